This is an optimization exercise on Yosys and OpenROAD, whose aim is small area, not a production implementation.
In this exercise RTL edits were held to simulation tests only and were not proved equivalent to the original.
Order is by start time. A run may have started before the one above it ended, and the first run may already hold edits.
Some runs may be left out. An edit can pass the tests and still lose a function that they never use.

==> flow/run.sh <==
#!/bin/bash
# synth_recipe.tcl (not shown) runs the flow's synth.tcl, then flattens the netlist and writes it again
# the make line also repeats each setting of config.mk as NAME=value (left out here)
make -C /OpenROAD-flow-scripts/flow DESIGN_CONFIG=/design/flow/config.mk WORK_HOME=/design/flow/orfs CLKGATE_MAP_FILE= SYNTH_SCRIPT=/design/flow/synth_recipe.tcl finish
==> flow/config.mk <==
export PLATFORM = sky130hd
export DESIGN_NAME = MasterShell
export DESIGN_NICKNAME = MasterShell
export VERILOG_FILES = /design/flow/design.v
export SDC_FILE = /design/flow/constraint.sdc
export NUM_CORES = 4
export LEC_CHECK = 0
export CAP_MARGIN = 20
export CORE_MARGIN = 2
export CORE_UTILIZATION = 40
export SLEW_MARGIN = 20
==> flow/constraint.sdc <==
create_clock -name core_clock -period 10.0 [get_ports {i_clk}]
set_input_delay 2.0000 -clock core_clock [delete_from_list [all_inputs] [get_ports {i_clk}]]
set_output_delay 2.0000 -clock core_clock [all_outputs]
set_load 0.01 [all_outputs]
==> flow/design.v <==
module MasterShell(
    input             i_clk,
    input             i_reset,
    input      [7:0]  i_dat,
    output     [7:0]  o_dat,
    output    [15:0]  o_addr,
    output            o_cs,
    output            o_we,
    input             i_ack,
    output            o_hsync,
    output            o_vsync,
    output            o_pixel,
    input             i_uart_rx,
    output            o_uart_tx
);
wire [15:0] vgamaster_addr;
wire vgamaster_cs;
wire vgamaster_access;
wire vgaslave_cs;
wire [7:0] o_vgaslave_dat;
wire [7:0] uartmaster_dat;
wire [15:0] uartmaster_addr;
wire uartmaster_ack;
wire uartmaster_we;
wire uartmaster_cs;
reg r_vga_active;
always @(posedge i_clk)
    if (vgamaster_access)
        r_vga_active <= 1;
    else
        r_vga_active <= 0;
MonoVgaText vga0(
    .i_clk(i_clk),
    .i_reset(i_reset),
    .o_vgamaster_addr(vgamaster_addr),
    .i_vgamaster_dat(i_dat),
    .o_vgamaster_cs(vgamaster_cs),
    .o_vgamaster_access(vgamaster_access),
    .i_vgaslave_dat(i_dat),
    .o_vgaslave_dat(o_vgaslave_dat),
    .i_vgaslave_addr(o_addr[1:0]),
    .i_vgaslave_cs(vgaslave_cs),
    .i_vgaslave_we(o_we),
    .o_vgaslave_ack(),
    .o_hsync(o_hsync),
    .o_vsync(o_vsync),
    .o_pixel(o_pixel)
);
UartMaster #(.BAUDRATE(115200),.SYS_FREQ(25000000)) uartmaster0(
    .i_clk(i_clk),
    .i_reset(i_reset),
    .i_data(i_dat),
    .o_data(uartmaster_dat),
    .o_addr(uartmaster_addr),
    .i_ack(uartmaster_ack),
    .o_we(uartmaster_we),
    .o_cs(uartmaster_cs),
    .i_uart_rx(i_uart_rx),
    .o_uart_tx(o_uart_tx)
);
assign          o_dat =  vgaslave_cs ? o_vgaslave_dat : uartmaster_dat;
assign         o_addr = r_vga_active ? vgamaster_addr : uartmaster_addr;
assign           o_we = r_vga_active ? 1'b0 : uartmaster_we;
assign           o_cs = r_vga_active ? vgamaster_cs : 
                         vgaslave_cs ? 1'b0 : uartmaster_cs;
assign    vgaslave_cs = (o_addr[15:1] == 15'h7ff8);  
assign uartmaster_ack = ~r_vga_active && i_ack;
endmodule
module MonoVgaText(
    input             i_clk,
    input             i_reset,
    output     [15:0] o_vgamaster_addr,
    input      [7:0]  i_vgamaster_dat,
    output            o_vgamaster_cs,
    output            o_vgamaster_access,
    input      [7:0]  i_vgaslave_dat,
    output reg [7:0]  o_vgaslave_dat,
    input      [1:0]  i_vgaslave_addr,
    input             i_vgaslave_cs,
    input             i_vgaslave_we,
    output reg        o_vgaslave_ack,
    output reg        o_hsync,
    output reg        o_vsync,
    output            o_pixel
);
parameter
    HSIZE = 640,
    HFP   = 16,
    HSYNC = 96,
    HBP   = 48,
    HPOL  = 0,
    VSIZE = 480,
    VFP   = 10,
    VSYNC = 2,
    VBP   = 33,
    VPOL  = 0;
parameter
    FONT_WIDTH = 8,
    FONT_HEIGHT = 16;
parameter
    FONT_BASE_INITIAL   = 4'h0,  
    SCREEN_BASE_INITIAL = 4'h1;  
reg [9:0] x;
reg [9:0] y;
wire h_start   = (x == 8 - 1);
wire h_fp      = (x == 8 + HSIZE - 1);  
wire h_sp      = (x == 8 + HSIZE + HFP - 1);  
wire h_bp      = (x == 8 + HSIZE + HFP + HSYNC - 1);  
wire h_last    = (x ==     HSIZE + HFP + HSYNC + HBP - 1);  
always @(posedge i_clk)
begin
    x <= h_last ? 'h0 : x + 'd1;
    if (i_reset)
        x <= 0;
end
reg isVisible_x;
always @(posedge i_clk)
begin
    if (h_start)
        isVisible_x <= 1'b1;
    if (h_fp || i_reset)
        isVisible_x <= 1'b0;
end
wire v_fp   = (y == VSIZE - 1);  
wire v_sp   = (y == VSIZE + VFP - 1);  
wire v_bp   = (y == VSIZE + VFP + VSYNC - 1);  
wire v_last = (y == VSIZE + VFP + VSYNC + VBP - 1);  
always @(posedge i_clk)
begin
    if (h_last)
        y <= v_last ? 'h0 : y + 'd1;
    if (i_reset)
        y <= VSIZE + VFP - 1;  
end
reg isVisible_y;
always @(posedge i_clk)
begin
    if (v_last && h_last)
        isVisible_y <= 1'b1;
    if (v_fp || i_reset)
        isVisible_y <= 1'b0;
end
wire isVisible = isVisible_x && isVisible_y;
always @(posedge i_clk)
begin
    if (h_sp) o_hsync <= HPOL;
    if (h_bp) o_hsync <= ~HPOL;
    if (v_sp) o_vsync <= VPOL;
    if (v_bp) o_vsync <= ~VPOL;
    if (i_reset) begin
        o_hsync <= ~HPOL;
        o_vsync <= ~VPOL;
    end
end
reg [15:12] r_font_base;  
reg [15:12] r_screen_base;  
reg [ 7: 0] r_cursor;
reg [11: 0] r_cursor_addr;
always @(posedge i_clk)
    case (i_vgaslave_addr)
        2'h0: o_vgaslave_dat <= {r_font_base[15:12], r_screen_base [15:12]};
        2'h1: o_vgaslave_dat <= r_cursor;
        2'h2: o_vgaslave_dat <= r_cursor_addr[ 7:0];
        2'h3: o_vgaslave_dat <= { 4'h0, r_cursor_addr[11:8]};
    endcase
always @(posedge i_clk)
begin
    if (i_vgaslave_cs)
    begin
        if (i_vgaslave_we) begin
            case (i_vgaslave_addr)
                2'h0: {r_font_base[15:12], r_screen_base [15:12]} <= i_vgaslave_dat[7:0];
                2'h1: r_cursor <= i_vgaslave_dat;
                2'h2: r_cursor_addr[ 7:0] <= i_vgaslave_dat;
                2'h3: r_cursor_addr[11:8] <= i_vgaslave_dat[3:0];
            endcase
        end
    end
    if (i_reset) begin
        r_font_base   <= FONT_BASE_INITIAL;
        r_screen_base <= SCREEN_BASE_INITIAL;
        r_cursor      <= 8'd219;
        r_cursor_addr <= 12'd0;
    end
end
always @(posedge i_clk)
    o_vgaslave_ack <= i_vgaslave_cs;
wire start_fetch = (isVisible && (x[2:0] == 3'h3)) || (isVisible_y && (x==3));
reg [3:0] r_phases;
always @(posedge i_clk)
begin
    if (start_fetch)
        r_phases <= 4'b0001;
    else
        r_phases <= { r_phases[2:0], 1'b0 };
end
wire output_addr_char_from_screen = r_phases[0];
wire       fetch_char_from_screen = r_phases[1];
wire      output_address_fontline = r_phases[2];
wire               fetch_fontline = r_phases[3];
reg [11:0] r_screen_addr_nextline;
always @(posedge i_clk)
begin
    if (h_last && (y[3:0] == 4'b1111))
        r_screen_addr_nextline <= r_screen_addr_nextline + HSIZE / FONT_WIDTH;
    if (~isVisible_y)
        r_screen_addr_nextline <= 0;
end
reg  [11:0] r_screen_addr_rel;  
always @(posedge i_clk)
begin
    if (x[2:0] == 3'b111) begin
        r_screen_addr_rel <= r_screen_addr_rel + 'h1;  
    end
    if (x==0)
        r_screen_addr_rel <= r_screen_addr_nextline;
end
wire [15:0] screen_addr = { r_screen_base[15:12], r_screen_addr_rel[11:0] };
reg [23:0] blink;
always @(posedge i_clk)
    if (i_reset)
        blink <= 24'd0;
    else
        blink <= blink + 1'b1;
wire on_cursor_position = (r_screen_addr_rel == r_cursor_addr) && blink[23];
wire [11:0] font_addr_rel;
wire [15:0] font_addr = { r_font_base[15:12], r_font_addr_rel[11:0] };
wire [7:0] character = on_cursor_position ? r_cursor : i_vgamaster_dat;
reg [11:0] r_font_addr_rel;
always @(posedge i_clk)
begin
    if (fetch_char_from_screen) begin
        r_font_addr_rel <= { character, y[3:0] };
    end
end
reg [7:0] r_fontline;
always @(posedge i_clk)
begin
    if (fetch_fontline)
    begin
        r_fontline <= i_vgamaster_dat;
    end
end
assign o_vgamaster_cs   = output_address_fontline || output_addr_char_from_screen;
assign o_vgamaster_addr = output_address_fontline      ? font_addr :
                          output_addr_char_from_screen ? screen_addr : 16'h00;
assign o_vgamaster_access = start_fetch || fetch_char_from_screen;
assign o_pixel = isVisible && r_fontline[~x[2:0]];
endmodule
module UartMaster(
    input  i_clk,
    input  i_reset,
    input  [7:0]  i_data,
    output [7:0]  o_data,
    output [15:0] o_addr,
    input  i_ack,
    output o_we,
    output o_cs,
    input  i_uart_rx,
    output o_uart_tx
);
parameter
    BAUDRATE = 115200,
    SYS_FREQ = 2500000;
wire uart_tx_ready;
wire uart_tx_pulse;
wire uart_rx_received;
wire [7:0] uart_rx_dat;
wire [7:0] uart_tx_dat;
UartProtocol uartprotocol0 (
    .i_clk(i_clk),
    .i_reset(i_reset),
    .i_ack(i_ack),
    .i_dat(i_data),
    .o_dat(o_data),
    .o_addr(o_addr),
    .o_we(o_we),
    .o_cs(o_cs),
    .i_uart_received_pulse(uart_rx_received),
    .i_uart_dat(uart_rx_dat),
    .i_uart_send_ready(uart_tx_ready),
    .o_uart_send_pulse(uart_tx_pulse),
    .o_uart_dat(uart_tx_dat)
);
uart_rx #(.TICK(SYS_FREQ/BAUDRATE)) uart_rx0(
    .i_clk(i_clk),
    .i_reset(i_reset),
    .o_dat(uart_rx_dat),
    .o_received(uart_rx_received),
    .rx(i_uart_rx)
);
uart_tx #(.TICK(SYS_FREQ/BAUDRATE)) uart_tx0(
    .i_clk(i_clk),
    .i_reset(i_reset),
    .i_dat(uart_tx_dat),
    .i_start(uart_tx_pulse),
    .o_ready(uart_tx_ready),
    .tx(o_uart_tx)
);
endmodule
module UartProtocol (
    input i_clk,
    input i_reset,
    input i_ack,
    input [7:0] i_dat,
    output [7:0] o_dat,
    output [15:0] o_addr,
    output o_we,
    output o_cs,
    input i_uart_received_pulse,
    input [7:0] i_uart_dat,
    input i_uart_send_ready,
    output o_uart_send_pulse,
    output [7:0] o_uart_dat
);
localparam
    MODE_ADDRESS = 0,
    MODE_WRITE   = 1;
reg r_mode;
wire address_pulse = i_uart_received_pulse && (i_uart_dat == "L");
wire write_pulse = i_uart_received_pulse && (i_uart_dat == "W");
wire perform_read_pulse = i_uart_received_pulse && (i_uart_dat == "R");
always @(posedge i_clk)
begin
    if (address_pulse || i_reset)
        r_mode <= MODE_ADDRESS;
    if (write_pulse)
        r_mode <= MODE_WRITE;
end
reg [1:0] r_nibble_idx;
always @(posedge i_clk)
begin
    if (address_pulse || write_pulse || perform_read_pulse || i_reset)
        r_nibble_idx <= 0;
    else if (i_uart_received_pulse)
        r_nibble_idx <= r_nibble_idx + 1'b1;
end
wire [7:0] nibble_09 = i_uart_dat - 8'd48;  
wire [7:0] nibble_af = i_uart_dat - 8'd97 + 8'd10;  
wire [7:0] nibble    = i_uart_dat[6] ? nibble_af : nibble_09; 
wire nibble_valid = ~|nibble[7:4] && i_uart_received_pulse;
wire perform_write_pulse = (r_mode == MODE_WRITE) && nibble_valid && r_nibble_idx[0];
reg [7:0] r_data;
always @(posedge i_clk)
begin
    if (r_mode == MODE_WRITE) begin
        if (nibble_valid) begin
            case (r_nibble_idx[0])
                0: r_data[3:0] <= nibble[3:0];
                1: r_data[7:4] <= nibble[3:0];
            endcase
        end
    end
    if (read_done_pulse) begin
        r_data <= i_dat;
    end
end
reg r_wstate;
always @(posedge i_clk)
begin
    case (r_wstate)
        0: if (perform_write_pulse) r_wstate <= 1;
        1: if (i_ack) r_wstate <= 0;
    endcase
    if (i_reset) begin
        r_wstate <= 0;
    end
end
wire write_done_pulse = r_wstate && i_ack;
reg [1:0] r_rstate;
always @(posedge i_clk)
begin
    case (r_rstate)
        0: if (perform_read_pulse) r_rstate <= 1;
        1: if (i_ack)              r_rstate <= 2;
        2: if (i_uart_send_ready)  r_rstate <= 3;
        3: if (i_uart_send_ready)  r_rstate <= 0;
    endcase
    if(i_reset) begin
        r_rstate <= 0;
    end
end
wire [3:0] nibble_read  = (r_rstate == 2) ? r_data[7:4] : r_data[3:0];
wire [7:0] ascii_nibble = { 4'd0, nibble_read } + ((nibble_read > 9) ? 8'd87 : 8'd48);
assign o_uart_dat = ascii_nibble;
assign o_uart_send_pulse = r_rstate[1] && i_uart_send_ready;
wire read_done_pulse = (r_rstate==1) && i_ack;
reg [15:0] r_address;
always @(posedge i_clk)
begin
    if (r_mode == MODE_ADDRESS) begin
        if (nibble_valid) begin
            case (r_nibble_idx)
                0: r_address[3:0] <= nibble[3:0];
                1: r_address[7:4] <= nibble[3:0];
                2: r_address[11:8] <= nibble[3:0];
                3: r_address[15:12] <= nibble[3:0];
            endcase
        end
    end
    if (read_done_pulse || write_done_pulse) begin
        r_address <= r_address + 1'b1;
    end
    if (i_reset) begin
        r_address <= 16'h0000;
    end
end
assign o_cs = r_wstate || (r_rstate == 1);
assign o_we = r_wstate;
assign o_addr = r_address;
assign o_dat = r_data;
endmodule
module uart_rx(
    input i_clk,
    input i_reset,
    output [7:0] o_dat,
    output o_received,
    input rx
);
parameter TICK = 21;  
reg [8:0] baud_rx;
wire baud_start;
wire baud_reset = (baud_rx[8:0] == TICK[8:0]);
wire tick_rx = (baud_rx[8:0] == TICK[8:0]/2);
always @(posedge i_clk) begin
    if( baud_start || baud_reset ) begin
        baud_rx <= 0;
    end else begin
        baud_rx <= baud_rx + 1;
    end
end
localparam
    IDLE = 10,
    STARTBIT = 11,
    STOPBIT = 8,
    INTERRUPT = 9,
    RECEIVE = 0;
reg [3:0] state_rx;
wire [2:0] bit_idx = state_rx[2:0];
assign baud_start = (state_rx == IDLE) && (rx == 1'b0);
assign o_received = (state_rx == INTERRUPT);
reg [7:0] rx_buf;  
always @(posedge i_clk) begin
    case( state_rx )
        IDLE:  
            if( rx == 1'b0 ) begin
                state_rx <= STARTBIT;
            end
        STARTBIT:
            if( tick_rx ) begin
                state_rx <= rx ? IDLE : RECEIVE;
            end
        STOPBIT:
            if( tick_rx ) begin
                state_rx <= rx ? INTERRUPT : IDLE;
            end
        INTERRUPT:
            begin
                state_rx <= IDLE;
            end
        default:
            if( tick_rx ) begin
                rx_buf[ bit_idx ] <= rx;
                state_rx <= state_rx + 1;
            end
    endcase
    if( i_reset ) begin
        state_rx <= IDLE;
    end
end
assign o_dat = rx_buf;
endmodule
/*verilator lint_off UNUSED*/
module uart_tx(
    i_clk,
    i_reset,
    i_dat,
    i_start,
    o_ready,
    tx
);
input i_clk;
input i_reset;
input [7:0] i_dat;
input i_start;
output o_ready;
output tx;
parameter TICK = 21;  
reg [7:0] r_data;
always @(posedge i_clk)
    if (i_start)
        r_data <= i_dat;
reg [8:0] baud_tx;
wire tick_tx = (baud_tx[8:0] == TICK[8:0]);
wire idle;
always @(posedge i_clk) begin
	if(idle || tick_tx) begin
		baud_tx <= 0;
	end else begin
		baud_tx <= baud_tx + 1;
	end
end
localparam
    SEND      = 4'd0,
    STOPBIT1  = 4'd8,
    STOPBIT2  = 4'd9,
    INTERRUPT = 4'd10,
    IDLE      = 4'd11,
    STARTBIT  = 4'd12;
reg [3:0] state_tx;
wire [2:0] bit_idx = state_tx[2:0];
assign tx = (state_tx  < STOPBIT1) ? r_data[ bit_idx ] :
            (state_tx == STARTBIT) ? 1'b0 :  
                                     1'b1;   
assign idle = (state_tx == IDLE);
always @(posedge i_clk)
begin
    case( state_tx )
        INTERRUPT:  
            begin
                state_tx <= IDLE;
            end
        IDLE:  
            if( i_start ) begin
                state_tx <= STARTBIT;
            end
        STARTBIT:  
            if( tick_tx ) begin
                state_tx <= SEND;
            end
        default:
            if( tick_tx ) begin
                state_tx <= state_tx + 1;
            end
    endcase
    if( i_reset ) begin
        state_tx <= IDLE;
    end
end
assign o_ready = idle;
endmodule
==> results of run 1 <==
-- cell families (layout without fill, tap and decap cells) --
group | after synthesis | in the layout | share of synthesized area (%)
simple gates | 455 | 455 | 22.2
flops | 200 | 200 | 44.6
compound gates | 198 | 198 | 12.0
xor+xnor | 84 | 84 | 7.20
buf+inv | 80 | 113 | 3.39
mux | 45 | 45 | 5.48
fa+ha+maj | 42 | 42 | 5.14
other cells | 1 | 1 | 0.0367
-- tightest hold or removal path: stages (launching register included) --
cell,delay (ps)
dfxtp_1,320
nand2_1,50
nand2_1,50
-- routing by layer --
| layer | routed length (microns) | global-route usage, % | vias up |
|---|---|---|---|
| li1 | - | - | 3969 |
| met1 | 11600 | 26.1 | 3673 |
| met2 | 10900 | 29.2 | 178 |
| met3 | 1220 | 3.18 | 31 |
| met4 | 469 | 6.50 | 0 |
| met5 | 0 | 0 | - |
-- sequential cells by signal (all words and copies together), names as in the netlist, 9 cells and up --
name,count
uartmaster0.uartprotocol0.r_address,16
vga0.x,10
vga0.y,10
uartmaster0.uart_tx0.baud_tx,9
vga0.blink,24
vga0.r_font_addr_rel,12
vga0.r_cursor_addr,12
vga0.r_screen_addr_rel,12
uartmaster0.uart_rx0.baud_rx,9
-- cell usage after synthesis (3+ instances only) --
cell        n  area [sq um]
inv_1      33           124
a41oi_1     5          43.8
nor3_1     15          75.1
a21boi_0    4          30.0
o311ai_0    4          35.0
a31o_2      4          35.0
nand3_1    47           235
mux2_2     18           203
and3_1     13          81.3
mux2i_1    20           200
nand4_1    33           206
a21o_1      3          22.5
buf_4       3          22.5
or3_1       8          50.1
nor4b_1     3          26.3
xnor2_1    32           280
o211ai_1   14           105
nand3b_1   21           158
and2_1     17           106
and4_1      5          43.8
nand2_1   106           398
or2_2       3          18.8
mux4_2      7           158
clkbuf_1   29           109
ha_1       42           526
nor2b_1    21           131
o22ai_1     5          31.3
o21ai_0    45           225
edfxtp_1   55          1650
buf_2      10          50.1
xor2_1     52           455
o21a_1      8          60.1
a21oi_1    58           290
buf_6       3          33.8
dfxtp_1   145          2900
nand2b_1   14          87.6
a31oi_1    25           156
nor2_1    131           492
nor4_1      6          37.5
-- layout make-up --
cell class / instances / area share [%]
Multi-Input combinational cell: 825 / 46.4
Tap cell: 330 / 3.60
Inverter: 34 / 1.11
Clock buffer: 17 / 3.71
Sequential cell: 200 / 39.7
Clock inverter: 15 / 1.51
Timing Repair Buffer: 47 / 3.93
-- metrics by stage --
stage / cell area, sq um / setup WS [ps] / std cells
after global routing: 11500 / 3740 / 1468
after CTS: 11500 / 3960 / 1468
after detailed placement: 10900 / 4450 / 1436
after floorplan: 10200 / 5900 / 1105
final: 11500 / 4020 / 1468
after global placement: 10900 / 4450 / 1436
-- path summary, 6_finish.rpt --
check | endpoint | cells past startpoint
setup / recovery | o_dat[3] | 9
hold / removal | vga0.o_vsync$_SDFFE_PP1N_ | 2
setup reg to reg | uartmaster0.uartprotocol0.r_data[6]$_DFFE_PP_ | 7
hold reg to reg | vga0.o_vsync$_SDFFE_PP1N_ | 2
==> results.sh, run 1 <==
export IMPL_gp_congestion=0.850
export IMPL_utilization_pct=45.7
export IMPL_setup_viol=0
export IMPL_crit_family="simple AND/OR/NAND/NOR gates"
export IMPL_drtAntennaViolNets=0
export IMPL_layout_commonest_cell="dfxtp_1"
export IMPL_synth_yosys_seq_area_share_pct=44.6
export IMPL_wl_per_cell_microns=16.5
export IMPL_track_usage_pct=18.7
export IMPL_antenna_found_initial=0
export IMPL_synth_edf_count=55
export IMPL_drc=0
export IMPL_drt_iter0_drc=723
export IMPL_cp_common_cell="buf_4"
export IMPL_crit_slowest_cell="dfxtp_1"
export IMPL_whs_ps=470
export IMPL_cts_made_buffers=17
export IMPL_ys_ff_latch=200
export IMPL_tns_ps=0
export IMPL_dp_hpwl_microns=17200
export IMPL_critPathArrivalTime_ps=3980
export IMPL_core_sq_um=25100
export IMPL_yosysWarnings=5
export IMPL_rows=58
export IMPL_path_class="register to output pin"
export IMPL_grt_max_degree=57
export IMPL_clock_latency_ps=440
export IMPL_rsz0062_at_grt="false"
export IMPL_status="timing/DRC/antenna clean"
export IMPL_cts_setup_buffers=0
export IMPL_cts_hold_buf=0
export IMPL_htree_levels=4
export IMPL_final_period_utilization_pct=59.8
export IMPL_portBuffers=41
export IMPL_worstHoldStart="vga0.o_vsync$_SDFFE_PP1N_"
export IMPL_path_buf_inv=3
export IMPL_drv_cap=0
export IMPL_grt_pass1_vias=7440
export IMPL_cts_max_path_buffers=2
export IMPL_cts_root_buf="clkbuf_16"
export IMPL_r2r_start="uartmaster0.uart_rx0.state_rx[0]$_SDFFE_PP0P_"
export IMPL_vias=7851
export IMPL_syn_nets=1159
export IMPL_syn_to_final_growth_pct=12.2
export IMPL_start_kind="register"
export IMPL_synth_distinct_cells=70
export IMPL_grt_pass1_wl_microns=39600
export IMPL_clkTransAtPathRegs_ps=80
export IMPL_filler_cell_count=2486
export IMPL_ioPinCount=42
export IMPL_worst_ep_required_time_ps=8000
export IMPL_worstMarginPinSlew_ps=917
export IMPL_clock_skew_ps=10.2
export IMPL_finalHoldViolCount=0
export IMPL_start_util_pct=40.7
export IMPL_crit_path_start="vga0.r_phases[2]$_SDFF_PP0_"
export IMPL_relSlewSlack_pct=38.8
export IMPL_drive_above_1_share_pct=7.03
export IMPL_crit_chain="nand3b_1, a31oi_2, buf_4, or4b_4, nor4_2, buf_4, nand2_1, mux2_2, clkdlybuf4s50_1"
export IMPL_final_seq_area_sq_um=4560
export IMPL_cts_num_sinks=200
export IMPL_syn_area_sq_um=10200
export IMPL_ctsResizeCount=0
export IMPL_path_max_fanout=34
export IMPL_cpPeakStageDelay_ps=920
export IMPL_via_per_inst=5.35
export IMPL_fmax_mhz=167
export IMPL_hold_path_class="register to register"
export IMPL_reg2reg_slack_ps=6570
export IMPL_multi_input_area_sq_um=5320
export IMPL_fp_dieH_microns=164
export IMPL_wl_microns=24200
export IMPL_fin_crit_ps=5980
export IMPL_postSynthCellCount=1105
export IMPL_ys_flop_type="dfxtp_1"
export IMPL_finalNetCount=1179
export IMPL_synthArstFlopShare_pct=0
export IMPL_syn_area_per_cell_sq_um=9.25
export IMPL_grt_overflow_total=0
export IMPL_first_pass_iters=5
export IMPL_dieArea_sq_um=26800
export IMPL_die_width_microns=164
export IMPL_diodes=0
export IMPL_final_cell_mix="144 x dfxtp_1, 131 x nor2_1, 106 x nand2_1"
export IMPL_critPathCaptureType="output pin"
export IMPL_drv_slew=0
export IMPL_tritoncts="done"
Power of run 1 is not shown: the default activity estimate is doubtful for this run.
==> run 2, diff against run 1 <==
==> flow/design.v (replaced) <==
module MasterShell(
    input             i_clk,
    input             i_reset,
    input      [7:0]  i_dat,
    output     [7:0]  o_dat,
    output    [15:0]  o_addr,
    output            o_cs,
    output            o_we,
    input             i_ack,
    output            o_hsync,
    output            o_vsync,
    output            o_pixel,
    input             i_uart_rx,
    output            o_uart_tx
);
wire [15:0] vga_addr;
wire        vga_active;
wire [7:0]  uart_dat;
wire [15:0] uart_addr;
wire        uart_we;
wire        uart_cs;
wire slave_hit = (uart_addr[15:1] == 15'h7ff8);
wire reg_we    = ~vga_active & uart_we & slave_hit;
MonoVgaText vga0(
    .i_clk(i_clk),
    .i_reset(i_reset),
    .i_dat(i_dat),
    .i_reg_we(reg_we),
    .i_reg_sel(uart_addr[0]),
    .o_addr(vga_addr),
    .o_active(vga_active),
    .o_hsync(o_hsync),
    .o_vsync(o_vsync),
    .o_pixel(o_pixel)
);
UartMaster uartmaster0(
    .i_clk(i_clk),
    .i_reset(i_reset),
    .i_data(i_dat),
    .o_data(uart_dat),
    .o_addr(uart_addr),
    .i_ack(~vga_active & i_ack),
    .o_we(uart_we),
    .o_cs(uart_cs),
    .i_uart_rx(i_uart_rx),
    .o_uart_tx(o_uart_tx)
);
assign o_dat  = uart_dat;
assign o_addr = vga_active ? vga_addr : uart_addr;
assign o_we   = ~vga_active & uart_we;
assign o_cs   = vga_active | (uart_cs & ~slave_hit);
endmodule
module MonoVgaText(
    input             i_clk,
    input             i_reset,
    input      [7:0]  i_dat,
    input             i_reg_we,
    input             i_reg_sel,
    output     [15:0] o_addr,
    output            o_active,
    output            o_hsync,
    output            o_vsync,
    output            o_pixel
);
reg [9:0] x;
reg [9:0] y;
wire h_last = x[9] & x[8] & (&x[4:0]);    
wire v_last = y[9] & y[3] & y[2];         
always @(posedge i_clk)
begin
    x <= h_last ? 10'd0 : x + 10'd1;
    if (i_reset)
        x <= 10'd0;
end
always @(posedge i_clk)
begin
    if (h_last)
        y <= v_last ? 10'd0 : y + 10'd1;
    if (i_reset)
        y <= 10'd489;
end
wire vis_y = (y <= 10'd478);
wire vis_x = (x >= 10'd8) && (x <= 10'd647);
assign o_hsync = ~((x >= 10'd664) && (x <= 10'd759));
assign o_vsync = ~(((y == 10'd489) && (x != 10'd0)) || (y == 10'd490) ||
                   ((y == 10'd491) && (x == 10'd0)));
reg [3:0] r_font_base;
reg [3:0] r_screen_base;
reg [7:0] r_cursor;
always @(posedge i_clk)
begin
    if (i_reg_we) begin
        if (i_reg_sel)
            r_cursor <= i_dat;
        else
            {r_font_base, r_screen_base} <= i_dat;
    end
    if (i_reset) begin
        r_font_base   <= 4'h0;
        r_screen_base <= 4'h1;
        r_cursor      <= 8'd219;
    end
end
reg [18:0] blink;
always @(posedge i_clk)
    if (i_reset)
        blink <= 19'd0;
    else if (&x[4:0])
        blink <= blink + 19'd1;
wire start_fetch = vis_y && (x[2:0] == 3'd3) && (x[9:3] <= 7'd80);
reg [3:0] r_phases;
always @(posedge i_clk)
    r_phases <= {r_phases[2:0], start_fetch};
wire [11:0] rel_addr = {{3'd0, y[8:4]} + {1'b0, y[8:4], 2'b0} + {5'd0, x[9:7]}, x[6:3]};
wire on_cursor = blink[18] && (y[8:4] == 5'd0) && (x[9:3] == 7'd0);
wire [7:0] character = on_cursor ? r_cursor : i_dat;
reg [11:0] r_addr;
always @(posedge i_clk)
    r_addr <= r_phases[1] ? {character, y[3:0]} : rel_addr;
reg [7:0] r_fontline;
always @(posedge i_clk)
    r_fontline <= r_phases[3] ? i_dat : {r_fontline[6:0], 1'b0};
assign o_active = r_phases[0] | r_phases[2];
assign o_addr   = {r_phases[2] ? r_font_base : r_screen_base, r_addr};
assign o_pixel  = vis_x && vis_y && r_fontline[7];
endmodule
module UartMaster(
    input  i_clk,
    input  i_reset,
    input  [7:0]  i_data,
    output [7:0]  o_data,
    output [15:0] o_addr,
    input  i_ack,
    output o_we,
    output o_cs,
    input  i_uart_rx,
    output o_uart_tx
);
wire uart_tx_ready;
wire uart_tx_pulse;
wire uart_rx_received;
wire [7:0] uart_rx_dat;
wire [3:0] uart_tx_nibble;
UartProtocol uartprotocol0 (
    .i_clk(i_clk),
    .i_reset(i_reset),
    .i_ack(i_ack),
    .i_dat(i_data),
    .o_dat(o_data),
    .o_addr(o_addr),
    .o_we(o_we),
    .o_cs(o_cs),
    .i_uart_received_pulse(uart_rx_received),
    .i_uart_dat(uart_rx_dat),
    .i_uart_send_ready(uart_tx_ready),
    .o_uart_send_pulse(uart_tx_pulse),
    .o_uart_nibble(uart_tx_nibble)
);
uart_rx uart_rx0(
    .i_clk(i_clk),
    .i_reset(i_reset),
    .o_dat(uart_rx_dat),
    .o_received(uart_rx_received),
    .rx(i_uart_rx)
);
uart_tx uart_tx0(
    .i_clk(i_clk),
    .i_reset(i_reset),
    .i_nibble(uart_tx_nibble),
    .i_start(uart_tx_pulse),
    .o_ready(uart_tx_ready),
    .tx(o_uart_tx)
);
endmodule
module UartProtocol (
    input i_clk,
    input i_reset,
    input i_ack,
    input [7:0] i_dat,
    output [7:0] o_dat,
    output [15:0] o_addr,
    output o_we,
    output o_cs,
    input i_uart_received_pulse,
    input [7:0] i_uart_dat,
    input i_uart_send_ready,
    output o_uart_send_pulse,
    output [3:0] o_uart_nibble
);
localparam
    MODE_ADDRESS = 0,
    MODE_WRITE   = 1;
reg r_mode;
wire address_pulse      = i_uart_received_pulse && (i_uart_dat == "L");
wire write_pulse        = i_uart_received_pulse && (i_uart_dat == "W");
wire perform_read_pulse = i_uart_received_pulse && (i_uart_dat == "R");
always @(posedge i_clk)
begin
    if (address_pulse || i_reset)
        r_mode <= MODE_ADDRESS;
    if (write_pulse)
        r_mode <= MODE_WRITE;
end
reg [1:0] r_nibble_idx;
always @(posedge i_clk)
begin
    if (address_pulse || write_pulse || perform_read_pulse || i_reset)
        r_nibble_idx <= 0;
    else if (i_uart_received_pulse)
        r_nibble_idx <= r_nibble_idx + 1'b1;
end
wire [7:0] nibble_09 = i_uart_dat - 8'd48;
wire [7:0] nibble_af = i_uart_dat - 8'd87;
wire [7:0] nibble    = i_uart_dat[6] ? nibble_af : nibble_09;
wire nibble_valid = ~|nibble[7:4] && i_uart_received_pulse;
wire perform_write_pulse = (r_mode == MODE_WRITE) && nibble_valid && r_nibble_idx[0];
reg r_wstate;
reg [1:0] r_rstate;
wire write_done_pulse = r_wstate && i_ack;
wire read_done_pulse  = (r_rstate == 2'd1) && i_ack;
reg [7:0] r_data;
always @(posedge i_clk)
begin
    if (r_mode == MODE_WRITE && nibble_valid) begin
        if (r_nibble_idx[0])
            r_data[7:4] <= nibble[3:0];
        else
            r_data[3:0] <= nibble[3:0];
    end
    if (read_done_pulse)
        r_data <= i_dat;
end
always @(posedge i_clk)
begin
    case (r_wstate)
        1'b0: if (perform_write_pulse) r_wstate <= 1'b1;
        1'b1: if (i_ack) r_wstate <= 1'b0;
    endcase
    if (i_reset)
        r_wstate <= 1'b0;
end
always @(posedge i_clk)
begin
    case (r_rstate)
        2'd0: if (perform_read_pulse) r_rstate <= 2'd1;
        2'd1: if (i_ack)              r_rstate <= 2'd2;
        2'd2: if (i_uart_send_ready)  r_rstate <= 2'd3;
        2'd3: if (i_uart_send_ready)  r_rstate <= 2'd0;
    endcase
    if (i_reset)
        r_rstate <= 2'd0;
end
assign o_uart_nibble     = (r_rstate == 2'd2) ? r_data[7:4] : r_data[3:0];
assign o_uart_send_pulse = r_rstate[1] && i_uart_send_ready;
reg [15:0] r_address;
always @(posedge i_clk)
begin
    if (r_mode == MODE_ADDRESS && nibble_valid) begin
        case (r_nibble_idx)
            2'd0: r_address[3:0]   <= nibble[3:0];
            2'd1: r_address[7:4]   <= nibble[3:0];
            2'd2: r_address[11:8]  <= nibble[3:0];
            2'd3: r_address[15:12] <= nibble[3:0];
        endcase
    end
    if (read_done_pulse || write_done_pulse)
        r_address <= r_address + 1'b1;
    if (i_reset)
        r_address <= 16'h0000;
end
assign o_cs   = r_wstate || (r_rstate == 2'd1);
assign o_we   = r_wstate;
assign o_addr = r_address;
assign o_dat  = r_data;
endmodule
module uart_rx(
    input i_clk,
    input i_reset,
    output [7:0] o_dat,
    output o_received,
    input rx
);
reg [7:0] baud_rx;
localparam
    IDLE = 10,
    STARTBIT = 11,
    STOPBIT = 8,
    INTERRUPT = 9;
reg [3:0] state_rx;
wire baud_start = (state_rx == IDLE) && (rx == 1'b0);
wire baud_reset = (baud_rx == 8'd217);
wire tick_rx    = (baud_rx == 8'd108);
always @(posedge i_clk)
    if (baud_start || baud_reset)
        baud_rx <= 8'd0;
    else
        baud_rx <= baud_rx + 8'd1;
assign o_received = (state_rx == INTERRUPT);
reg [7:0] rx_buf;
always @(posedge i_clk) begin
    case (state_rx)
        IDLE:
            if (rx == 1'b0)
                state_rx <= STARTBIT;
        STARTBIT:
            if (tick_rx)
                state_rx <= rx ? IDLE : 4'd0;
        STOPBIT:
            if (tick_rx)
                state_rx <= rx ? INTERRUPT : IDLE;
        INTERRUPT:
            state_rx <= IDLE;
        default:
            if (tick_rx) begin
                rx_buf   <= {rx, rx_buf[7:1]};
                state_rx <= state_rx + 4'd1;
            end
    endcase
    if (i_reset)
        state_rx <= IDLE;
end
assign o_dat = rx_buf;
endmodule
module uart_tx(
    input i_clk,
    input i_reset,
    input [3:0] i_nibble,
    input i_start,
    output o_ready,
    output tx
);
reg [3:0] r_nibble;
always @(posedge i_clk)
    if (i_start)
        r_nibble <= i_nibble;
wire [7:0] ascii = {4'd0, r_nibble} + ((r_nibble > 4'd9) ? 8'd87 : 8'd48);
reg [7:0] baud_tx;
wire tick_tx = (baud_tx == 8'd217);
wire idle;
always @(posedge i_clk)
    if (idle || tick_tx)
        baud_tx <= 8'd0;
    else
        baud_tx <= baud_tx + 8'd1;
localparam
    STOPBIT1  = 4'd8,
    INTERRUPT = 4'd10,
    IDLE      = 4'd11,
    STARTBIT  = 4'd12;
reg [3:0] state_tx;
assign tx = (state_tx < STOPBIT1)  ? ascii[state_tx[2:0]] :
            (state_tx == STARTBIT) ? 1'b0 : 1'b1;
assign idle = (state_tx == IDLE);
always @(posedge i_clk)
begin
    case (state_tx)
        INTERRUPT:
            state_tx <= IDLE;
        IDLE:
            if (i_start)
                state_tx <= STARTBIT;
        STARTBIT:
            if (tick_tx)
                state_tx <= 4'd0;
        default:
            if (tick_tx)
                state_tx <= state_tx + 4'd1;
    endcase
    if (i_reset)
        state_tx <= IDLE;
end
assign o_ready = idle;
endmodule
==> results.sh, run 2 <==
export IMPL_r2r_start="uartmaster0.uart_rx0.rx_buf[4]$_DFFE_PP_"
export IMPL_ys_flop_type="dfxtp_1"
export IMPL_antenna_found_initial=0
export IMPL_worst_ep_required_time_ps=8000
export IMPL_first_pass_iters=5
export IMPL_critPathCaptureType="output pin"
export IMPL_syn_to_final_growth_pct=15.5
export IMPL_postSynthCellCount=850
export IMPL_hold_depth=1
export IMPL_start_kind="register"
export IMPL_synth_top_area_share_pct=32.1
export IMPL_grt_max_degree=57
export IMPL_gp_congestion=0.842
export IMPL_largest_reg_flops=19
export IMPL_reg2regPathDepth=7
export IMPL_die_width_microns=144
export IMPL_drv_slew=0
export IMPL_finalHoldViolCount=0
export IMPL_status="timing/DRC/antenna clean"
export IMPL_wl_per_cell_microns=15.6
export IMPL_worstMarginPinSlew_ps=904
export IMPL_core_sq_um=19300
export IMPL_start_util_pct=40.4
export IMPL_synth_most_common_cell="dfxtp_1"
export IMPL_path_class="register to output pin"
export IMPL_synth_fa_ha_area_share_pct=8.06
export IMPL_syn_nets=911
export IMPL_final_cell_mix="125 x dfxtp_1, 94 x nor2_1, 62 x nand2_1"
export IMPL_portBuffers=41
export IMPL_synthMuxAreaShare_pct=9.18
export IMPL_final_area_sq_um=9000
export IMPL_fmax_mhz=199
export IMPL_clock_skew_ps=5.04
export IMPL_synth_top_family_by_area="simple AND/OR/NAND/NOR gates"
export IMPL_hold_path_class="register to register"
export IMPL_yosys_top_cells_count="125 x dfxtp_1, 94 x nor2_1, 62 x nand2_1"
export IMPL_final_period_utilization_pct=50.1
export IMPL_place_area_sq_um=8420
export IMPL_cts_max_path_buffers=2
export IMPL_drc=0
export IMPL_synth_largest_area_cell="dfxtp_1"
export IMPL_synth_simple_gate_area_share_pct=21.0
export IMPL_synth_compound_area_share_pct=12.9
export IMPL_drtAntennaViolNets=0
export IMPL_rsz0062_at_grt="false"
export IMPL_synth_yosys_seq_area_share_pct=39.8
export IMPL_synth_edf_count=20
export IMPL_fin_crit_ps=5010
export IMPL_fp_dieH_microns=144
export IMPL_critPathArrivalTime_ps=3010
export IMPL_cts_root_buf="clkbuf_16"
export IMPL_drv_cap=0
export IMPL_clock_latency_ps=420
export IMPL_synth_xor_area_share_pct=5.39
export IMPL_diodes=0
export IMPL_drive_above_1_share_pct=9.38
export IMPL_tns_ps=0
export IMPL_rows=51
export IMPL_dieArea_sq_um=20600
export IMPL_whs_ps=451
export IMPL_dp_hpwl_microns=13000
export IMPL_drt_iter0_drc=484
export IMPL_layout_commonest_cell="dfxtp_1"
export IMPL_ioPinCount=42
export IMPL_cts_setup_buffers=0
export IMPL_regMostFlops="vga0.blink"
export IMPL_reg_largest_list="vga0.blink: 19 flops, uartmaster0.uartprotocol0.r_address: 16 flops, vga0.r_addr: 12 flops"
export IMPL_syn_area_per_cell_sq_um=9.17
export IMPL_ctsResizeCount=0
export IMPL_relSlewSlack_pct=39.7
export IMPL_clkTransAtPathRegs_ps=60
export IMPL_ys_ff_latch=145
export IMPL_whs_endpoint="vga0.r_fontline[3]$_DFF_P_"
export IMPL_grt_pass1_wl_microns=29900
export IMPL_tritoncts="done"
export IMPL_setup_viol=0
export IMPL_finalNetCount=944
export IMPL_cts_hold_buf=0
export IMPL_path_max_fanout=9
export IMPL_syn_area_sq_um=7790
export IMPL_track_usage_pct=18.5
export IMPL_yosysWarnings=4
export IMPL_synth_distinct_cells=75
export IMPL_worstHoldStart="vga0.r_fontline[2]$_DFF_P_"
export IMPL_synthArstFlopShare_pct=0
export IMPL_grt_overflow_total=0
export IMPL_filler_cell_count=1872
export IMPL_yosys_top_cells_area="dfxtp_1 32%, edfxtp_1 7.7%, ha_1 7.5%"
export IMPL_cts_num_sinks=145
export IMPL_reg2reg_slack_ps=7190
export IMPL_grt_pass1_vias=5756
export IMPL_reg2reg_to="uartmaster0.uartprotocol0.r_data[3]$_DFFE_PP_"
export IMPL_via_per_inst=5.33
export IMPL_wl_microns=18100
export IMPL_vias=6192
export IMPL_htree_levels=4
export IMPL_cts_made_buffers=17
## run 2: changes by cell type in the layout (fill, tap and decap cells not counted), sizes merged, moves of 12 or more
cell    previous run  this run
dfxtp            145       125
nand4             33        21
mux2              18        34
a31oi             26        12
xor2              52        22
nor2b             21         8
nand3b            21         6
nand3             47        33
nand2            106        62
a21oi             58        39
o211ai            14         2
edfxtp            55        20
nor2             133        94
## run 2: kinds of logic (layout without fill, tap and decap cells)
kind of cell / count (synthesis) / after routing
mux: 66 / 66
buf+inv: 72 / 118
fa+ha+maj: 49 / 49
compound gates: 152 / 152
xor+xnor: 48 / 48
flops: 145 / 145
simple gates: 318 / 318
## run 2: worst max-delay path by stage
stage | start | to | slack [ps] | depth (start not counted)
2_1_floorplan | uartmaster0.uart_tx0.r_nibble[1]$_DFFE_PP_ | o_uart_tx | 6000 | 8
3_3_place_gp | uartmaster0.uart_tx0.r_nibble[1]$_DFFE_PP_ | o_uart_tx | 5510 | 8
3_5_place_dp | uartmaster0.uart_tx0.r_nibble[1]$_DFFE_PP_ | o_uart_tx | 5430 | 8
4_1_cts | uartmaster0.uart_tx0.r_nibble[1]$_DFFE_PP_ | o_uart_tx | 4970 | 8
5_1_grt | uartmaster0.uart_tx0.r_nibble[1]$_DFFE_PP_ | o_uart_tx | 4800 | 10
6_report | uartmaster0.uart_tx0.r_nibble[1]$_DFFE_PP_ | o_uart_tx | 4990 | 8
## run 2: per-stage QoR
step,utilization [%],setup WS (ps),cells
after global routing,46.7,4800,1161
after floorplan,-,6000,850
final,46.7,4990,1161
after detailed placement,43.7,5430,1129
after global placement,43.7,5510,1129
after CTS,46.7,4970,1161
## run 2: routing by layer
metal / share of wire [%] / GRT usage [%] / vias to the layer above
met5: 0 / 0 / -
met4: 1.5 / 5.83 / 0
met3: 3.4 / 3.63 / 21
met2: 46 / 29.2 / 112
met1: 49 / 25.6 / 2913
li1: - / - / 3146
## run 2: area by class of cell
class / count / area [sq um] / share of cell area, %
Multi-Input combinational cell: 633 / 4400 / 48.9
Tap cell: 265 / 332 / 3.68
Clock buffer: 20 / 478 / 5.31
Sequential cell: 145 / 3100 / 34.5
Clock inverter: 12 / 105 / 1.17
Timing Repair Buffer: 44 / 428 / 4.75
Inverter: 42 / 158 / 1.75
## run 2: worst max-delay path: stages, from the launching register on
cell and delay (ps):
edfxtp_1 500, nor2_1 190, nor2b_1 90, ha_1 370
a311oi_1 250, a21oi_1 60, mux4_2 480, o22a_1 180
clkdlybuf4s50_1 470
Power of run 2 is not shown: the default activity estimate is doubtful for this run.
==> run 3, diff against run 2 <==
--- a/flow/design.v
+++ b/flow/design.v
@@ -211,6 +211,8 @@
 end
-wire [7:0] nibble_09 = i_uart_dat - 8'd48;
-wire [7:0] nibble_af = i_uart_dat - 8'd87;
-wire [7:0] nibble    = i_uart_dat[6] ? nibble_af : nibble_09;
-wire nibble_valid = ~|nibble[7:4] && i_uart_received_pulse;
+wire [3:0] d = i_uart_dat[3:0];
+wire [3:0] nibble = i_uart_dat[6] ? {~(d[3] ^ (d[2] & d[1] & d[0])), d[2] ^ (d[1] & d[0]), d[1] ^ d[0], ~d[0]} : d;
+wire is_09 = (i_uart_dat[7:4] == 4'h3);
+wire is_57 = (i_uart_dat[7:4] == 4'h5) && (d >= 4'd7);
+wire is_60 = (i_uart_dat[7:4] == 4'h6) && (d <= 4'd6);
+wire nibble_valid = (is_09 || is_57 || is_60) && i_uart_received_pulse;
 wire perform_write_pulse = (r_mode == MODE_WRITE) && nibble_valid && r_nibble_idx[0];
@@ -290,4 +292,4 @@
 wire baud_start = (state_rx == IDLE) && (rx == 1'b0);
-wire baud_reset = (baud_rx == 8'd217);
-wire tick_rx    = (baud_rx == 8'd108);
+wire baud_reset = (baud_rx == 8'd115);
+wire tick_rx    = (baud_rx == 8'd72);
 always @(posedge i_clk)
@@ -296,3 +298,3 @@
     else
-        baud_rx <= baud_rx + 8'd1;
+        baud_rx <= {baud_rx[6:0], ~(baud_rx[7] ^ baud_rx[5] ^ baud_rx[4] ^ baud_rx[3])};
 assign o_received = (state_rx == INTERRUPT);
@@ -335,5 +337,17 @@
         r_nibble <= i_nibble;
-wire [7:0] ascii = {4'd0, r_nibble} + ((r_nibble > 4'd9) ? 8'd87 : 8'd48);
+wire letter = r_nibble[3] & (r_nibble[2] | r_nibble[1]);
+reg [3:0] low;
+always @(*)
+    case (r_nibble)
+        4'ha: low = 4'h1;
+        4'hb: low = 4'h2;
+        4'hc: low = 4'h3;
+        4'hd: low = 4'h4;
+        4'he: low = 4'h5;
+        4'hf: low = 4'h6;
+        default: low = r_nibble;
+    endcase
+wire [7:0] ascii = {1'b0, letter, 1'b1, ~letter, low};
 reg [7:0] baud_tx;
-wire tick_tx = (baud_tx == 8'd217);
+wire tick_tx = (baud_tx == 8'd115);
 wire idle;
@@ -343,3 +357,3 @@
     else
-        baud_tx <= baud_tx + 8'd1;
+        baud_tx <= {baud_tx[6:0], ~(baud_tx[7] ^ baud_tx[5] ^ baud_tx[4] ^ baud_tx[3])};
 localparam
==> flow/flow/run.sh (new file) <==
#!/bin/bash
# Standard synthesis, then the combinational logic remapped for area with
# Yosys/ABC (flip-flops untouched), then the standard layout.
set -euo pipefail
W=$PWD
F=$W/flow
R=$W/orfs/results/$FLOW_PLATFORM/MasterShell/base
LIB=$FLOW_HOME/platforms/$FLOW_PLATFORM/lib/sky130_fd_sc_hd__tt_025C_1v80.lib

bash standard.sh synth > $W/std_synth.log 2>&1

mkdir -p $W/resyn
python3 $F/splitlib.py $LIB $F/dontuse.txt $W/resyn > $W/splitlib.log 2>&1
cp $R/1_2_yosys.v $W/resyn/in.v
cp $F/resyn.ys $F/abc.script $W/resyn/
(cd $W/resyn && yosys -l $W/resyn.log -q resyn.ys) > /dev/null 2>&1
cp $W/resyn/out.v $R/1_2_yosys.v
rm -f $R/1_synth.odb $W/resyn/*.lib

bash standard.sh finish > $W/std_layout.log 2>&1
==> flow/flow/abc.script (new file) <==
strash
ifraig
scorr
dc2
balance
rewrite
refactor
balance
rewrite
rewrite -z
balance
refactor -z
rewrite -z
balance
strash
dch -f
amap
==> flow/flow/dontuse.txt (new file) <==
sky130_fd_sc_hd__fill_1
sky130_fd_sc_hd__fill_2
sky130_fd_sc_hd__fill_4
sky130_fd_sc_hd__fill_8
sky130_fd_sc_hd__lpflow_bleeder_1
sky130_fd_sc_hd__lpflow_clkbufkapwr_1
sky130_fd_sc_hd__lpflow_clkbufkapwr_16
sky130_fd_sc_hd__lpflow_clkbufkapwr_2
sky130_fd_sc_hd__lpflow_clkbufkapwr_4
sky130_fd_sc_hd__lpflow_clkbufkapwr_8
sky130_fd_sc_hd__lpflow_clkinvkapwr_1
sky130_fd_sc_hd__lpflow_clkinvkapwr_16
sky130_fd_sc_hd__lpflow_clkinvkapwr_2
sky130_fd_sc_hd__lpflow_clkinvkapwr_4
sky130_fd_sc_hd__lpflow_clkinvkapwr_8
sky130_fd_sc_hd__lpflow_decapkapwr_12
sky130_fd_sc_hd__lpflow_decapkapwr_3
sky130_fd_sc_hd__lpflow_decapkapwr_4
sky130_fd_sc_hd__lpflow_decapkapwr_6
sky130_fd_sc_hd__lpflow_decapkapwr_8
sky130_fd_sc_hd__lpflow_inputiso0n_1
sky130_fd_sc_hd__lpflow_inputiso0p_1
sky130_fd_sc_hd__lpflow_inputiso1n_1
sky130_fd_sc_hd__lpflow_inputiso1p_1
sky130_fd_sc_hd__lpflow_inputisolatch_1
sky130_fd_sc_hd__lpflow_isobufsrc_1
sky130_fd_sc_hd__lpflow_isobufsrc_16
sky130_fd_sc_hd__lpflow_isobufsrc_2
sky130_fd_sc_hd__lpflow_isobufsrc_4
sky130_fd_sc_hd__lpflow_isobufsrc_8
sky130_fd_sc_hd__lpflow_isobufsrckapwr_16
sky130_fd_sc_hd__lpflow_lsbuf_lh_hl_isowell_tap_1
sky130_fd_sc_hd__lpflow_lsbuf_lh_hl_isowell_tap_2
sky130_fd_sc_hd__lpflow_lsbuf_lh_hl_isowell_tap_4
sky130_fd_sc_hd__lpflow_lsbuf_lh_isowell_4
sky130_fd_sc_hd__lpflow_lsbuf_lh_isowell_tap_1
sky130_fd_sc_hd__lpflow_lsbuf_lh_isowell_tap_2
sky130_fd_sc_hd__lpflow_lsbuf_lh_isowell_tap_4
sky130_fd_sc_hd__probe_p_8
sky130_fd_sc_hd__probec_p_8
==> flow/flow/resyn.ys (new file) <==
# Remap the combinational logic of the standard synthesis' netlist for area.
# The flip-flops stay as they are, with their names and cell types.
read_liberty -lib seq.lib
read_liberty -ignore_miss_func comb.lib
read_verilog in.v
hierarchy -top MasterShell
flatten
opt -purge
abc -liberty map.lib -D 10000 -script abc.script
opt_clean -purge
setundef -zero
hilomap -singleton -hicell sky130_fd_sc_hd__conb_1 HI -locell sky130_fd_sc_hd__conb_1 LO
splitnets
opt_clean -purge
stat -liberty map.lib -liberty seq.lib
write_verilog -noattr -nohex -nodec out.v
==> flow/flow/splitlib.py (new file) <==
# Split a liberty file into its combinational cells (comb.lib), its sequential
# cells (seq.lib) and the combinational cells that mapping may use (map.lib).
import re, sys

lib, dontuse_file, outdir = sys.argv[1:4]
src = open(lib).read()
dont = set(open(dontuse_file).read().split())
pat = re.compile(r'\bcell\s*\(\s*"?([\w]+)"?\s*\)\s*\{')
m = pat.search(src)
head = src[:m.start()]
pos = m.start()
cells = []
while True:
    m = pat.search(src, pos)
    if not m:
        break
    depth = 0
    j = m.end() - 1
    while True:
        c = src[j]
        if c == '{':
            depth += 1
        elif c == '}':
            depth -= 1
            if depth == 0:
                break
        j += 1
    cells.append((m.group(1), src[m.start():j + 1]))
    pos = j + 1
tail = src[pos:]
seq_re = re.compile(r'\b(ff|latch|ff_bank|latch_bank|statetable)\s*\(')
comb = [(n, t) for n, t in cells if not seq_re.search(t)]
seq = [(n, t) for n, t in cells if seq_re.search(t)]
usable = [t for n, t in comb if n not in dont and 'lpflow' not in n and 'probe' not in n]
open(outdir + '/comb.lib', 'w').write(head + "\n".join(t for n, t in comb) + tail)
open(outdir + '/seq.lib', 'w').write(head + "\n".join(t for n, t in seq) + tail)
open(outdir + '/map.lib', 'w').write(head + "\n".join(usable) + tail)
print(len(comb), len(seq), len(usable))
==> flow/standard.sh (new file) <==
#!/bin/bash
# synth_recipe.tcl (not shown) runs the flow's synth.tcl, then flattens the netlist and writes it again
# the make line also repeats each setting of config.mk as NAME=value (left out here)
make -C /OpenROAD-flow-scripts/flow DESIGN_CONFIG=/design/flow/config.mk WORK_HOME=/design/flow/orfs CLKGATE_MAP_FILE= SYNTH_SCRIPT=/design/flow/synth_recipe.tcl "${@:-finish}"
removed: flow/run.sh
==> results.sh, run 3 <==
export IMPL_status="timing/DRC/antenna clean"
export IMPL_drtAntennaViolNets=0
export IMPL_drt_iter0_drc=350
export IMPL_track_usage_pct=19.8
export IMPL_cts_root_buf="clkbuf_16"
export IMPL_crit_slowest_cell="nor3_1"
export IMPL_fin_crit_ps=5000
export IMPL_final_period_utilization_pct=50.0
export IMPL_drv_slew=0
export IMPL_reg2reg_slack_ps=6150
export IMPL_syn_nets=770
export IMPL_cts_made_buffers=17
export IMPL_final_cell_mix="167 x nor2_1, 125 x dfxtp_1, 96 x clkinv_1"
export IMPL_yosysWarnings=4
export IMPL_syn_area_sq_um=6180
export IMPL_wl_met2_microns=7340
export IMPL_clkTransAtPathRegs_ps=60
export IMPL_first_pass_iters=5
export IMPL_worst_ep_required_time_ps=10290
export IMPL_wl_microns=15600
export IMPL_wl_met1_microns=7170
export IMPL_syn_to_final_growth_pct=19.0
export IMPL_diodes=0
export IMPL_relSlewSlack_pct=30.6
export IMPL_hold_path_class="register to register"
export IMPL_dieArea_sq_um=16500
export IMPL_top_layer_used="met4"
export IMPL_ctsResizeCount=0
export IMPL_crit_chain="clkdlybuf4s50_1, nand2_1, nor3_1, nor2_1, nor3_1, nand2_1, nor2_1, nand2_1, nor2_1, nand2_1, nor3_1, nand2_1, a31oi_1, nor2_1"
export IMPL_wl_per_cell_microns=15.2
export IMPL_cts_num_sinks=145
export IMPL_die_width_microns=128
export IMPL_reg2regPathDepth=15
export IMPL_critPathCaptureType="register"
export IMPL_drc=0
export IMPL_fmax_mhz=200
export IMPL_ioPinCount=42
export IMPL_tritoncts="done"
export IMPL_rsz0062_at_grt="false"
export IMPL_gp_congestion=0.905
export IMPL_portBuffers=41
export IMPL_drv_cap=0
export IMPL_cp_depth=14
export IMPL_worstMarginPinSlew_ps=1030
export IMPL_grt_pass1_vias=5259
export IMPL_core_sq_um=15100
export IMPL_grt_pass1_wl_microns=25500
export IMPL_grt_max_degree=58
export IMPL_htree_levels=4
export IMPL_path_buf_inv=1
export IMPL_critPathArrivalTime_ps=5300
export IMPL_start_kind="input pin"
export IMPL_hold_depth=0
export IMPL_cts_setup_buffers=0
export IMPL_start_util_pct=40.8
export IMPL_crit_family="simple AND/OR/NAND/NOR gates"
export IMPL_wl_met3_microns=774
export IMPL_rows=45
export IMPL_cp_common_cell="nand2_1"
export IMPL_grt_overflow_total=0
export IMPL_largest_reg_flops=19
export IMPL_antenna_found_initial=0
export IMPL_drive_above_1_share_pct=3.84
export IMPL_finalNetCount=832
export IMPL_reg_largest_list="vga0.blink: 19 flops, uartmaster0.uartprotocol0.r_address: 16 flops, vga0.r_addr: 12 flops"
export IMPL_clock_latency_ps=420
export IMPL_clock_skew_ps=7.45
export IMPL_tns_ps=0
export IMPL_vias=5555
export IMPL_postSynthCellCount=758
export IMPL_via_per_inst=5.44
export IMPL_regMostFlops="vga0.blink"
export IMPL_fp_dieH_microns=128
export IMPL_setup_viol=0
export IMPL_cts_hold_buf=0
export IMPL_path_max_fanout=8
export IMPL_layout_commonest_cell="nor2_1"
export IMPL_dp_hpwl_microns=11300
export IMPL_syn_area_per_cell_sq_um=8.15
export IMPL_path_class="input pin to register"
export IMPL_cts_max_path_buffers=2
export IMPL_finalHoldViolCount=0
export IMPL_cpPeakStageDelay_ps=650
## run 3: layer usage
metal	track usage (%)	vias to the layer above
li1	-	2830
met1	25.0	2563
met5	0	-
met2	32.7	139
met4	7.37	0
met3	5.01	23
## run 3: per-stage QoR
step | instances | hold slack [ps] | cell area, sq um | setup slack (ps) | util (%)
2_1_floorplan | 758 | 355 | 6180 | 5620 | -
3_3_place_gp | 989 | 416 | 6830 | 4800 | 45.1
3_5_place_dp | 989 | 410 | 6830 | 4650 | 45.1
4_1_cts | 1021 | 418 | 7350 | 5080 | 48.6
5_1_grt | 1021 | 426 | 7350 | 4720 | 48.6
6_report | 1021 | 421 | 7350 | 5000 | 48.6
## run 3: worst paths after layout
kind                                 start                                                   end
setup / recovery                     i_ack  uartmaster0.uartprotocol0.r_address[12]$_SDFFE_PP0P_
hold / removal    vga0.r_phases[0]$_DFF_P_                              vga0.r_phases[1]$_DFF_P_
setup reg to reg  vga0.r_phases[2]$_DFF_P_  uartmaster0.uartprotocol0.r_address[12]$_SDFFE_PP0P_
hold reg to reg   vga0.r_phases[0]$_DFF_P_                              vga0.r_phases[1]$_DFF_P_
## run 3: cell type report
| cell class | count | area [sq um] |
|---|---|---|
| flip-flops and latches | 145 | 3100 |
| well taps | 188 | 235 |
| fillers | 1419 | 7790 |
| multi-input cells | 519 | 2720 |
| repair buffers | 43 | 420 |
| clock inverters | 14 | 91.3 |
| clock buffers | 18 | 429 |
| inverters | 94 | 353 |
Power of run 3 is not shown: the default activity estimate is doubtful for this run.
==> run 4, diff against run 3 <==
--- a/flow/flow/run.sh
+++ b/flow/flow/run.sh
@@ -2,3 +2,4 @@
 # Standard synthesis, then the combinational logic remapped for area with
-# Yosys/ABC (flip-flops untouched), then the standard layout.
+# Yosys/ABC (flip-flops untouched), then the standard layout with buf_1 port
+# buffers.
 set -euo pipefail
@@ -19,2 +20,6 @@
 
-bash standard.sh finish > $W/std_layout.log 2>&1
+EXTRA=("BUFFER_PORTS_ARGS=-buffer_cell sky130_fd_sc_hd__buf_1")
+if [[ -f $F/cts_args.txt ]]; then
+  EXTRA+=("CTS_ARGS=$(cat $F/cts_args.txt)")
+fi
+bash standard.sh "${EXTRA[@]}" finish > $W/std_layout.log 2>&1
==> flow/flow/abc.script (replaced) <==
strash
&get -n
&deepsyn -T 60
&put
dch -f
amap
--- a/flow/config.mk
+++ b/flow/config.mk
@@ -10,2 +10,3 @@
 export CORE_UTILIZATION = 40
+export CTS_BUF_LIST = sky130_fd_sc_hd__clkbuf_8
 export SLEW_MARGIN = 20
==> results.sh, run 4 <==
export IMPL_status="timing/DRC/antenna clean"
export IMPL_clock_latency_ps=450
export IMPL_finalNonFillerCells=986
export IMPL_reg2reg_slack_ps=6220
export IMPL_first_pass_iters=5
export IMPL_ioPinCount=42
export IMPL_relSlewSlack_pct=35.1
export IMPL_antenna_found_initial=0
export IMPL_yosysWarnings=4
export IMPL_vias=5276
export IMPL_fmax_mhz=214
export IMPL_place_ws_ps=4970
export IMPL_hold_path_class="register to register"
export IMPL_critPathCaptureType="register"
export IMPL_whs_endpoint="vga0.r_phases[1]$_DFF_P_"
export IMPL_core_sq_um=14600
export IMPL_diodes=0
export IMPL_clock_skew_ps=12.9
export IMPL_setup_viol=0
export IMPL_finalNetCount=802
export IMPL_gp_congestion=0.884
export IMPL_final_area_sq_um=6780
export IMPL_reg2reg_to="uartmaster0.uartprotocol0.r_address[10]$_SDFFE_PP0P_"
export IMPL_syn_area_per_cell_sq_um=8.22
export IMPL_syn_area_sq_um=5990
export IMPL_cts_max_path_buffers=2
export IMPL_wl_microns=14600
export IMPL_dp_hpwl_microns=10900
export IMPL_grt_overflow_total=0
export IMPL_reg_largest_list="vga0.blink: 19 flops, uartmaster0.uartprotocol0.r_address: 16 flops, vga0.r_addr: 12 flops"
export IMPL_finalHoldViolCount=0
export IMPL_fp_dieH_microns=126
export IMPL_place_area_sq_um=6390
export IMPL_dieArea_sq_um=16000
export IMPL_drv_slew=0
export IMPL_cts_hold_buf=0
export IMPL_die_width_microns=126
export IMPL_start_kind="input pin"
export IMPL_wl_per_cell_microns=14.8
export IMPL_cts_root_buf="clkbuf_8"
export IMPL_path_class="input pin to register"
export IMPL_drt_iter0_drc=408
export IMPL_dp_cells=955
export IMPL_drive_above_1_share_pct=3.62
export IMPL_cts_made_buffers=17
export IMPL_drc=0
export IMPL_hold_depth=0
export IMPL_start_util_pct=41.0
export IMPL_path_max_fanout=10
export IMPL_htree_levels=4
export IMPL_clkTransAtPathRegs_ps=70
export IMPL_cts_setup_buffers=0
export IMPL_cts_num_sinks=145
export IMPL_layout_commonest_cell="nor2_1"
export IMPL_worstMarginPinSlew_ps=966
export IMPL_critPathArrivalTime_ps=5060
export IMPL_track_usage_pct=19.0
export IMPL_rsz0062_at_grt="false"
export IMPL_fin_ws_ps=5330
export IMPL_tritoncts="done"
export IMPL_postSynthCellCount=728
export IMPL_grt_max_degree=40
export IMPL_r2r_start="vga0.r_phases[2]$_DFF_P_"
export IMPL_syn_nets=740
export IMPL_grt_pass1_vias=4998
export IMPL_grt_pass1_wl_microns=24000
export IMPL_ctsResizeCount=0
export IMPL_final_cell_mix="134 x nor2_1, 125 x dfxtp_1, 100 x clkinv_1"
export IMPL_fin_crit_ps=4670
export IMPL_syn_to_final_growth_pct=13.2
export IMPL_portBuffers=41
export IMPL_worst_ep_required_time_ps=10390
export IMPL_reg2regPathDepth=19
export IMPL_regMostFlops="vga0.blink"
export IMPL_drv_cap=0
export IMPL_via_per_inst=5.35
export IMPL_final_period_utilization_pct=46.7
export IMPL_rows=44
export IMPL_worstHoldStart="vga0.r_phases[0]$_DFF_P_"
export IMPL_tns_ps=0
export IMPL_drtAntennaViolNets=0
export IMPL_largest_reg_flops=19
[run 4: worst max-delay path by stage]
stage          start                                                   end  slack [ps]  cells after the start
3_5_place_dp   i_ack  uartmaster0.uartprotocol0.r_address[10]$_SDFFE_PP0P_        4970                     18
2_1_floorplan  i_ack  uartmaster0.uartprotocol0.r_address[10]$_SDFFE_PP0P_        5570                     17
6_report       i_ack  uartmaster0.uartprotocol0.r_address[10]$_SDFFE_PP0P_        5330                     18
4_1_cts        i_ack  uartmaster0.uartprotocol0.r_address[10]$_SDFFE_PP0P_        5450                     18
5_1_grt        i_ack  uartmaster0.uartprotocol0.r_address[10]$_SDFFE_PP0P_        5030                     18
3_3_place_gp   i_ack  uartmaster0.uartprotocol0.r_address[10]$_SDFFE_PP0P_        5170                     18
[run 4: routing by layer]
metal  wire (microns)  part of all wire (%)  GRT usage (%)
met5                0                     0              0
met4              249                   1.7           7.24
met3              636                   4.4           4.26
met2             6770                    46           31.3
met1             6920                    47           24.6
[run 4: final cells by class]
cell class	instances	area (sq um)
clock buffers	19	262
repair buffers	43	170
inverters	100	375
multi-input cells	483	2510
clock inverters	12	129
flip-flops and latches	145	3100
fillers	1430	7810
well taps	184	230
[run 4: through the flow]
| step | hold slack (ps) | util [%] |
|---|---|---|
| floorplan | 345 | - |
| global placement | 382 | 43.8 |
| detailed placement | 380 | 43.8 |
| global route | 402 | 46.4 |
| finish | 397 | 46.4 |
| CTS | 400 | 46.4 |
[run 4: critical path, cell delays in order]
cell      delay [ps]
buf_1            120
nand2_1           80
nor3_1           740
nor2_1           210
clkinv_1         110
nand2_1           70
nor2_1           200
nand2_1          120
nor2_1           170
nand2_1          130
nor2_1           170
nand2_1          110
nor2_1           150
clkinv_1         130
nor3_1           250
o21ai_0          110
o21a_1           110
nor2_1            70
Power of run 4 is not shown: the default activity estimate is doubtful for this run.
==> run 5, diff against run 4 <==
--- a/flow/flow/run.sh
+++ b/flow/flow/run.sh
@@ -3,3 +3,4 @@
 # Yosys/ABC (flip-flops untouched), then the standard layout with buf_1 port
-# buffers.
+# buffers and a clock tree of clkbuf_4 without dummy loads (clkbuf_8 if the
+# flip-flop clock pins' slew comes out too high).
 set -euo pipefail
@@ -20,6 +21,11 @@
 
-EXTRA=("BUFFER_PORTS_ARGS=-buffer_cell sky130_fd_sc_hd__buf_1")
-if [[ -f $F/cts_args.txt ]]; then
-  EXTRA+=("CTS_ARGS=$(cat $F/cts_args.txt)")
+PORTS="BUFFER_PORTS_ARGS=-buffer_cell sky130_fd_sc_hd__buf_1"
+CTS="CTS_ARGS=-sink_clustering_enable -repair_clock_nets -dont_use_dummy_load -buf_list"
+bash standard.sh "$PORTS" "$CTS sky130_fd_sc_hd__clkbuf_4" finish > $W/std_layout.log 2>&1
+
+LIB=$LIB RESULTS=$R OUT=$W/clkslew.txt openroad -no_init -exit $F/clkslew.tcl > $W/clkslew.log 2>&1
+if (( $(cat $W/clkslew.txt) > 125 )); then
+  mkdir -p $W/first
+  mv $R/4_* $R/5_* $R/6_* $W/out/final.def $W/first/
+  bash standard.sh "$PORTS" "$CTS sky130_fd_sc_hd__clkbuf_8" finish > $W/std_layout2.log 2>&1
 fi
-bash standard.sh "${EXTRA[@]}" finish > $W/std_layout.log 2>&1
==> flow/flow/clkslew.tcl (new file) <==
# Largest slew at a flip-flop clock pin of the final layout, in ps.
read_liberty $::env(LIB)
read_db $::env(RESULTS)/6_final.odb
read_sdc $::env(RESULTS)/6_final.sdc
read_spef $::env(RESULTS)/6_final.spef
set_propagated_clock [all_clocks]
set worst 0
foreach pin [all_registers -clock_pins -edge_triggered] {
  foreach edge {rise fall} {
    foreach analysis {min max} {
      set s [expr {[sta::time_ui_sta [get_property $pin slew_${analysis}_$edge]] * 1e12}]
      set worst [expr {max($worst, $s)}]
    }
  }
}
set f [open $::env(OUT) w]
puts $f [expr {int(ceil($worst))}]
close $f
==> results.sh, run 5 <==
export IMPL_cts_made_buffers=17
export IMPL_reg2regPathDepth=20
export IMPL_vias=5361
export IMPL_start_util_pct=41.2
export IMPL_cts_num_sinks=145
export IMPL_drt_iter0_drc=315
export IMPL_path_buf_inv=4
export IMPL_reg2reg_slack_ps=5780
export IMPL_grt_pass1_wl_microns=23900
export IMPL_drtAntennaViolNets=0
export IMPL_drv_slew=0
export IMPL_fmax_mhz=194
export IMPL_syn_nets=749
export IMPL_setup_viol=0
export IMPL_drive_above_1_share_pct=2.51
export IMPL_via_per_inst=5.46
export IMPL_finalNetCount=811
export IMPL_worstHoldStart="vga0.r_phases[2]$_DFF_P_"
export IMPL_relSlewSlack_pct=38.4
export IMPL_filler_cell_count=1460
export IMPL_core_sq_um=14600
export IMPL_whs_endpoint="vga0.r_phases[3]$_DFF_P_"
export IMPL_finalHoldViolCount=0
export IMPL_ioPinCount=42
export IMPL_grt_overflow_total=0
export IMPL_dieArea_sq_um=16000
export IMPL_utilization_pct=44.8
export IMPL_yosysWarnings=4
export IMPL_cpPeakStageDelay_ps=600
export IMPL_critPathCaptureType="register"
export IMPL_fp_dieH_microns=127
export IMPL_critPathArrivalTime_ps=5570
export IMPL_clock_skew_ps=21.7
export IMPL_crit_path_start="i_ack"
export IMPL_antenna_found_initial=0
export IMPL_hold_depth=0
export IMPL_hold_path_class="register to register"
export IMPL_rsz0062_at_grt="false"
export IMPL_portBuffers=41
export IMPL_syn_area_sq_um=6010
export IMPL_tritoncts="done"
export IMPL_regMostFlops="vga0.blink"
export IMPL_layout_commonest_cell="nor2_1"
export IMPL_wl_per_cell_microns=14.2
export IMPL_path_class="input pin to register"
export IMPL_drc=0
export IMPL_final_cell_mix="155 x nor2_1, 125 x dfxtp_1, 96 x clkinv_1"
export IMPL_cts_setup_buffers=0
export IMPL_diodes=0
export IMPL_dp_hpwl_microns=10600
export IMPL_path_max_fanout=8
export IMPL_cts_max_path_buffers=2
export IMPL_start_kind="input pin"
export IMPL_gp_congestion=0.840
export IMPL_rows=44
export IMPL_track_usage_pct=18.5
export IMPL_final_period_utilization_pct=51.4
export IMPL_crit_family="simple AND/OR/NAND/NOR gates"
export IMPL_fin_crit_ps=5140
export IMPL_syn_to_final_growth_pct=8.78
export IMPL_htree_levels=4
export IMPL_syn_area_per_cell_sq_um=8.16
export IMPL_worst_ep_required_time_ps=10430
export IMPL_first_pass_iters=5
export IMPL_postSynthCellCount=737
export IMPL_cts_root_buf="clkbuf_4"
export IMPL_grt_max_degree=38
export IMPL_reg_largest_list="vga0.blink: 19 flops, uartmaster0.uartprotocol0.r_address: 16 flops, vga0.r_addr: 12 flops"
export IMPL_worstMarginPinSlew_ps=914
export IMPL_place_ws_ps=4360
export IMPL_wl_microns=14000
export IMPL_crit_slowest_cell="nor3_1"
export IMPL_clock_latency_ps=520
export IMPL_cts_hold_buf=0
export IMPL_r2r_start="vga0.r_phases[0]$_DFF_P_"
export IMPL_crit_chain="buf_1, nand2_1, nor3_1, nor2_1, clkinv_1, nand2_1, nor2_1, nand2_1, nor2_1, clkinv_1, nor2_1, clkinv_1, nor3_1, and3_1, and3_1, and2_0, and3_1, nand2_1, a22oi_1, o22ai_1"
export IMPL_die_width_microns=127
export IMPL_fin_ws_ps=4860
export IMPL_reg2reg_to="uartmaster0.uartprotocol0.r_address[15]$_SDFFE_PP0P_"
export IMPL_tns_ps=0
export IMPL_ctsResizeCount=0
export IMPL_largest_reg_flops=19
export IMPL_drv_cap=0
export IMPL_status="timing/DRC/antenna clean"
export IMPL_whs_ps=401
export IMPL_grt_pass1_vias=5013
export IMPL_clkTransAtPathRegs_ps=110
==> run 5: how the worst max path moves through the flow <==
| stage | end | slack [ps] | depth (start not counted) |
|---|---|---|---|
| after floorplan | uartmaster0.uartprotocol0.r_address[15]$_SDFFE_PP0P_ | 4910 | 19 |
| after global placement | uartmaster0.uartprotocol0.r_address[15]$_SDFFE_PP0P_ | 4510 | 20 |
| after detailed placement | uartmaster0.uartprotocol0.r_address[15]$_SDFFE_PP0P_ | 4360 | 20 |
| after CTS | uartmaster0.uartprotocol0.r_address[15]$_SDFFE_PP0P_ | 4940 | 20 |
| after global routing | uartmaster0.uartprotocol0.r_address[15]$_SDFFE_PP0P_ | 4360 | 20 |
| final | uartmaster0.uartprotocol0.r_address[15]$_SDFFE_PP0P_ | 4860 | 20 |
==> run 5: metrics by stage <==
step | std cells | instance area (sq um)
3_5_place_dp | 964 | 6410
6_report | 981 | 6540
5_1_grt | 981 | 6540
4_1_cts | 981 | 6540
2_1_floorplan | 737 | 6010
3_3_place_gp | 964 | 6410
==> run 5: cell type report <==
type                            count  area (sq um)  area share [%]
Sequential cell                   145          3100            47.5
Multi-Input combinational cell    496          2550            39.0
Inverter                           96           360            5.51
Tap cell                          184           230            3.52
Timing Repair Buffer               43           170            2.60
Clock buffer                       17           128            1.95
==> run 5: per-layer routing <==
metal  vias up  track usage (%)  share of wire (%)
met5         -                0                  0
met4         0             5.43                1.4
met3        18             4.89                6.9
met2       154             29.7                 46
met1      2482             24.5                 46
li1       2707                -                  -
==> run 5: worst reg2reg max path, delay by kind of cell, from the launching register on <==
kind,cells,cell delay [ps]
flip-flops,1,410
AO/OA/AOI/OAI,2,250
AND/OR/NAND/NOR,15,3110
buffers and inverters,3,360
Power of run 5 is not shown: the default activity estimate is doubtful for this run.
==> run 6, diff against run 5 <==
--- a/flow/flow/run.sh
+++ b/flow/flow/run.sh
@@ -13,9 +13,27 @@
 
+# remap with four ABC seeds in parallel and keep the smallest netlist
 mkdir -p $W/resyn
 python3 $F/splitlib.py $LIB $F/dontuse.txt $W/resyn > $W/splitlib.log 2>&1
-cp $R/1_2_yosys.v $W/resyn/in.v
-cp $F/resyn.ys $F/abc.script $W/resyn/
-(cd $W/resyn && yosys -l $W/resyn.log -q resyn.ys) > /dev/null 2>&1
-cp $W/resyn/out.v $R/1_2_yosys.v
-rm -f $R/1_synth.odb $W/resyn/*.lib
+for S in 0 5 7 13; do
+  D=$W/resyn/s$S
+  mkdir -p $D
+  cp $R/1_2_yosys.v $D/in.v
+  cp $F/resyn.ys $D/
+  ln -s ../comb.lib ../seq.lib ../map.lib $D/
+  sed "s/@SEED@/$S/" $F/abc.script.in > $D/abc.script
+  (cd $D && yosys -l $W/resyn_s$S.log -q resyn.ys > /dev/null 2>&1) &
+done
+wait
+BEST=""
+BEST_AREA=""
+for S in 0 5 7 13; do
+  A=$(grep -m1 "Chip area" $W/resyn_s$S.log | awk '{print $NF}' || true)
+  [[ -n "$A" && -f $W/resyn/s$S/out.v ]] || continue
+  if [[ -z "$BEST" ]] || python3 -c "import sys; sys.exit(0 if $A < $BEST_AREA else 1)"; then
+    BEST=$S; BEST_AREA=$A
+  fi
+done
+echo "best seed $BEST area $BEST_AREA" > $W/resyn_best.txt
+cp $W/resyn/s$BEST/out.v $R/1_2_yosys.v
+rm -f $R/1_synth.odb $W/resyn/*.lib $W/resyn/s*/*.lib
 
==> flow/flow/abc.script.in (new file) <==
strash
&get -n
&deepsyn -J 300 -T 240 -S @SEED@
&put
dch -f
amap
removed: flow/flow/abc.script
==> results.sh, run 6 <==
export IMPL_track_usage_pct=17.9
export IMPL_grt_overflow_total=0
export IMPL_start_util_pct=41.0
export IMPL_layout_commonest_cell="dfxtp_1"
export IMPL_path_class="input pin to register"
export IMPL_rsz0062_at_grt="false"
export IMPL_fin_crit_ps=4480
export IMPL_critPathArrivalTime_ps=4920
export IMPL_place_area_sq_um=6350
export IMPL_ioPinCount=42
export IMPL_diodes=0
export IMPL_grt_pass1_wl_microns=23100
export IMPL_largest_reg_flops=19
export IMPL_final_seq_area_sq_um=3100
export IMPL_worstHoldStart="vga0.r_phases[0]$_DFF_P_"
export IMPL_status="timing/DRC/antenna clean"
export IMPL_cp_depth=18
export IMPL_regMostFlops="vga0.blink"
export IMPL_clock_latency_ps=530
export IMPL_critPathCaptureType="register"
export IMPL_syn_nets=722
export IMPL_yosysWarnings=4
export IMPL_crit_family="simple AND/OR/NAND/NOR gates"
export IMPL_filler_cell_count=1457
export IMPL_cts_made_buffers=17
export IMPL_first_pass_iters=7
export IMPL_finalHoldViolCount=0
export IMPL_drive_above_1_share_pct=2.47
export IMPL_relSlewSlack_pct=39.6
export IMPL_clkTransAtPathRegs_ps=120
export IMPL_syn_area_sq_um=5960
export IMPL_htree_levels=4
export IMPL_syn_area_per_cell_sq_um=8.39
export IMPL_drv_slew=0
export IMPL_whs_endpoint="vga0.r_phases[1]$_DFF_P_"
export IMPL_cts_root_buf="clkbuf_4"
export IMPL_drt_iter0_drc=327
export IMPL_whs_ps=411
export IMPL_path_max_fanout=4
export IMPL_crit_slowest_cell="nor3_1"
export IMPL_wl_per_cell_microns=14.6
export IMPL_fp_dieH_microns=126
export IMPL_reg2regPathDepth=18
export IMPL_path_buf_inv=2
export IMPL_drv_cap=0
export IMPL_reg2reg_slack_ps=6170
export IMPL_tritoncts="done"
export IMPL_grt_pass1_vias=4878
export IMPL_cts_max_path_buffers=2
export IMPL_dp_hpwl_microns=10500
export IMPL_hold_path_class="register to register"
export IMPL_multi_input_area_sq_um=2490
export IMPL_rows=44
export IMPL_setup_viol=0
export IMPL_dieArea_sq_um=15900
export IMPL_cp_common_cell="nand2_1"
export IMPL_r2r_start="vga0.r_phases[2]$_DFF_P_"
export IMPL_syn_to_final_growth_pct=8.74
export IMPL_gp_congestion=0.880
export IMPL_final_area_sq_um=6480
export IMPL_final_cell_mix="125 x dfxtp_1, 119 x nor2_1, 96 x clkinv_1"
export IMPL_fmax_mhz=223
export IMPL_cpPeakStageDelay_ps=340
export IMPL_core_sq_um=14500
export IMPL_portBuffers=41
export IMPL_vias=5185
export IMPL_ctsResizeCount=0
export IMPL_cts_hold_buf=0
export IMPL_clock_skew_ps=31.3
export IMPL_start_kind="input pin"
export IMPL_finalNetCount=783
export IMPL_via_per_inst=5.44
export IMPL_antenna_found_initial=0
export IMPL_worst_ep_required_time_ps=10440
export IMPL_drtAntennaViolNets=0
export IMPL_worstMarginPinSlew_ps=897
export IMPL_tns_ps=0
export IMPL_cts_num_sinks=145
export IMPL_reg_largest_list="vga0.blink: 19 flops, uartmaster0.uartprotocol0.r_address: 16 flops, vga0.r_addr: 12 flops"
export IMPL_postSynthCellCount=710
export IMPL_die_width_microns=126
export IMPL_grt_max_degree=40
export IMPL_cts_setup_buffers=0
export IMPL_crit_chain="buf_1, clkinv_1, nor3_1, nand2_1, nor2_1, nand2_1, nor2_1, nand2_1, nor2_1, nand2_1, nor2_1, and3_1, nand2_1, nor2_1, and3_1, nand2_1, xor2_1, a221oi_1"
export IMPL_drc=0
export IMPL_final_period_utilization_pct=44.8
export IMPL_reg2reg_to="uartmaster0.uartprotocol0.r_address[15]$_SDFFE_PP0P_"
export IMPL_wl_microns=13900
export IMPL_hold_depth=0
-- run 6: area by class of cell --
class / instances / area share, %
inverters: 96 / 5.56
repair buffers: 42 / 2.51
clock buffers: 17 / 1.97
well taps: 184 / 3.55
multi-input cells: 469 / 38.5
flip-flops and latches: 145 / 47.9
-- run 6: worst max-delay path by stage --
| stage | slack, ps | startpoint | to |
|---|---|---|---|
| after global routing | 5050 | i_ack | uartmaster0.uartprotocol0.r_address[15]$_SDFFE_PP0P_ |
| after floorplan | 5580 | i_ack | uartmaster0.uartprotocol0.r_address[15]$_SDFFE_PP0P_ |
| after detailed placement | 5000 | i_ack | uartmaster0.uartprotocol0.r_address[15]$_SDFFE_PP0P_ |
| after CTS | 5520 | vga0.x[3]$_SDFF_PP0_ | o_vsync |
| after global placement | 5140 | i_ack | uartmaster0.uartprotocol0.r_address[15]$_SDFFE_PP0P_ |
| final | 5520 | i_ack | uartmaster0.uartprotocol0.r_address[15]$_SDFFE_PP0P_ |
-- run 6: metrics by stage --
step / worst slack, ps / utilization [%] / std cells
2_1_floorplan: 5580 / - / 710
3_3_place_gp: 5140 / 43.7 / 936
3_5_place_dp: 5000 / 43.7 / 936
4_1_cts: 5520 / 44.6 / 953
5_1_grt: 5050 / 44.6 / 953
6_report: 5520 / 44.6 / 953
-- run 6: worst reg2reg max path, stage by stage (launching register included) --
cell,delay (ps)
dfxtp_1,380
nor2_1,170
clkinv_1,360
nor3_1,450
nand2_1,140
nor2_1,170
nand2_1,110
nor2_1,160
nand2_1,110
nor2_1,160
nand2_1,130
nor2_1,190
and3_1,230
nand2_1,80
nor2_1,190
and3_1,230
nand2_1,90
xor2_1,150
a221oi_1,240
-- run 6: layer usage --
metal  routed length [microns]  track usage, %  part of all wire, %  vias to the layer above
met3                       618            3.99                  4.5                       18
met1                      6510            23.6                   47                     2398
met4                       223            6.33                  1.6                        0
met2                      6530            29.1                   47                      123
li1                          -               -                    -                     2646
met5                         0               0                    0                        -
Power of run 6 is not shown: the default activity estimate is doubtful for this run.

static timing again, ports no longer ideal:
Ports are ideal in the flow. The routed layouts listed here were re-timed in OpenROAD. Step 1 (the two cells are an assumption about what drives the block):
set clk [get_ports {i_clk}]
set_driving_cell -lib_cell sky130_fd_sc_hd__clkbuf_16 $clk
set_driving_cell -lib_cell sky130_fd_sc_hd__buf_2 [delete_from_list [all_inputs] $clk]
Step 2 times the ports against the registers' clock, not the clock port: input delays grow and output delays shrink by t, the midpoint of the rising clock arrivals with the driver on. a / b / c = ideal ports / drivers / drivers and shift; a / b = the first two.
| run | shift t [ns] | setup slack, ns | pins driven straight from the clock port |
|---|---|---|---|
| run 1 | 0.483 | 4.016 / 3.968 / 4.451 | 1 |
| run 2 | 0.465 | 4.986 / 4.942 / 5.407 | 1 |
| run 3 | 0.461 | 4.997 / 5.013 / 4.552 | 1 |
| run 4 | 0.478 | 5.331 / 5.344 / 4.865 | 1 |
| run 5 | 0.552 | 4.858 / 4.867 / 4.314 | 1 |
| run 6 | 0.547 | 5.525 / 5.501 / 4.974 | 1 |
After both steps setup and hold are still met in every run listed. For run 6, which loses most, drivers alone change the setup slack by -0.024 ns; drivers and shift together by -0.551 ns.
